Background: an optimization exercise with open tools, aiming at small area and a short achievable clock period. Do not read the settings as production practice.
Where RTL was checked, it was by simulation tests only, not by an equivalence proof against the original.
Order is by start time. A run may have started before the one above it ended, and the first run may already hold edits.
Some runs may be left out. An edit can pass the tests and still lose a function that they never use.
No functional check of the RTL was part of runs 2 to 4.
No activity file was given, so power comes from the tool's default toggle rates.

--- flow/config.mk ---
export PLATFORM = sky130hd
export DESIGN_NAME = wbDualPortBRAM
export DESIGN_NICKNAME = wbDualPortBRAM
export VERILOG_FILES = /design/flow/design.v
export SDC_FILE = /design/flow/constraint.sdc
export NUM_CORES = 4
export LEC_CHECK = 0
export CAP_MARGIN = 20
export CELL_PAD_IN_SITES_DETAIL_PLACEMENT = 1
export CELL_PAD_IN_SITES_GLOBAL_PLACEMENT = 2
export CORE_MARGIN = 2
export CORE_UTILIZATION = 30
export PLACE_DENSITY = 0.5
export SLEW_MARGIN = 20
--- flow/constraint.sdc ---
create_clock -name core_clock -period 6.5 [get_ports {i_clk}]
set_input_delay 1.3000 -clock core_clock [delete_from_list [all_inputs] [get_ports {i_clk}]]
set_output_delay 1.3000 -clock core_clock [all_outputs]
set_load 0.01 [all_outputs]
--- flow/design.v ---
`default_nettype none
`timescale 1ps/1ps
module wbDualPortBRAM #(  
    parameter ADDR_WIDTH = 7,   
    parameter DATA_WIDTH = 32,   
    localparam MEM_SIZE   = (1 << ADDR_WIDTH)  
) (
    input wire                            i_clk,  
    input wire                            i_rst,  
    input wire                            i_wb_cyc,    
    input wire                            i_wb_stb,    
    input wire                            i_wb_we,     
    input wire [ADDR_WIDTH-1:0]           i_wb_adr,    
    input wire [DATA_WIDTH-1:0]           i_wb_dat,    
    input wire [DATA_WIDTH/8-1:0]         i_wb_sel,    
    output reg                            o_wb_ack,    
    output reg [DATA_WIDTH-1:0]           o_wb_dat,    
    output reg                            o_wb_err     
);
    logic [DATA_WIDTH-1:0] mem [MEM_SIZE-1:0];
    logic        _i_wb_cyc_r;
    logic        _i_wb_stb_r;
    logic        _i_wb_we_r;
    logic [ADDR_WIDTH-1:0] _i_wb_adr_r;
    logic [DATA_WIDTH-1:0] _i_wb_dat_r;
    logic [DATA_WIDTH/8-1:0] _i_wb_sel_r;
    logic        _o_wb_ack_next;
    assign o_wb_err = 1'b0;
    always_ff @(posedge i_clk or posedge i_rst) begin
        if (i_rst) begin
            _i_wb_cyc_r <= 1'b0;
            _i_wb_stb_r <= 1'b0;
            _i_wb_we_r  <= 1'b0;
            _i_wb_adr_r <= '0;
            _i_wb_dat_r <= '0;
            _i_wb_sel_r <= '0;
            o_wb_ack    <= 1'b0;
            o_wb_dat    <= '0;
            _o_wb_ack_next <= 1'b0;
        end else begin
            _i_wb_cyc_r <= i_wb_cyc;
            _i_wb_stb_r <= i_wb_stb;
            _i_wb_we_r  <= i_wb_we;
            _i_wb_adr_r <= i_wb_adr;
            _i_wb_dat_r <= i_wb_dat;
            _i_wb_sel_r <= i_wb_sel;
            _o_wb_ack_next <= i_wb_stb && i_wb_cyc;
            if (_i_wb_stb_r && _i_wb_cyc_r && _i_wb_we_r) begin
                for (int i = 0; i < DATA_WIDTH/8; i++) begin
                    if (_i_wb_sel_r[i]) begin
                        mem[_i_wb_adr_r][(i*8) +: 8] <= _i_wb_dat_r[(i*8) +: 8];
                    end
                end
            end
            if (_i_wb_stb_r && _i_wb_cyc_r && !_i_wb_we_r) begin
                o_wb_dat <= mem[_i_wb_adr_r];
            end else if (!(_i_wb_stb_r && _i_wb_cyc_r)) begin
                o_wb_dat <= '0;
            end
            o_wb_ack <= _o_wb_ack_next;
        end
    end
endmodule
--- flow/run.sh ---
#!/bin/bash
# synth_recipe.tcl (not shown) runs the flow's synth.tcl, then flattens the netlist and writes it again
# the make line also repeats each setting of config.mk as NAME=value (left out here)
make -C /OpenROAD-flow-scripts/flow DESIGN_CONFIG=/design/flow/config.mk WORK_HOME=/design/flow/orfs CLKGATE_MAP_FILE= SYNTH_SCRIPT=/design/flow/synth_recipe.tcl finish
==> results of run 1 <==
## flip-flops by register name, indices dropped and copies added, names as in the netlist
register	flops
_i_wb_we_r	1
_i_wb_dat_r	32
_i_wb_cyc_r	1
o_wb_ack	1
mem	4096
_i_wb_stb_r	1
_o_wb_ack_next	1
_i_wb_sel_r	4
o_wb_dat	32
_i_wb_adr_r	7
## layout by cell type, fill, tap and decap left out, drive strengths merged, types with 11 or more instances in the layout
cell type and n:
inv 14, a32oi 32, nand2 428, buf 983, o2111ai 11, a2111oi 16, nor2 714, a22o 149
and4 11, mux2i 54, bufinv 44, nor3 81, a222oi 65, o21ai 62, and3 37, a21oi 114
a22oi 1526, nand4 173, diode 172, a31oi 13, a221oi 93, dfrtp 80, or4 41, o22ai 154
clkdlybuf4s50 80, mux2 27, edfxtp 4096, nor4 100, a221o 14, clkinv 225, o211ai 21, nand3 91
clkbuf 575, clkinvlp 18
## path summary, 6_finish.rpt
check	slack (ps)	cells after the start	endpoint
min in group asynchronous	520	2	_i_wb_dat_r[13]
max	630	11	o_wb_dat[19]
max in group asynchronous	3260	5	_i_wb_dat_r[0]
max reg2reg	630	11	o_wb_dat[19]
min reg2reg	360	0	o_wb_ack
min	360	0	o_wb_ack
## area by class of cell
cell class | count | area share
clock buffer | 574 | 0.0652
timing repair buffer | 1064 | 0.0500
sequential | 4176 | 0.670
clock inverter | 295 | 0.0161
antenna | 172 | 0.00230
multi-input combinational | 4177 | 0.151
tap | 6757 | 0.0453
inverter | 6 | 0.000161
## worst max-delay path, stage by stage (launching register included)
cell      delay, ps
dfrtp_4         820
buf_4           490
nand4b_1        210
buf_4           600
nor2_4          320
buf_12          290
a22oi_1         270
nand2_1          90
nor3_1          900
nand3_1         350
nor4_1         1010
a31oi_1         200
## routing by layer
| metal | track usage | vias to the layer above |
|---|---|---|
| met4 | 0.292 | 62 |
| met3 | 0.148 | 2880 |
| met1 | 0.530 | 64000 |
| li1 | - | 39000 |
| met5 | 0 | - |
| met2 | 0.573 | 12700 |
## cell families (layout without fill, tap and decap cells)
kind of cell,Yosys count,after routing,synth area share
flops,4176,4176,0.810
compound gates,2332,2332,0.114
simple gates,1761,1761,0.0536
buf+inv,589,1939,0.0170
mux,81,81,0.00547
xor+xnor,2,2,0.000114
other cells,1,173,0.0000243
## power groups by stage
stage	registers, mW	clock network (mW)	logic (mW)
after floorplan	30.4	0	0.546
after global placement	30.5	0	2.06
after detailed placement	30.5	0	2.09
after CTS	29.9	27.1	2.09
after global routing	29.9	28.0	2.13
final	29.9	27.1	2.25
## through the flow
| stage | power, mW | std cells | hold WS, ps | cell area (sq um) | util |
|---|---|---|---|---|---|
| 6_report | 59.3 | 17200 | 356 | 187000 | 0.364 |
| 5_1_grt | 60.0 | 17100 | 369 | 186000 | 0.364 |
| 4_1_cts | 59.1 | 17000 | 356 | 186000 | 0.363 |
| 3_5_place_dp | 32.6 | 16200 | 343 | 171000 | 0.333 |
| 3_3_place_gp | 32.5 | 16100 | 333 | 170000 | 0.332 |
| 2_1_floorplan | 30.9 | 8942 | 331 | 154000 | - |
==> metrics.md, run 1 <==
| Metric | Value |
|---|---|
| Fillcell total | `50900` |
| 1st-iter DRT viols | `29200` |
| Post-place setup slack | `1030 ps` |
| Total setup buffers inserted after CTS | `0` |
| DIE HEIGHT | `721 um` |
| Synthesized Nets | `8990` |
| Initial antenna violation count | `233` |
| Top-level I/O count | `82` |
| Nets@finish | `9938` |
| Final hold violations | `0` |
| Crit. End Element | `flop` |
| CP required | `7450 ps` |
| Std cell rows | `263` |
| Power Density | `317 nW/um^2` |
| Clock tree from TritonCTS | `yes` |
| Total Routing Usage GR | `0.412` |
| Final setup violation count | `0` |
| RSZ-0062 raised after global routing | `no` |
| Psw | `14.2 mW` |
| Synth top cells by count | `edfxtp_1, a22oi_1, nor2_1` |
| DR DRC count | `0` |
| Max cap viols | `0` |
| Clk network pwr share | `0.458` |
| Final HPWL from detailed placement | `752000 um` |
| Setup TNS | `0 ps` |
| Final worst slack | `632 ps` |
| Number of flops mapped to enable cells by yosys | `4096` |
| Met3 Wirelength | `152000 um` |
| Post-cts repair resize count | `0` |
| Slew headroom | `0.0847` |
| Share of cells above drive strength 1 | `0.192` |
| Crit share post-route | `0.903` |
| Critical path startpoint | `_i_wb_adr_r[0]` |
| Routed wl met2 | `452000 um` |
| Sw frac | `0.240` |
| Fmax | `0.170 GHz` |
| Commonest register cell after synthesis | `edfxtp_1` |
| Worst path arrival time | `6820 ps` |
| Area grow syn2layout | `21.0%` |
| Startpoint Class | `flop` |
| Clock Skews | `78.5 ps` |
| CTS root buffer | `clkbuf_16` |
| Overall die width | `721 um` |
| Multi-input gate area | `28200 sq um` |
| Sequential share of the synthesized area | `0.810` |
| Worst reg2reg path startpoint | `_i_wb_adr_r[0]` |
| Average size of a mapped cell | `17.3 sq um` |
| Area contributors post-synth | `edfxtp_1, a22oi_1, nor2_1, dfrtp_1, nand2_1` |
| Sink Count | `4176` |
| DRT met1 WL | `405000 um` |
| Leading area contributor after synthesis | `edfxtp_1` |
| TritonRoute pass-1 iters | `10` |
| Max clock buf depth | `4` |
| Synth top area share | `0.797` |
| Final ANT Viol Nets | `0` |
| Vias after detailed routing | `119000` |
| Max FO, Critical Path | `36` |
| Post-synthesis cell area | `154000 sq um` |
| Max Transition Viols Final | `0` |
| Kind of critical path | `flop to flop` |
| Clock slew at reported path FFs | `60 ps` |
| H-tree levels | `5` |
| P_leak | `58.4 nW` |
| Top Layer Used | `met5` |
| Routed WL | `1100000 um` |
| Later-pin clock latency in the skew report | `1140 ps` |
| VDD IR-drop max | `0.274 mV` |
| Flop and latch count out of synthesis | `4176` |
| Vias in the first global route | `105000` |
| Global placement routability congestion | `1.02` |
| Share of total power in sequential cells | `0.504` |
| Worst slew pin tran | `1370 ps` |
| Synthesized instance count | `8942` |
| First-pass GRT wire length | `1340000 um` |
| Maximum number of pins on one net before global-route repair | `93` |
| Hold path startpoint | `_o_wb_ack_next` |
| Wire length per cell | `64.0 um` |
| Async set-reset flop share out of synthesis | `0.0192` |
| Post-synthesis cell type count | `85` |
| Hold_buf cts | `0` |
| Initial core utilization | `0.301` |
| Global route total overflow | `0` |
| Port buffer count | `80` |
| Internal power | `45.1 mW` |
| Status | `complete, no violations` |
| Count leader, synth | `edfxtp_1` |
| Area of the core | `513000 sq um` |
| CTS buffer count | `465` |
| Warnings, synthesis | `3` |
| Die area | `520000 sq um` |
| Vias per std cell | `6.89` |
| Register area | `125000 sq um` |
| Worst min path class | `flop to flop` |
| Comb pwr share | `0.038` |
| Period minus WS final | `5870 ps` |
==> inputs of run 2 (changes only) <==
==> flow/design.v (replaced) <==
`default_nettype none
`timescale 1ps/1ps
module wbDualPortBRAM #(
    parameter ADDR_WIDTH = 7,
    parameter DATA_WIDTH = 32,
    localparam MEM_SIZE   = (1 << ADDR_WIDTH)
) (
    input wire                            i_clk,
    input wire                            i_rst,
    input wire                            i_wb_cyc,
    input wire                            i_wb_stb,
    input wire                            i_wb_we,
    input wire [ADDR_WIDTH-1:0]           i_wb_adr,
    input wire [DATA_WIDTH-1:0]           i_wb_dat,
    input wire [DATA_WIDTH/8-1:0]         i_wb_sel,
    output reg                            o_wb_ack,
    output reg [DATA_WIDTH-1:0]           o_wb_dat,
    output reg                            o_wb_err
);
    localparam NB = DATA_WIDTH/8;
    logic [DATA_WIDTH-1:0] mem [MEM_SIZE-1:0];
    logic                  ack_q;
    logic [NB-1:0]         wbe_q;       
    logic [ADDR_WIDTH-1:0] wadr_q;
    logic [DATA_WIDTH-1:0] wdat_q;
    logic [MEM_SIZE-1:0]   rsel_q;      
    assign o_wb_err = 1'b0;
    wire req = i_wb_stb && i_wb_cyc;
    always_ff @(posedge i_clk or posedge i_rst) begin
        if (i_rst) begin
            ack_q    <= 1'b0;
            o_wb_ack <= 1'b0;
            wbe_q    <= '0;
        end else begin
            ack_q    <= req;
            o_wb_ack <= ack_q;
            wbe_q    <= (req && i_wb_we) ? i_wb_sel : '0;
        end
    end
    always_ff @(posedge i_clk) begin
        wadr_q <= i_wb_adr;
        wdat_q <= i_wb_dat;
        for (int w = 0; w < MEM_SIZE; w++)
            rsel_q[w] <= (i_wb_adr == w);
    end
    always_ff @(posedge i_clk) begin
        for (int w = 0; w < MEM_SIZE; w++)
            for (int b = 0; b < NB; b++)
                if (wbe_q[b] && wadr_q == w)
                    mem[w][b*8 +: 8] <= wdat_q[b*8 +: 8];
    end
    logic [DATA_WIDTH-1:0] rd;
    always_comb begin
        rd = '0;
        for (int w = 0; w < MEM_SIZE; w++)
            rd = rd | (mem[w] & {DATA_WIDTH{rsel_q[w]}});
    end
    always_ff @(posedge i_clk)
        o_wb_dat <= rd;
endmodule
--- a/flow/config.mk
+++ b/flow/config.mk
@@ -9,6 +9,7 @@
 export CELL_PAD_IN_SITES_DETAIL_PLACEMENT = 1
 export CELL_PAD_IN_SITES_GLOBAL_PLACEMENT = 2
 export CORE_MARGIN = 2
-export CORE_UTILIZATION = 30
-export PLACE_DENSITY = 0.5
+export CORE_UTILIZATION = 60
+export PLACE_DENSITY = 0.7
+export SETUP_SLACK_MARGIN = 3.5
 export SLEW_MARGIN = 20
==> run 2 against run 1 <==
  * Core utilization increased by 32 points
  * Power decreased by 4.3%
  * Clock power decreased by 8.9%
  * Count of clock-buffer cells in the layout decreased by 28
  * Worst hold slack got worse by 2.8 ps
  * Routed wire length decreased by 54%
  * Critical path depth decreased by 7
  * First-iteration DRC count decreased by 55%
  * Die area decreased by 50%
  * Largest power group unchanged
  * Still clean
==> metrics.md, run 2 <==
| Metric | Value |
|---|---|
| Fmax | `0.302 GHz (was 0.170 GHz)` |
| Setup TNS | `0 ps (unchanged)` |
| Later-pin clock latency in the skew report | `1020 ps (was 1140 ps)` |
| Comb pwr share | `0.022 (was 0.038)` |
| TritonRoute pass-1 iters | `6 (was 10)` |
| Commonest register cell after synthesis | `edfxtp_1 (unchanged)` |
| Clk network pwr share | `0.435 (was 0.458)` |
| Final HPWL from detailed placement | `317000 um (was 752000 um)` |
| Flop and latch count out of synthesis | `4301 (was 4176)` |
| Final hold violations | `0 (unchanged)` |
| Psw | `11.8 mW (was 14.2 mW)` |
| Period minus WS final | `3310 ps (was 5870 ps)` |
| Sequential share of the synthesized area | `0.827 (was 0.810)` |
| Total Routing Usage GR | `0.388 (was 0.412)` |
| VDD IR-drop max | `0.284 mV (was 0.274 mV)` |
| Most frequent cells in the layout | `edfxtp_1, a22o_1, a22oi_1, a221oi_1, and2_1 (was edfxtp_1, a22oi_1, buf_4, nor2_1, clkbuf_16)` |
| Leading area contributor after synthesis | `edfxtp_1 (unchanged)` |
| Clock slew at reported path FFs | `60 ps (about the same)` |
| Worst min path class | `flop to flop (unchanged)` |
| Synth top cells by count | `edfxtp_1, a221oi_1, a22o_1 (was edfxtp_1, a22oi_1, nor2_1)` |
| Die area | `260000 sq um (was 520000 sq um)` |
| Crit share post-route | `0.509 (was 0.903)` |
| Startpoint Class | `flop (unchanged)` |
| Slew headroom | `0.161 (was 0.0847)` |
| Status | `complete, no violations (unchanged)` |
| Largest register FFs | `4096 (unchanged)` |
| Nets@finish | `8492 (was 9938)` |
| Global route total overflow | `0 (unchanged)` |
| Clock tree from TritonCTS | `yes (unchanged)` |
| Vias per std cell | `7.25 (was 6.89)` |
| Global placement routability congestion | `0.915 (was 1.02)` |
| Maximum number of pins on one net before global-route repair | `81 (was 93)` |
| Top-level I/O count | `82 (unchanged)` |
| Biggest regs | `mem (4096), rsel_q (128) (was mem (4096), _i_wb_dat_r (32), o_wb_dat (32))` |
| Average size of a mapped cell | `18.9 sq um (was 17.3 sq um)` |
| Count leader, synth | `edfxtp_1 (unchanged)` |
| Final ANT Viol Nets | `0 (unchanged)` |
| DR DRC count | `0 (unchanged)` |
| Initial antenna violation count | `60 (was 233)` |
| Post-synthesis cell type count | `29 (was 85)` |
| Synthesized Nets | `8189 (was 8990)` |
| Async set-reset flop share out of synthesis | `0.00140 (was 0.0192)` |
| Vias in the first global route | `87600 (was 105000)` |
| Routed WL | `509000 um (was 1100000 um)` |
| First-pass GRT wire length | `695000 um (was 1340000 um)` |
| Area contributors post-synth | `edfxtp_1, a221oi_1, a22o_1, a22oi_1, dfxtp_1 (was edfxtp_1, a22oi_1, nor2_1, dfrtp_1, nand2_1)` |
| Number of flops mapped to enable cells by yosys | `4096 (unchanged)` |
| Fillcell total | `20100 (was 50900)` |
| Share of cells above drive strength 1 | `0.146 (was 0.192)` |
| Max Transition Viols Final | `0 (unchanged)` |
| Crit. End Element | `flop (unchanged)` |
| Wire length per cell | `41.7 um (was 64.0 um)` |
| Vias after detailed routing | `88500 (was 119000)` |
| Worst path arrival time | `3950 ps (was 6820 ps)` |
| Worst slew pin tran | `1260 ps (was 1370 ps)` |
| Max cap viols | `0 (unchanged)` |
| Sink Count | `4301 (was 4176)` |
| Most flops, register | `mem (unchanged)` |
| Hold_buf cts | `0 (unchanged)` |
| Post-synthesis cell area | `154000 sq um (about the same)` |
| DIE HEIGHT | `510 um (was 721 um)` |
| Area of the core | `254000 sq um (was 513000 sq um)` |
| Area grow syn2layout | `14.0% (was 21.0%)` |
| Clock Skews | `65.1 ps (was 78.5 ps)` |
| P_leak | `55.1 nW (was 58.4 nW)` |
| Power Density | `324 nW/um^2 (was 317 nW/um^2)` |
| CTS buffer count | `429 (was 465)` |
| Max FO, Critical Path | `8 (was 36)` |
| 1st-iter DRT viols | `13200 (was 29200)` |
| RSZ-0062 raised after global routing | `yes (was no)` |
| Synthesized instance count | `8141 (was 8942)` |
| Overall die width | `510 um (was 721 um)` |
| Kind of critical path | `flop to flop (unchanged)` |
| Internal power | `44.9 mW (was 45.1 mW)` |
| Final core utilization | `0.688 (was 0.364)` |
| Final setup violation count | `0 (unchanged)` |
| CTS root buffer | `clkbuf_16 (unchanged)` |
| H-tree levels | `5 (unchanged)` |
| Share of total power in sequential cells | `0.543 (was 0.504)` |
| Initial core utilization | `0.604 (was 0.301)` |
| Most common cell after layout, fill and taps aside | `edfxtp_1 (unchanged)` |
| Synth top area share | `0.800 (was 0.797)` |
| CP required | `7140 ps (was 7450 ps)` |
| Sw frac | `0.208 (was 0.240)` |
| Std cell rows | `185 (was 263)` |
| Port buffer count | `80 (unchanged)` |
| Warnings, synthesis | `3 (unchanged)` |
| Max clock buf depth | `4 (unchanged)` |
run 2: changes by cell type in the layout (fill, tap and decap cells not counted), moves of 113 or more:
| cell | before | now |
|---|---|---|
| o22ai_1 | 152 | 0 |
| nand2_1 | 399 | 13 |
| a21oi_1 | 113 | 0 |
| a22o_1 | 149 | 687 |
| diode_2 | 172 | 46 |
| a221oi_1 | 90 | 631 |
| a22oi_1 | 1526 | 640 |
| buf_4 | 888 | 204 |
| nand4_1 | 173 | 290 |
| and2_1 | 6 | 486 |
| nor2_1 | 566 | 186 |
run 2: routing by layer:
metal	global-route usage	share of wire	up-vias
met2	0.591	0.46	5897
met3	0.0962	0.12	1042
met4	0.161	0.049	12
met1	0.540	0.37	46600
li1	-	-	35000
met5	0	0.00076	-
run 2: cell families after synthesis:
family,share of synthesized area
compound gates,0.112
flops,0.827
buf+inv,0.0129
simple gates,0.0481
other cells,0.0000244
run 2: worst paths after layout:
kind / cells past startpoint / slack [ps] / from / end
max in group asynchronous: 2 / 5740 / i_rst / wbe_q[2]
max reg2reg: 4 / 3190 / wadr_q[3] / mem[123][28]
min in group asynchronous: 2 / 550 / i_rst / wbe_q[1]
min reg2reg: 0 / 350 / ack_q / o_wb_ack
min: 0 / 350 / ack_q / o_wb_ack
max: 4 / 3190 / wadr_q[3] / mem[123][28]
run 2: area by class of cell:
class	count	area, sq um	area share
antenna	46	115	0.000657
inverter	1	3.75	0.0000214
clock buffer	546	11400	0.0653
timing repair buffer	343	3310	0.0189
multi-input combinational	3368	26200	0.149
sequential	4301	127000	0.728
clock inverter	238	2420	0.0138
tap	3366	4210	0.0241
run 2: power by group through the flow:
stage / clock network (mW) / registers [mW] / logic (mW)
6_report: 24.7 / 30.8 / 1.27
5_1_grt: 25.6 / 30.8 / 1.27
4_1_cts: 24.7 / 30.8 / 1.20
3_5_place_dp: 0 / 31.4 / 1.19
3_3_place_gp: 0 / 31.3 / 1.14
2_1_floorplan: 0 / 31.3 / 0.254
run 2: repair_timing:
action | CTS | global route
setup endpoints to repair | 1876 | 1622
buffers inserted | 14 | 21
resized for setup | 266 | 156
pin swaps | 57 | 62
cloned | 5 | 7
run 2: critical path, stage by stage, from the launching register on:
cell     delay (ps)
dfxtp_1         550
nor2b_1         450
nand3_2         650
nor2_2          800
and2_1          500
run 2: stage by stage:
stage               hold slack (ps)  cells  worst slack (ps)  total power, mW  cell area (sq um)
floorplan                       331   8141              4110             31.5             154000
global placement                337  11300              1930             32.5             159000
detailed placement              344  11300              2670             32.6             159000
CTS                             357  12100              3270             56.7             174000
global route                    379  12200              3240             57.7             175000
finish                          353  12200              3190             56.7             175000
==> inputs of run 3 (changes only) <==
==> flow/design.v (replaced) <==
`default_nettype none
`timescale 1ps/1ps
module wbDualPortBRAM #(
    parameter ADDR_WIDTH = 7,
    parameter DATA_WIDTH = 32,
    localparam MEM_SIZE   = (1 << ADDR_WIDTH)
) (
    input wire                            i_clk,
    input wire                            i_rst,
    input wire                            i_wb_cyc,
    input wire                            i_wb_stb,
    input wire                            i_wb_we,
    input wire [ADDR_WIDTH-1:0]           i_wb_adr,
    input wire [DATA_WIDTH-1:0]           i_wb_dat,
    input wire [DATA_WIDTH/8-1:0]         i_wb_sel,
    output reg                            o_wb_ack,
    output reg [DATA_WIDTH-1:0]           o_wb_dat,
    output reg                            o_wb_err
);
    localparam NB = DATA_WIDTH/8;
    logic [MEM_SIZE-1:0][DATA_WIDTH-1:0] mem;
    logic                  ack_q;
    logic [DATA_WIDTH-1:0] rdat_q;
    assign o_wb_err = 1'b0;
    wire req = i_wb_stb && i_wb_cyc;
    always_ff @(posedge i_clk or posedge i_rst) begin
        if (i_rst) begin
            ack_q    <= 1'b0;
            o_wb_ack <= 1'b0;
        end else begin
            ack_q    <= req;
            o_wb_ack <= ack_q;
        end
    end
    logic [MEM_SIZE-1:0] dec;
    for (genvar w = 0; w < MEM_SIZE; w++) begin : g_dec
        assign dec[w] = (i_wb_adr == w);
    end
    wire [NB-1:0] wbe = i_wb_sel & {NB{req && i_wb_we && !i_rst}};
    for (genvar w = 0; w < MEM_SIZE; w++) begin : g_word
        for (genvar b = 0; b < NB; b++) begin : g_byte
            always_ff @(posedge i_clk)
                if (wbe[b] && dec[w])
                    mem[w][b*8 +: 8] <= i_wb_dat[b*8 +: 8];
        end
    end
    logic [MEM_SIZE-1:0][DATA_WIDTH-1:0] sel_w;
    for (genvar w = 0; w < MEM_SIZE; w++) begin : g_rd
        assign sel_w[w] = mem[w] & {DATA_WIDTH{dec[w]}};
    end
    logic [DATA_WIDTH-1:0] rd;
    always_comb begin
        rd = '0;
        for (int w = 0; w < MEM_SIZE; w++)
            rd = rd | sel_w[w];
    end
    always_ff @(posedge i_clk) begin
        rdat_q   <= rd;
        o_wb_dat <= rdat_q;
    end
endmodule
--- a/flow/config.mk
+++ b/flow/config.mk
@@ -10,6 +10,9 @@
 export CELL_PAD_IN_SITES_GLOBAL_PLACEMENT = 2
 export CORE_MARGIN = 2
 export CORE_UTILIZATION = 60
+export CTS_BUF_LIST = sky130_fd_sc_hd__clkbuf_8
+export CTS_CLUSTER_DIAMETER = 60
+export CTS_CLUSTER_SIZE = 40
 export PLACE_DENSITY = 0.7
-export SETUP_SLACK_MARGIN = 3.5
+export SETUP_SLACK_MARGIN = 4.0
 export SLEW_MARGIN = 20
==> run 3 against run 2 <==
  * The run now fails in global routing (5_1_grt)
  * Area after synthesis increased by 1.1%
  * Synthesized cell count up 11%
==> metrics.md, run 3 <==
| Metric | Value |
|---|---|
| Final HPWL from detailed placement | `577000 um (was 317000 um)` |
| CTS root buffer | `clkbuf_8 (was clkbuf_16)` |
| Post-synthesis cell area | `155000 sq um (was 154000 sq um)` |
| Global placement routability congestion | `1.15 (was 0.915)` |
| Synthesized instance count | `9040 (was 8141)` |
| Total Routing Usage GR | `0.883` |
| Sequential share of the synthesized area | `0.801 (was 0.827)` |
| Average size of a mapped cell | `17.2 sq um (was 18.9 sq um)` |
| Area contributors post-synth | `edfxtp_1, a22oi_1, nor2_1, mux2i_1, nand4_1 (was edfxtp_1, a221oi_1, a22o_1, a22oi_1, dfxtp_1)` |
| Status | `stopped before the end (was complete, no violations)` |
| Top-level I/O count | `82 (unchanged)` |
| Error message | `[ERROR GRT-0116] Global routing finished with congestion. Check the congestion regions in the DRC Viewer.` |
| Flop and latch count out of synthesis | `4162 (was 4301)` |
| H-tree levels | `4 (was 5)` |
| Post-place setup slack | `713 ps (was 2670 ps)` |
| Leading area contributor after synthesis | `edfxtp_1 (unchanged)` |
| DIE HEIGHT | `513 um (was 510 um)` |
| Count leader, synth | `edfxtp_1 (unchanged)` |
| Sink Count | `4162 (was 4301)` |
| Std cell rows | `186 (was 185)` |
| Post-synthesis cell type count | `78 (was 29)` |
| Vias in the first global route | `145000` |
| Initial core utilization | `0.604 (about the same)` |
| Port buffer count | `80 (unchanged)` |
| Synthesized Nets | `9088 (was 8189)` |
| Async set-reset flop share out of synthesis | `0.000481 (was 0.00140)` |
| First-pass GRT wire length | `1550000 um` |
| Number of flops mapped to enable cells by yosys | `4096 (unchanged)` |
| Global route total overflow | `1557` |
| Synth top cells by count | `edfxtp_1, a22oi_1, nor2_1 (was edfxtp_1, a221oi_1, a22o_1)` |
| Commonest register cell after synthesis | `edfxtp_1 (unchanged)` |
| Max clock buf depth | `3 (was 4)` |
| Maximum number of pins on one net before global-route repair | `90` |
| CTS buffer count | `213 (was 429)` |
| Synth top area share | `0.792 (was 0.800)` |
| Warnings, synthesis | `2 (was 3)` |
| Overall die width | `513 um (was 510 um)` |
| Failed at | `global routing (5_1_grt)` |
run 3: changes by cell type after synthesis, sizes merged, moves of 135 or more:
| cell | previous run | this run |
|---|---|---|
| mux2i | 0 | 190 |
| a22o | 704 | 158 |
| nand2 | 22 | 227 |
| and2 | 495 | 7 |
| dfxtp | 199 | 64 |
| buf | 61 | 249 |
| a221oi | 704 | 64 |
| nand3 | 110 | 298 |
| a22oi | 640 | 1089 |
| and3 | 26 | 172 |
| nor2 | 258 | 663 |
run 3: worst min path at each step:
stage | cells after the start | to | slack [ps]
after detailed placement | 0 | o_wb_ack | 360
after CTS | 3 | o_wb_ack | 170
after floorplan | 0 | o_wb_dat[0] | 310
after global placement | 0 | o_wb_ack | 340
run 3: what timing repair did:
item,CTS
gates cloned,83
resized for setup,1271
pin swaps,585
buffers inserted,1004
hold buffers,0
endpoints found under the setup margin,4161
endpoints found under the hold margin,0
run 3: per-layer routing:
layer  GRT overflow  GRT usage
met3            218      0.821
met1            175      0.898
met2            685      0.957
met5             29      0.685
met4            450      0.836
run 3: per-stage QoR:
step / utilization / cells / total power, mW / area (sq um)
after CTS: 0.759 / 13800 / 46.3 / 195000
after global placement: 0.657 / 12300 / 32.5 / 169000
after detailed placement: 0.657 / 12400 / 32.6 / 169000
after floorplan: - / 9040 / 31.0 / 164000
run 3: power by group through the flow:
| stage | combinational [mW] | sequential [mW] | clock, mW |
|---|---|---|---|
| 3_5_place_dp | 2.31 | 30.2 | 0 |
| 2_1_floorplan | 0.852 | 30.2 | 0 |
| 4_1_cts | 2.94 | 29.7 | 13.7 |
| 3_3_place_gp | 2.24 | 30.2 | 0 |
run 3: logic make-up after synthesis:
logic type | Yosys count | synth area share
other | 1 | 0.0000241
buffers and inverters | 631 | 0.0171
AOI/OAI and AO/OA | 2029 | 0.100
and+or+nand+nor | 1923 | 0.0621
muxes | 294 | 0.0198
DFF | 4162 | 0.801
==> inputs of run 4 (changes only) <==
--- a/flow/design.v
+++ b/flow/design.v
@@ -20,7 +20,7 @@
     localparam NB = DATA_WIDTH/8;
     logic [MEM_SIZE-1:0][DATA_WIDTH-1:0] mem;
     logic                  ack_q;
-    logic [DATA_WIDTH-1:0] rdat_q;
+    logic [ADDR_WIDTH-1:0] radr_q;
     assign o_wb_err = 1'b0;
     wire req = i_wb_stb && i_wb_cyc;
     always_ff @(posedge i_clk or posedge i_rst) begin
@@ -32,21 +32,20 @@
             o_wb_ack <= ack_q;
         end
     end
-    logic [MEM_SIZE-1:0] dec;
-    for (genvar w = 0; w < MEM_SIZE; w++) begin : g_dec
-        assign dec[w] = (i_wb_adr == w);
-    end
     wire [NB-1:0] wbe = i_wb_sel & {NB{req && i_wb_we && !i_rst}};
     for (genvar w = 0; w < MEM_SIZE; w++) begin : g_word
+        wire hit = (i_wb_adr == w);
         for (genvar b = 0; b < NB; b++) begin : g_byte
             always_ff @(posedge i_clk)
-                if (wbe[b] && dec[w])
+                if (wbe[b] && hit)
                     mem[w][b*8 +: 8] <= i_wb_dat[b*8 +: 8];
         end
     end
+    always_ff @(posedge i_clk)
+        radr_q <= i_wb_adr;
     logic [MEM_SIZE-1:0][DATA_WIDTH-1:0] sel_w;
     for (genvar w = 0; w < MEM_SIZE; w++) begin : g_rd
-        assign sel_w[w] = mem[w] & {DATA_WIDTH{dec[w]}};
+        assign sel_w[w] = mem[w] & {DATA_WIDTH{radr_q == w}};
     end
     logic [DATA_WIDTH-1:0] rd;
     always_comb begin
@@ -54,8 +53,6 @@
         for (int w = 0; w < MEM_SIZE; w++)
             rd = rd | sel_w[w];
     end
-    always_ff @(posedge i_clk) begin
-        rdat_q   <= rd;
-        o_wb_dat <= rdat_q;
-    end
+    always_ff @(posedge i_clk)
+        o_wb_dat <= rd;
 endmodule
--- a/flow/config.mk
+++ b/flow/config.mk
@@ -14,5 +14,5 @@
 export CTS_CLUSTER_DIAMETER = 60
 export CTS_CLUSTER_SIZE = 40
 export PLACE_DENSITY = 0.7
-export SETUP_SLACK_MARGIN = 4.0
+export SETUP_SLACK_MARGIN = 4.1
 export SLEW_MARGIN = 20
==> run 4 against run 3 <==
  * The flow again stops in global routing (5_1_grt)
  * Synthesized cell count grew 1.4%
  * Area after synthesis is essentially flat
==> metrics.md, run 4 <==
| Metric | Value |
|---|---|
| Flop and latch count out of synthesis | `4137 (was 4162)` |
| Leading area contributor after synthesis | `edfxtp_1 (unchanged)` |
| Maximum number of pins on one net before global-route repair | `87` |
| Area contributors post-synth | `edfxtp_1, a22oi_1, nand3_1, nor2_1, nand4_1 (was edfxtp_1, a22oi_1, nor2_1, mux2i_1, nand4_1)` |
| Vias in the first global route | `141000` |
| Post-synthesis cell area | `155000 sq um (about the same)` |
| Async set-reset flop share out of synthesis | `0.000483 (was 0.000481)` |
| Synthesized instance count | `9169 (was 9040)` |
| Synth Area in XOR/XNOR | `0 (unchanged)` |
| Count leader, synth | `edfxtp_1 (unchanged)` |
| CTS root buffer | `clkbuf_8 (unchanged)` |
| Synthesized Nets | `9217 (was 9088)` |
| Top-level I/O count | `82 (unchanged)` |
| Number of flops mapped to enable cells by yosys | `4096 (unchanged)` |
| Largest family of logic cells by synthesized area | `compound AO/OA/AOI/OAI gates (unchanged)` |
| Max clock buf depth | `3 (unchanged)` |
| Overall die width | `513 um (about the same)` |
| Post-synthesis cell type count | `85 (was 78)` |
| Initial core utilization | `0.604 (about the same)` |
| Mux cell area share after synthesis | `0.0167 (was 0.0198)` |
| Global placement routability congestion | `1.17 (was 1.15)` |
| First-pass GRT wire length | `1500000 um` |
| Total Routing Usage GR | `0.861` |
| Std cell rows | `186 (unchanged)` |
| Failed at | `global routing (5_1_grt) (unchanged)` |
| H-tree levels | `4 (unchanged)` |
| Hold_buf cts | `0 (unchanged)` |
| Sequential share of the synthesized area | `0.797 (was 0.801)` |
| Warnings, synthesis | `2 (unchanged)` |
| Average size of a mapped cell | `16.9 sq um (was 17.2 sq um)` |
| Port buffer count | `80 (unchanged)` |
| Synth top area share | `0.792 (about the same)` |
| Synth Area in Compound Gates | `0.0943 (was 0.100)` |
| Global route total overflow | `672` |
| CTS buffer count | `226 (was 213)` |
| Synth top cells by count | `edfxtp_1, a22oi_1, nor2_1 (unchanged)` |
| Post-Synth Adder-Cell Area | `0 (unchanged)` |
| Commonest register cell after synthesis | `edfxtp_1 (unchanged)` |
| DIE HEIGHT | `513 um (about the same)` |
| Sink Count | `4137 (was 4162)` |
| Status | `stopped before the end (unchanged)` |
| Post-Synth Simple-Gate Area | `0.0740 (was 0.0621)` |
| Final HPWL from detailed placement | `601000 um (was 577000 um)` |
| Error message | `[ERROR GRT-0116] Global routing finished with congestion. Check the congestion regions in the DRC Viewer. (unchanged)` |
[run 4: power groups by stage]
stage          Sequential, mW  Clock (mW)  Combinational [mW]
2_1_floorplan            30.0           0               0.736
3_3_place_gp             30.1           0                2.28
3_5_place_dp             30.1           0                2.33
4_1_cts                  29.5        13.9                2.98
[run 4: worst max path at each step]
stage | endpoint | slack [ps] | depth (start not counted)
after floorplan | mem[1536] | 3650 | 3
after global placement | mem[19] | 1180 | 6
after detailed placement | mem[3284] | 1200 | 5
after CTS | o_wb_dat[12] | 3110 | 11
[run 4: stage by stage]
stage                     instance area, sq um  std cells  total power [mW]  setup slack, ps
after CTS                               190000      13800              46.4             3110
after detailed placement                167000      12500              32.4             1200
after global placement                  166000      12500              32.3             1180
after floorplan                         161000       9169              30.7             3650
[run 4: routing by layer]
| metal | overflow | global-route usage |
|---|---|---|
| met1 | 74 | 0.882 |
| met2 | 282 | 0.939 |
| met3 | 78 | 0.799 |
| met4 | 223 | 0.803 |
| met5 | 15 | 0.597 |
[run 4: cell families after synthesis]
group           count (synthesis)
compound gates               1894
buf+inv                       627
flops                        4137
mux                           245
other cells                     1
simple gates                 2265
[run 4: what timing repair did]
action                     4_1_cts
pin swaps                      539
cloned                          62
gates resized for setup       1389
setup endpoints to repair     4161
buffers inserted               838
==> inputs of run 5 (changes only) <==
--- a/flow/design.v
+++ b/flow/design.v
@@ -1,5 +1,54 @@
 `default_nettype none
 `timescale 1ps/1ps
+module wbbram_ao22 (input wire a1, a2, b1, b2, output wire y);
+    assign y = (a1 & a2) | (b1 & b2);
+endmodule
+module wbbram_aoi222 (input wire a1, a2, b1, b2, c1, c2, output wire y);
+    assign y = ~((a1 & a2) | (b1 & b2) | (c1 & c2));
+endmodule
+module wbbram_aoi22 (input wire a1, a2, b1, b2, output wire y);
+    assign y = ~((a1 & a2) | (b1 & b2));
+endmodule
+module wbbram_nand2 (input wire a, b, output wire y);
+    assign y = ~(a & b);
+endmodule
+module wbbram_nor2 (input wire a, b, output wire y);
+    assign y = ~(a | b);
+endmodule
+module wbbram_nand4 (input wire a, b, c, d, output wire y);
+    assign y = ~(a & b & c & d);
+endmodule
+module wbbram_nand3 (input wire a, b, c, output wire y);
+    assign y = ~(a & b & c);
+endmodule
+module wbbram_nor4 (input wire a, b, c, d, output wire y);
+    assign y = ~(a | b | c | d);
+endmodule
+module wbbram_nor3 (input wire a, b, c, output wire y);
+    assign y = ~(a | b | c);
+endmodule
+module wbbram_rdbit (
+    input  wire [127:0] sel,
+    input  wire [127:0] bits,
+    output wire         y
+);
+    wire [42:0] g_n;
+    for (genvar g = 0; g < 42; g++) begin : g_l1
+        wbbram_aoi222 u (.a1(sel[3*g]), .a2(bits[3*g]), .b1(sel[3*g+1]), .b2(bits[3*g+1]),
+                         .c1(sel[3*g+2]), .c2(bits[3*g+2]), .y(g_n[g]));
+    end
+    wbbram_aoi22 u_l1_last (.a1(sel[126]), .a2(bits[126]), .b1(sel[127]), .b2(bits[127]), .y(g_n[42]));
+    wire [10:0] h;
+    for (genvar g = 0; g < 10; g++) begin : g_l2
+        wbbram_nand4 u (.a(g_n[4*g]), .b(g_n[4*g+1]), .c(g_n[4*g+2]), .d(g_n[4*g+3]), .y(h[g]));
+    end
+    wbbram_nand3 u_l2_last (.a(g_n[40]), .b(g_n[41]), .c(g_n[42]), .y(h[10]));
+    wire [2:0] j_n;
+    wbbram_nor4 u_l3_0 (.a(h[0]), .b(h[1]), .c(h[2]),  .d(h[3]), .y(j_n[0]));
+    wbbram_nor4 u_l3_1 (.a(h[4]), .b(h[5]), .c(h[6]),  .d(h[7]), .y(j_n[1]));
+    wbbram_nor3 u_l3_2 (.a(h[8]), .b(h[9]), .c(h[10]), .y(j_n[2]));
+    wbbram_nand3 u_l4 (.a(j_n[0]), .b(j_n[1]), .c(j_n[2]), .y(y));
+endmodule
 module wbDualPortBRAM #(
     parameter ADDR_WIDTH = 7,
     parameter DATA_WIDTH = 32,
@@ -20,7 +69,7 @@
     localparam NB = DATA_WIDTH/8;
     logic [MEM_SIZE-1:0][DATA_WIDTH-1:0] mem;
     logic                  ack_q;
-    logic [ADDR_WIDTH-1:0] radr_q;
+    logic [MEM_SIZE-1:0]   rsel_q;      
     assign o_wb_err = 1'b0;
     wire req = i_wb_stb && i_wb_cyc;
     always_ff @(posedge i_clk or posedge i_rst) begin
@@ -33,25 +82,45 @@
         end
     end
     wire [NB-1:0] wbe = i_wb_sel & {NB{req && i_wb_we && !i_rst}};
+    wire [15:0] hi, hi_n;
+    wire [7:0]  lo_n;
+    for (genvar h = 0; h < 16; h++) begin : g_hi
+        assign hi[h]   = (i_wb_adr[6:3] == h);
+        assign hi_n[h] = ~hi[h];
+    end
+    wire [7:0][NB-1:0] lob, lob_n;
+    for (genvar l = 0; l < 8; l++) begin : g_lo
+        assign lo_n[l] = ~(i_wb_adr[2:0] == l);
+        for (genvar b = 0; b < NB; b++) begin : g_b
+            assign lob[l][b]   = (i_wb_adr[2:0] == l) & wbe[b];
+            assign lob_n[l][b] = ~lob[l][b];
+        end
+    end
+    logic [MEM_SIZE-1:0][DATA_WIDTH-1:0] mem_d;
+    logic [MEM_SIZE-1:0] dec;           
     for (genvar w = 0; w < MEM_SIZE; w++) begin : g_word
-        wire hit = (i_wb_adr == w);
+        wbbram_nor2 u_dec (.a(hi_n[w/8]), .b(lo_n[w%8]), .y(dec[w]));
         for (genvar b = 0; b < NB; b++) begin : g_byte
-            always_ff @(posedge i_clk)
-                if (wbe[b] && hit)
-                    mem[w][b*8 +: 8] <= i_wb_dat[b*8 +: 8];
+            wire load, keep;
+            wbbram_nor2  u_ld (.a(hi_n[w/8]), .b(lob_n[w%8][b]), .y(load));
+            wbbram_nand2 u_kp (.a(hi[w/8]),   .b(lob[w%8][b]),   .y(keep));
+            for (genvar i = 0; i < 8; i++) begin : g_bit
+                wbbram_ao22 u_nx (.a1(mem[w][b*8+i]), .a2(keep), .b1(i_wb_dat[b*8+i]), .b2(load),
+                                  .y(mem_d[w][b*8+i]));
+            end
         end
     end
     always_ff @(posedge i_clk)
-        radr_q <= i_wb_adr;
-    logic [MEM_SIZE-1:0][DATA_WIDTH-1:0] sel_w;
-    for (genvar w = 0; w < MEM_SIZE; w++) begin : g_rd
-        assign sel_w[w] = mem[w] & {DATA_WIDTH{radr_q == w}};
-    end
+        mem <= mem_d;
+    always_ff @(posedge i_clk)
+        rsel_q <= dec;
     logic [DATA_WIDTH-1:0] rd;
-    always_comb begin
-        rd = '0;
-        for (int w = 0; w < MEM_SIZE; w++)
-            rd = rd | sel_w[w];
+    for (genvar i = 0; i < DATA_WIDTH; i++) begin : g_rd
+        wire [MEM_SIZE-1:0] col;
+        for (genvar w = 0; w < MEM_SIZE; w++) begin : g_col
+            assign col[w] = mem[w][i];
+        end
+        wbbram_rdbit u_rd (.sel(rsel_q), .bits(col), .y(rd[i]));
     end
     always_ff @(posedge i_clk)
         o_wb_dat <= rd;
==> flow/flow/run.sh (new file) <==
#!/bin/bash
set -euo pipefail
MARGIN=$(cat flow/setup_margin.txt)
bash standard.sh SETUP_SLACK_MARGIN=0 synth floorplan > flow_1_synth_floorplan.log 2>&1
bash standard.sh SETUP_SLACK_MARGIN="$MARGIN" finish > flow_2_place_to_finish.log 2>&1
==> flow/flow/setup_margin.txt (new file) <==
3.7
==> flow/standard.sh (new file) <==
#!/bin/bash
# synth_recipe.tcl (not shown) runs the flow's synth.tcl, then flattens the netlist and writes it again
# the make line also repeats each setting of config.mk as NAME=value (left out here)
make -C /OpenROAD-flow-scripts/flow DESIGN_CONFIG=/design/flow/config.mk WORK_HOME=/design/flow/orfs CLKGATE_MAP_FILE= SYNTH_SCRIPT=/design/flow/synth_recipe.tcl "${@:-finish}"
--- a/flow/config.mk
+++ b/flow/config.mk
@@ -9,10 +9,10 @@
 export CELL_PAD_IN_SITES_DETAIL_PLACEMENT = 1
 export CELL_PAD_IN_SITES_GLOBAL_PLACEMENT = 2
 export CORE_MARGIN = 2
-export CORE_UTILIZATION = 60
-export CTS_BUF_LIST = sky130_fd_sc_hd__clkbuf_8
+export CORE_UTILIZATION = 62
+export CTS_BUF_LIST = sky130_fd_sc_hd__clkbuf_16
 export CTS_CLUSTER_DIAMETER = 60
-export CTS_CLUSTER_SIZE = 40
-export PLACE_DENSITY = 0.7
-export SETUP_SLACK_MARGIN = 4.1
+export CTS_CLUSTER_SIZE = 30
+export PLACE_DENSITY = 0.75
 export SLEW_MARGIN = 20
+export SYNTH_HIERARCHICAL = 1
removed: flow/run.sh
==> run 5 against run 4 <==
  * The flow stops in global placement without I/O (3_1_place_gp_skip_io)
  * Synthesized cell count is 26% higher
  * Area after synthesis fell by 7.5%
==> metrics.md, run 5 <==
| Metric | Value |
|---|---|
| Overall die width | `485 um (was 513 um)` |
| Failed at | `global placement without I/O (3_1_place_gp_skip_io) (was global routing (5_1_grt))` |
| Synthesized instance count | `11500 (was 9169)` |
| Post-synthesis cell area | `144000 sq um (was 155000 sq um)` |
| Average size of a mapped cell | `12.5 sq um (was 16.9 sq um)` |
| Error message | `[ERROR GPL-0301] Utilization 102.224 % exceeds 100%. (was [ERROR GRT-0116] Global routing finished with congestion. Check the congestion regions in the DRC Viewer.)` |
| Synth top area share | `0.593 (was 0.792)` |
| Synthesized Nets | `11600 (was 9217)` |
| Commonest register cell after synthesis | `dfxtp_1 (was edfxtp_1)` |
| Async set-reset flop share out of synthesis | `0.000470 (was 0.000483)` |
| Area contributors post-synth | `dfxtp_1, a22o_1, a222oi_1, nor2_1, nand4_1 (was edfxtp_1, a22oi_1, nand3_1, nor2_1, nand4_1)` |
| Number of flops mapped to enable cells by yosys | `0 (was 4096)` |
| Initial core utilization | `0.624 (was 0.604)` |
| Flop and latch count out of synthesis | `4258 (was 4137)` |
| Synth top cells by count | `dfxtp_1, a22o_1, a222oi_1 (was edfxtp_1, a22oi_1, nor2_1)` |
| Std cell rows | `176 (was 186)` |
| Status | `stopped before the end (unchanged)` |
| Post-synthesis cell type count | `29 (was 85)` |
| Warnings, synthesis | `8 (was 2)` |
| Count leader, synth | `dfxtp_1 (was edfxtp_1)` |
| DIE HEIGHT | `485 um (was 513 um)` |
| Leading area contributor after synthesis | `dfxtp_1 (was edfxtp_1)` |
| Sequential share of the synthesized area | `0.593 (was 0.797)` |
-- run 5: changes by cell type after synthesis, moves of 159 or more --
cell	delta
and3_1	-159
edfxtp_1	-4096
a222oi_1	+1236
buf_2	-179
clkbuf_1	-322
a22oi_1	-1013
a22o_1	+3940
dfxtp_1	+4217
nand2_1	+297
nand3_1	-489
-- run 5: cells by family after synthesis --
kind of cell | share of synthesized area
AOI/OAI and AO/OA | 0.346
DFF | 0.593
and+or+nand+nor | 0.0595
buffers and inverters | 0.000914
other | 0.0000261
-- run 5: modules after synthesis (local to each module, per instance), a selection --
| module | cells inside | area, sq um | flops+latches |
|---|---|---|---|
| wbbram_ao22 | 1 | 8.76 | 0 |
| wbbram_aoi222 | 1 | 10.0 | 0 |
| wbbram_nand2 | 1 | 3.75 | 0 |
| wbbram_nor2 | 1 | 3.75 | 0 |
| wbbram_nand3 | 1 | 5.00 | 0 |
| wbbram_nor4 | 1 | 12.5 | 0 |
| wbDualPortBRAM | 4417 | 86200 | 4258 |
| wbbram_nand4 | 1 | 6.26 | 0 |
| wbbram_nor3 | 1 | 10.0 | 0 |
| wbbram_aoi22 | 1 | 12.5 | 0 |
==> inputs of run 6 (changes only) <==
--- a/flow/design.v
+++ b/flow/design.v
@@ -2,9 +2,6 @@
 `timescale 1ps/1ps
 module wbbram_ao22 (input wire a1, a2, b1, b2, output wire y);
     assign y = (a1 & a2) | (b1 & b2);
-endmodule
-module wbbram_aoi222 (input wire a1, a2, b1, b2, c1, c2, output wire y);
-    assign y = ~((a1 & a2) | (b1 & b2) | (c1 & c2));
 endmodule
 module wbbram_aoi22 (input wire a1, a2, b1, b2, output wire y);
     assign y = ~((a1 & a2) | (b1 & b2));
@@ -18,36 +15,28 @@
 module wbbram_nand4 (input wire a, b, c, d, output wire y);
     assign y = ~(a & b & c & d);
 endmodule
-module wbbram_nand3 (input wire a, b, c, output wire y);
-    assign y = ~(a & b & c);
-endmodule
 module wbbram_nor4 (input wire a, b, c, d, output wire y);
     assign y = ~(a | b | c | d);
-endmodule
-module wbbram_nor3 (input wire a, b, c, output wire y);
-    assign y = ~(a | b | c);
 endmodule
 module wbbram_rdbit (
     input  wire [127:0] sel,
     input  wire [127:0] bits,
     output wire         y
 );
-    wire [42:0] g_n;
-    for (genvar g = 0; g < 42; g++) begin : g_l1
-        wbbram_aoi222 u (.a1(sel[3*g]), .a2(bits[3*g]), .b1(sel[3*g+1]), .b2(bits[3*g+1]),
-                         .c1(sel[3*g+2]), .c2(bits[3*g+2]), .y(g_n[g]));
+    wire [63:0] g_n;
+    for (genvar g = 0; g < 64; g++) begin : g_l1
+        wbbram_aoi22 u (.a1(sel[2*g]), .a2(bits[2*g]), .b1(sel[2*g+1]), .b2(bits[2*g+1]),
+                        .y(g_n[g]));
     end
-    wbbram_aoi22 u_l1_last (.a1(sel[126]), .a2(bits[126]), .b1(sel[127]), .b2(bits[127]), .y(g_n[42]));
-    wire [10:0] h;
-    for (genvar g = 0; g < 10; g++) begin : g_l2
+    wire [15:0] h;
+    for (genvar g = 0; g < 16; g++) begin : g_l2
         wbbram_nand4 u (.a(g_n[4*g]), .b(g_n[4*g+1]), .c(g_n[4*g+2]), .d(g_n[4*g+3]), .y(h[g]));
     end
-    wbbram_nand3 u_l2_last (.a(g_n[40]), .b(g_n[41]), .c(g_n[42]), .y(h[10]));
-    wire [2:0] j_n;
-    wbbram_nor4 u_l3_0 (.a(h[0]), .b(h[1]), .c(h[2]),  .d(h[3]), .y(j_n[0]));
-    wbbram_nor4 u_l3_1 (.a(h[4]), .b(h[5]), .c(h[6]),  .d(h[7]), .y(j_n[1]));
-    wbbram_nor3 u_l3_2 (.a(h[8]), .b(h[9]), .c(h[10]), .y(j_n[2]));
-    wbbram_nand3 u_l4 (.a(j_n[0]), .b(j_n[1]), .c(j_n[2]), .y(y));
+    wire [3:0] j_n;
+    for (genvar g = 0; g < 4; g++) begin : g_l3
+        wbbram_nor4 u (.a(h[4*g]), .b(h[4*g+1]), .c(h[4*g+2]), .d(h[4*g+3]), .y(j_n[g]));
+    end
+    wbbram_nand4 u_l4 (.a(j_n[0]), .b(j_n[1]), .c(j_n[2]), .d(j_n[3]), .y(y));
 endmodule
 module wbDualPortBRAM #(
     parameter ADDR_WIDTH = 7,
==> flow/flow/run.sh (replaced) <==
#!/bin/bash
set -euo pipefail
MARGIN=$(cat flow/setup_margin.txt)
bash standard.sh ABC_LOAD_IN_FF=1 SETUP_SLACK_MARGIN=0 synth floorplan > flow_1_synth_floorplan.log 2>&1
bash standard.sh SETUP_SLACK_MARGIN="$MARGIN" finish > flow_2_place_to_finish.log 2>&1
==> flow/flow/setup_margin.txt (replaced) <==
3.75
--- a/flow/config.mk
+++ b/flow/config.mk
@@ -7,12 +7,12 @@
 export LEC_CHECK = 0
 export CAP_MARGIN = 20
 export CELL_PAD_IN_SITES_DETAIL_PLACEMENT = 1
-export CELL_PAD_IN_SITES_GLOBAL_PLACEMENT = 2
+export CELL_PAD_IN_SITES_GLOBAL_PLACEMENT = 1
 export CORE_MARGIN = 2
-export CORE_UTILIZATION = 62
+export CORE_UTILIZATION = 56
 export CTS_BUF_LIST = sky130_fd_sc_hd__clkbuf_16
 export CTS_CLUSTER_DIAMETER = 60
 export CTS_CLUSTER_SIZE = 30
-export PLACE_DENSITY = 0.75
+export PLACE_DENSITY = 0.7
 export SLEW_MARGIN = 20
 export SYNTH_HIERARCHICAL = 1
==> run 6 against run 5 <==
  * Now clean on timing, DRC and antenna
  * Synthesized cell count up 7.5%
  * Area after synthesis up 1.6%
==> metrics.md, run 6 <==
| Metric | Value |
|---|---|
| Kind of critical path | `flop to flop` |
| Vias per std cell | `7.61` |
| Met3 Wirelength | `61600 um` |
| Async set-reset flop share out of synthesis | `0.000470 (unchanged)` |
| Later-pin clock latency in the skew report | `980 ps` |
| P_leak | `59.7 nW` |
| CTS buffer count | `241` |
| Final setup violation count | `0` |
| Synth top cells by count | `dfxtp_1, a22o_1, a22oi_1 (was dfxtp_1, a22o_1, a222oi_1)` |
| Average size of a mapped cell | `11.8 sq um (was 12.5 sq um)` |
| Std cell rows | `187 (was 176)` |
| Final worst slack | `3500 ps` |
| DRT met1 WL | `234000 um` |
| Total Routing Usage GR | `0.433` |
| Clock slew at reported path FFs | `120 ps` |
| Sink Count | `4258` |
| Hold path startpoint | `ack_q` |
| Worst min path class | `flop to flop` |
| Maximum number of pins on one net before global-route repair | `119` |
| Initial antenna violation count | `37` |
| Post-synthesis cell area | `146000 sq um (was 144000 sq um)` |
| Wire length per cell | `35.9 um` |
| Hold path cells | `0` |
| Hold endpoint | `o_wb_ack` |
| Worst slew pin tran | `1280 ps` |
| Final HPWL from detailed placement | `394000 um` |
| Max FO, Critical Path | `17` |
| Area grow syn2layout | `13.3%` |
| Status | `complete, no violations (was stopped before the end)` |
| Post-route total power | `46.1 mW` |
| Area contributors post-synth | `dfxtp_1, a22o_1, a22oi_1, nand4_1, nor2_1 (was dfxtp_1, a22o_1, a222oi_1, nor2_1, nand4_1)` |
| Top-level I/O count | `82` |
| Most frequent cells in the layout | `dfxtp_1, a22o_1, a22oi_1, nand4_1, nand2_1` |
| Port buffer count | `80` |
| Clock tree from TritonCTS | `yes` |
| Routed WL | `600000 um` |
| Crit. End Element | `flop` |
| Nets@finish | `13100` |
| Most common cell after layout, fill and taps aside | `dfxtp_1` |
| Overall die width | `514 um (was 485 um)` |
| Number of flops mapped to enable cells by yosys | `0 (unchanged)` |
| Global placement routability congestion | `0.977` |
| Sequential share of the synthesized area | `0.584 (was 0.593)` |
| Setup slack, reg-to-reg | `3500 ps` |
| Warnings, synthesis | `8 (unchanged)` |
| Setup TNS | `0 ps` |
| Crit share post-route | `0.462` |
| Most flops, register | `mem` |
| Startpoint Class | `flop` |
| Flop and latch count out of synthesis | `4258 (unchanged)` |
| Multi-input gate area | `62500 sq um` |
| First-pass GRT wire length | `867000 um` |
| Largest register FFs | `4096` |
| Initial core utilization | `0.562 (was 0.624)` |
| Synthesized Nets | `12400 (was 11600)` |
| Synthesized instance count | `12400 (was 11500)` |
| Final instance count without filler cells | `16700` |
| Leading area contributor after synthesis | `dfxtp_1 (unchanged)` |
| Synth top area share | `0.584 (was 0.593)` |
| Slew headroom | `0.148` |
| Global route total overflow | `0` |
| Max clock buf depth | `4` |
| Register area | `85300 sq um` |
| Worst path arrival time | `3720 ps` |
| Period minus WS final | `3000 ps` |
| Post-synthesis cell type count | `27 (was 29)` |
| Final ANT Viol Nets | `0` |
| H-tree levels | `4` |
| Worst flop-to-flop path endpoint | `o_wb_dat[15]` |
| Area of the core | `259000 sq um` |
| CTS root buffer | `clkbuf_16` |
| Max Transition Viols Final | `0` |
| DR DRC count | `0` |
| Max cap viols | `0` |
| Worst reg2reg path startpoint | `rsel_q[123]` |
| Count leader, synth | `dfxtp_1 (unchanged)` |
| Post-place setup slack | `1760 ps` |
| Share of cells above drive strength 1 | `0.110` |
| CP required | `7220 ps` |
| Vias after detailed routing | `127000` |
| VDD IR-drop max | `0.269 mV` |
| TritonRoute pass-1 iters | `9` |
| Fmax | `0.333 GHz` |
| Biggest regs | `mem (4096), rsel_q (128), o_wb_dat (32)` |
| Fillcell total | `25700` |
| Top Layer Used | `met5` |
| Power Density | `279 nW/um^2` |
| Commonest register cell after synthesis | `dfxtp_1 (unchanged)` |
| Vias in the first global route | `125000` |
| RSZ-0062 raised after global routing | `yes` |
| Clock Skews | `34.9 ps` |
| FF-to-FF path depth | `5` |
| Final core utilization | `0.637` |
| Placed Cells | `16200` |
| DIE HEIGHT | `514 um (was 485 um)` |
| Final hold violations | `0` |
| 1st-iter DRT viols | `16400` |
| Die area | `265000 sq um` |
| Routed wl met2 | `269000 um` |
| Hold_buf cts | `0` |
## run 6: kinds of logic (layout without fill, tap and decap cells)
group,Yosys count,count (layout),synth area share
other,1,30,0.0000257
and+or+nand+nor,1959,1964,0.0636
AOI/OAI and AO/OA,6144,6144,0.351
buffers and inverters,23,926,0.00102
DFF,4258,4258,0.584
## run 6: worst max-delay path: stages (launching register included)
cell and delay (ps):
dfxtp_1 540, buf_4 340, a22oi_1 260, nand4_1 260, nor4_1 960, nand4_1 380
## run 6: worst max path at each step
stage,startpoint,end,slack [ps],cells after the start
4_1_cts,o_wb_dat[12],o_wb_dat[12],3630,1
2_1_floorplan,i_wb_adr[3],mem[0],510,5
3_3_place_gp,i_wb_adr[2],mem[2959],1840,5
3_5_place_dp,i_wb_adr[2],mem[3465],1760,5
5_1_grt,i_rst,mem[795],3570,7
6_report,rsel_q[123],o_wb_dat[15],3500,5
## run 6: Yosys stat by module (local to each module, per instance), excerpt
module,flops+latches,area (sq um),copies in the design,cells
wbbram_nor2,0,3.75,640,1
wbbram_ao22,0,8.76,4096,1
wbbram_aoi22,0,7.51,2048,1
wbDualPortBRAM,4258,86200,1,4417
wbbram_nand2,0,3.75,512,1
wbbram_nor4,0,6.26,128,1
wbbram_nand4,0,6.26,544,1
## run 6: power by group
group	total [mW]	internal (mW)	switching (mW)
clock network	18.4	7.95	10.4
logic	1.31	0.282	1.02
registers	26.4	26.3	0.147
## run 6: repair_timing
item | in CTS | in global routing
endpoints found under the setup margin | 4170 | 3042
gates resized for setup | 581 | 217
cloned | 5 | 0
setup buffers | 42 | 6
pin swaps | 13 | 3
## run 6: through the flow
| step | hold WS, ps | instance area (sq um) |
|---|---|---|
| floorplan | 331 | 146000 |
| global placement | 339 | 154000 |
| detailed placement | 345 | 154000 |
| CTS | 362 | 164000 |
| global route | 374 | 165000 |
| finish | 361 | 165000 |
## run 6: routing by layer
layer	global-route usage	vias up
li1	-	53200
met1	0.560	64700
met2	0.670	7592
met3	0.102	1728
met4	0.235	10
met5	0	-
## run 6: final cells by class
class	count	share of cell area
sequential	4258	0.516
multi-input combinational	8109	0.378
clock buffer	243	0.0368
timing repair buffer	479	0.0259
tap	3402	0.0257
clock inverter	201	0.0166
antenna	29	0.000439
inverter	3	0.0000908
==> inputs of run 7 (changes only) <==
--- a/flow/design.v
+++ b/flow/design.v
@@ -15,13 +15,10 @@
 module wbbram_nand4 (input wire a, b, c, d, output wire y);
     assign y = ~(a & b & c & d);
 endmodule
-module wbbram_nor4 (input wire a, b, c, d, output wire y);
-    assign y = ~(a | b | c | d);
-endmodule
 module wbbram_rdbit (
     input  wire [127:0] sel,
     input  wire [127:0] bits,
-    output wire         y
+    output wire         y_n
 );
     wire [63:0] g_n;
     for (genvar g = 0; g < 64; g++) begin : g_l1
@@ -32,11 +29,15 @@
     for (genvar g = 0; g < 16; g++) begin : g_l2
         wbbram_nand4 u (.a(g_n[4*g]), .b(g_n[4*g+1]), .c(g_n[4*g+2]), .d(g_n[4*g+3]), .y(h[g]));
     end
-    wire [3:0] j_n;
-    for (genvar g = 0; g < 4; g++) begin : g_l3
-        wbbram_nor4 u (.a(h[4*g]), .b(h[4*g+1]), .c(h[4*g+2]), .d(h[4*g+3]), .y(j_n[g]));
+    wire [7:0] j_n;
+    for (genvar g = 0; g < 8; g++) begin : g_l3
+        wbbram_nor2 u (.a(h[2*g]), .b(h[2*g+1]), .y(j_n[g]));
     end
-    wbbram_nand4 u_l4 (.a(j_n[0]), .b(j_n[1]), .c(j_n[2]), .d(j_n[3]), .y(y));
+    wire [1:0] k;
+    for (genvar g = 0; g < 2; g++) begin : g_l4
+        wbbram_nand4 u (.a(j_n[4*g]), .b(j_n[4*g+1]), .c(j_n[4*g+2]), .d(j_n[4*g+3]), .y(k[g]));
+    end
+    wbbram_nor2 u_l5 (.a(k[0]), .b(k[1]), .y(y_n));
 endmodule
 module wbDualPortBRAM #(
     parameter ADDR_WIDTH = 7,
@@ -103,14 +104,14 @@
         mem <= mem_d;
     always_ff @(posedge i_clk)
         rsel_q <= dec;
-    logic [DATA_WIDTH-1:0] rd;
+    logic [DATA_WIDTH-1:0] rd_n;
     for (genvar i = 0; i < DATA_WIDTH; i++) begin : g_rd
         wire [MEM_SIZE-1:0] col;
         for (genvar w = 0; w < MEM_SIZE; w++) begin : g_col
             assign col[w] = mem[w][i];
         end
-        wbbram_rdbit u_rd (.sel(rsel_q), .bits(col), .y(rd[i]));
+        wbbram_rdbit u_rd (.sel(rsel_q), .bits(col), .y_n(rd_n[i]));
     end
     always_ff @(posedge i_clk)
-        o_wb_dat <= rd;
+        o_wb_dat <= ~rd_n;
 endmodule
==> run 7 against run 6 <==
  * Register-to-register slack about the same
  * Count of clock-buffer cells in the layout decreased by 5
  * Area after synthesis increased by 0.37%
==> metrics.md, run 7 <==
| Metric | Value |
|---|---|
| Status | `complete, no violations (unchanged)` |
| Vias after detailed routing | `130000 (was 127000)` |
| Max Transition Viols Final | `0 (unchanged)` |
| Crit. End Element | `primary output (was flop)` |
| Synthesized instance count | `12600 (was 12400)` |
| Die area | `266000 sq um (was 265000 sq um)` |
| CTS root buffer | `clkbuf_16 (unchanged)` |
| Startpoint Class | `flop (unchanged)` |
| Std cell rows | `187 (unchanged)` |
| Critical path startpoint | `o_wb_ack (was rsel_q[123])` |
| CTS buffer count | `235 (was 241)` |
| Setup TNS | `0 ps (unchanged)` |
| Vias per std cell | `7.65 (was 7.61)` |
| Share of cells above drive strength 1 | `0.117 (was 0.110)` |
| Hold_buf cts | `0 (unchanged)` |
| Final Cell Area | `167000 sq um (was 165000 sq um)` |
| Critical Path Max Stage Delay | `640 ps (was 960 ps)` |
| Wire length per cell | `37.5 um (was 35.9 um)` |
| Kind of critical path | `flop to primary output (was flop to flop)` |
| Crit share post-route | `0.480 (was 0.462)` |
| Overall die width | `515 um (was 514 um)` |
| Largest register FFs | `4096 (unchanged)` |
| Later-pin clock latency in the skew report | `1010 ps (was 980 ps)` |
| Area of the core | `260000 sq um (was 259000 sq um)` |
| Period minus WS final | `3120 ps (was 3000 ps)` |
| Top-level I/O count | `82 (unchanged)` |
| H-tree levels | `4 (unchanged)` |
| CP delay by family, top | `flip-flops (was simple AND/OR/NAND/NOR gates)` |
| Largest family of logic cells by synthesized area | `compound AO/OA/AOI/OAI gates (unchanged)` |
| Biggest regs | `mem (4096), rsel_q (128), o_wb_dat (32) (unchanged)` |
| Slew headroom | `0.206 (was 0.148)` |
| Area contributors post-synth | `dfxtp_1, a22o_1, a22oi_1, nand4_1, nor2_1 (unchanged)` |
| Synthesized Nets | `12700 (was 12400)` |
| Post-Synth Adder-Cell Area | `0 (unchanged)` |
| Initial core utilization | `0.563 (was 0.562)` |
| Most frequent cells in the layout | `dfxtp_1, a22o_1, a22oi_1, nand4_1, nand2_1 (unchanged)` |
| Stages on the worst setup path | `1 (was 5)` |
| Nets@finish | `13300 (was 13100)` |
| Final ANT Viol Nets | `0 (unchanged)` |
| Flop and latch count out of synthesis | `4258 (unchanged)` |
| Warnings, synthesis | `8 (unchanged)` |
| Mux cell area share after synthesis | `0 (unchanged)` |
| DR DRC count | `0 (unchanged)` |
| 1st-iter DRT viols | `17500 (was 16400)` |
| Final setup violation count | `0 (unchanged)` |
| Global placement routability congestion | `0.959 (was 0.977)` |
| FF-to-FF path depth | `7 (was 5)` |
| First-pass GRT wire length | `891000 um (was 867000 um)` |
| Fmax | `0.321 GHz (was 0.333 GHz)` |
| Final HPWL from detailed placement | `399000 um (was 394000 um)` |
| Final worst slack | `3380 ps (was 3500 ps)` |
| Most flops, register | `mem (unchanged)` |
| Initial antenna violation count | `47 (was 37)` |
| Routed WL | `636000 um (was 600000 um)` |
| P_leak | `60.2 nW (was 59.7 nW)` |
| Post-synthesis cell area | `146000 sq um (about the same)` |
| Synth top cells by count | `dfxtp_1, a22o_1, a22oi_1 (unchanged)` |
| Maximum number of pins on one net before global-route repair | `100 (was 119)` |
| Setup slack, reg-to-reg | `3510 ps (was 3500 ps)` |
| Synth Area in Compound Gates | `0.350 (was 0.351)` |
| Max clock buf depth | `4 (unchanged)` |
| Synth Area in XOR/XNOR | `0 (unchanged)` |
| Crit path buf inv count | `1 (unchanged)` |
| Area grow syn2layout | `14.1% (was 13.3%)` |
| Post-Synth Simple-Gate Area | `0.0665 (was 0.0636)` |
| Post-synthesis cell type count | `29 (was 27)` |
| Hold path cells | `0 (unchanged)` |
| Placement Cell Area | `154000 sq um (about the same)` |
| Max cap viols | `0 (unchanged)` |
| RSZ-0062 raised after global routing | `yes (unchanged)` |
| Hold path startpoint | `ack_q (unchanged)` |
| Count leader, synth | `dfxtp_1 (unchanged)` |
| Clock tree from TritonCTS | `yes (unchanged)` |
| Synth top area share | `0.582 (was 0.584)` |
| Worst slew pin tran | `1190 ps (was 1280 ps)` |
| TritonRoute pass-1 iters | `7 (was 9)` |
| Global route total overflow | `0 (unchanged)` |
| Number of flops mapped to enable cells by yosys | `0 (unchanged)` |
| Hold WS | `365 ps (was 361 ps)` |
| CP required | `5200 ps (was 7220 ps)` |
| Leading area contributor after synthesis | `dfxtp_1 (unchanged)` |
| Worst reg2reg path startpoint | `rsel_q[13] (was rsel_q[123])` |
| Average size of a mapped cell | `11.6 sq um (was 11.8 sq um)` |
| VDD IR-drop max | `0.277 mV (was 0.269 mV)` |
| Final hold violations | `0 (unchanged)` |
| Sink Count | `4258 (unchanged)` |
| Max FO, Critical Path | `1 (was 17)` |
| Commonest register cell after synthesis | `dfxtp_1 (unchanged)` |
| Power Density | `274 nW/um^2 (was 279 nW/um^2)` |
| Port buffer count | `80 (unchanged)` |
| Worst path slowest cell | `dfrtp_4 (was nor4_1)` |
| Total Routing Usage GR | `0.448 (was 0.433)` |
| Worst path cell trace | `buf_6 (was buf_4, a22oi_1, nand4_1, nor4_1, nand4_1)` |
| Sequential share of the synthesized area | `0.582 (was 0.584)` |
| Clock Skews | `42.6 ps (was 34.9 ps)` |
| DIE HEIGHT | `515 um (was 514 um)` |
| Worst min path class | `flop to flop (unchanged)` |
| Clock slew at reported path FFs | `110 ps (was 120 ps)` |
| Post-place setup slack | `1640 ps (was 1760 ps)` |
| Async set-reset flop share out of synthesis | `0.000470 (unchanged)` |
| Worst path arrival time | `1820 ps (was 3720 ps)` |
| Most common cell after layout, fill and taps aside | `dfxtp_1 (unchanged)` |
| Vias in the first global route | `129000 (was 125000)` |
[run 7: cell count changes in the layout (fill, tap and decap cells not counted), moves of 28 or more]
cell | previous run | this run
buf_12 | 30 | 61
buf_4 | 341 | 204
dfxtp_2 | 4 | 32
inv_1 | 2 | 41
nand2_1 | 494 | 432
nand2_2 | 35 | 95
nand4_1 | 553 | 581
nor2_1 | 248 | 417
nor2_2 | 345 | 303
nor2_4 | 62 | 219
nor4_1 | 108 | 0
[run 7: logic make-up (layout without fill, tap and decap cells)]
group                  Yosys count  after routing
flip-flops                    4258           4258
AO/OA/AOI/OAI                 6144           6144
other                            1             22
buffers and inverters           53            883
AND/OR/NAND/NOR               2150           2151
[run 7: Yosys stat by module, one instance, submodules excluded, a selection]
| module | cell area (sq um) | flip-flops and latches | copies in the design |
|---|---|---|---|
| wbbram_aoi22 | 7.51 | 0 | 2048 |
| wbbram_nor2 | 3.75 | 0 | 928 |
| wbbram_nand2 | 3.75 | 0 | 512 |
| wbDualPortBRAM | 86200 | 4258 | 1 |
| wbbram_ao22 | 8.76 | 0 | 4096 |
| wbbram_nand4 | 6.26 | 0 | 576 |
[run 7: repair_timing]
item                       in CTS  in global routing
pin swaps                      19                 33
cloned                          0                 12
gates resized for setup       701                537
buffers inserted               13                 41
setup endpoints to repair    4225               4047
[run 7: metrics by stage]
| step | utilization | total power, mW | instances |
|---|---|---|---|
| finish | 0.643 | 45.7 | 17000 |
| floorplan | - | 27.3 | 12600 |
| detailed placement | 0.593 | 28.2 | 16400 |
| CTS | 0.632 | 45.6 | 16900 |
| global placement | 0.593 | 28.2 | 16400 |
| global route | 0.643 | 46.7 | 16900 |
[run 7: final cells by class]
class                      instances  area (sq um)
inverter                          35           131
fill                           25700         92800
antenna                           21          52.6
multi-input combinational       8296         64200
timing repair buffer             413          4600
tap                             3496          4370
sequential                      4258         85300
clock inverter                   197          2480
clock buffer                     238          5960
[run 7: worst paths after layout]
| path | endpoint |
|---|---|
| min reg2reg | o_wb_ack |
| max | o_wb_ack |
| min in group asynchronous | o_wb_ack |
| max reg2reg | o_wb_dat[20] |
| min | o_wb_ack |
| max in group asynchronous | ack_q |
[run 7: layer usage]
layer / vias to the layer above / share of wire / global-route usage / routed length (um)
met4: 32 / 0.081 / 0.315 / 51300
li1: 53400 / - / - / -
met2: 8331 / 0.43 / 0.671 / 273000
met3: 2131 / 0.12 / 0.112 / 73300
met1: 65800 / 0.37 / 0.565 / 238000
met5: - / 0.00064 / 0 / 408
[run 7: report_power, final]
part | leakage [nW] | switching [mW] | internal [mW] | total, mW
logic | 21.7 | 1.06 | 0.281 | 1.34
registers | 34.3 | 0.155 | 26.3 | 26.4
clock network | 4.09 | 10.2 | 7.74 | 18.0

==> static timing again, ports no longer ideal <==
No port has a modelled driver above. Below, the same layouts with a new extraction and two added sets of constraints.
Step 1 (the two cells are an assumption about what drives the block):
set clk [get_ports {i_clk}]
set_driving_cell -lib_cell sky130_fd_sc_hd__clkbuf_16 $clk
set_driving_cell -lib_cell sky130_fd_sc_hd__buf_2 [delete_from_list [all_inputs] $clk]
Step 2 moves the port delays by t, midway between the first and last clock arrival at a register: inputs arrive t later, outputs are due t later. That takes back most of the time a late clock gives input paths.
Three values: no drivers, after step 1, after step 2; two values: the first two.
run	shift t [ns]	setup WS [ns]	worst hold slack (ns)	worst setup path at the end	worst data-port slew with drivers (ns)
run 1	1.244	0.632 / 0.632 / 0.632	0.356 / 0.356 / 0.356	register to register	0.04
run 2	1.087	3.191 / 3.191 / 2.321	0.353 / 0.353 / 0.353	input to register	0.45
run 6	1.062	3.500 / 3.476 / 2.413	0.361 / 0.361 / 0.361	input to register	0.40
run 7	1.099	3.381 / 3.269 / 2.321	0.365 / 0.365 / 0.365	input to register	0.36
After both steps every run listed still meets setup and hold. For run 6, which loses most, drivers alone change the setup slack by -0.024 ns; drivers and shift together by -1.087 ns.
